Background: an optimization exercise with open tools, aiming at small area. Do not read the settings as production practice.
Where RTL was checked, it was by simulation tests only, not by an equivalence proof against the original.
The runs stand in the order in which they began. Some may have run side by side, so a run need not build on the results above it, and the first need not be the original design.
Some runs may be left out. An edit can pass the tests and still lose a function that they never use.
Only the layout flow was run in runs 4 to 6; the RTL was not checked for function there.
Power and IR drop assume default switching activity.

$ cat flow/config.mk
export PLATFORM = sky130hd
export DESIGN_NAME = r_top
export DESIGN_NICKNAME = r_top
export VERILOG_FILES = /design/flow/design.v
export SDC_FILE = /design/flow/constraint.sdc
export NUM_CORES = 4
export LEC_CHECK = 0
export CAP_MARGIN = 20
export CORE_MARGIN = 2
export CORE_UTILIZATION = 40
export SLEW_MARGIN = 20
$ cat flow/constraint.sdc
create_clock -name core_clock -period 5.0 [get_ports {clk}]
set_input_delay 1.0000 -clock core_clock [delete_from_list [all_inputs] [get_ports {clk}]]
set_output_delay 1.0000 -clock core_clock [all_outputs]
set_load 0.01 [all_outputs]
$ cat flow/design.v
module r_fifo(
    input clk, resetn, soft_reset, write_enb, read_enb, lfd_state,
    input [7:0] data_in,
    output full, empty,
    output reg [7:0] data_out);
    reg [4 : 0] write_ptr, read_ptr;
    reg [9-1 : 0] fifo_mem [16-1 : 0];
    reg [6 : 0]packet_len_count;
    reg lfd_temp;
always@(posedge clk) begin
    if(~resetn) begin
        lfd_temp <= 0;
    end
    else begin
        lfd_temp <= lfd_state;
    end
end
   always@(posedge clk) begin
        if(~resetn) begin
            for(int i=0; i< 16; i=i+1) begin
                fifo_mem[i] <= 0;
            end            
        end
        else if(soft_reset) begin
            for(int i=0; i< 16; i=i+1) begin
                fifo_mem[i] <= 0;
            end            
        end
        else if (write_enb && ~full) begin
            {fifo_mem[write_ptr[3:0]][8], fifo_mem[write_ptr[3:0]][7:0]} <= {lfd_temp, data_in};
        end
   end
   always@(posedge clk) begin
        if(~resetn) begin
            data_out <= 0;
        end
        else if(soft_reset || (packet_len_count==0)) begin
            data_out <= 0;
        end
        else if(read_enb && ~empty) begin
            data_out <= fifo_mem[read_ptr[3:0]];
        end
   end
   always @(posedge clk) begin
        if(~resetn) begin
            packet_len_count <= 0;
        end
        else if(read_enb && ~empty) begin
            if(fifo_mem[read_ptr[3:0]][8]) begin
                packet_len_count <= fifo_mem[read_ptr[3:0]][7:2];
            end
            else if(packet_len_count == 0) begin
                packet_len_count <= packet_len_count;
            end
            else 
                packet_len_count <= packet_len_count - 1;
        end
   end
   always@(posedge clk) begin
        if(~resetn) begin
            write_ptr <= 0;
            read_ptr <= 0;
        end
        else begin
            if(write_enb && ~full) begin
                write_ptr <= write_ptr + 1;
            end
            if(read_enb && ~empty) begin
                read_ptr <= read_ptr + 1;
            end
        end
   end
   assign full = ((write_ptr[4] != read_ptr[4]) && (write_ptr[3:0] == read_ptr[3:0]));
   assign empty = ((write_ptr == read_ptr));
endmodule
module r_fsm(clk, resetn, pkt_valid,   fifo_full, fifo_empty_0, fifo_empty_1, fifo_empty_2, fifo_empty_3, soft_reset_0, soft_reset_1, soft_reset_2, soft_reset_3, parity_done, low_packet_valid,
            write_enb_reg, detect_add, ld_state, laf_state, lfd_state, full_state, rst_int_reg, busy);
            input clk, resetn, pkt_valid;
            input fifo_full, fifo_empty_0, fifo_empty_1, fifo_empty_2, fifo_empty_3;
            input soft_reset_0, soft_reset_1, soft_reset_2, soft_reset_3, parity_done, low_packet_valid;
            output reg write_enb_reg, detect_add, ld_state, laf_state, lfd_state;
            output reg full_state, rst_int_reg, busy;
            typedef enum {DECODE_ADDRESS, LOAD_FIRST_DATA, LOAD_DATA, LOAD_PARITY, FIFO_FULL_STATE, LOAD_AFTER_FULL, WAIT_TILL_EMPTY, CHECK_PARITY_ERROR} r_state;
            r_state current_state, next_state;
            always @(posedge clk) begin
                if(~resetn) begin
                    current_state <= DECODE_ADDRESS; 
                end
                else if(soft_reset_0 || soft_reset_1 || soft_reset_2 || soft_reset_3)
                    current_state <= DECODE_ADDRESS;
                else begin
                    current_state <= next_state;
                end
            end
            always@(*) begin
                write_enb_reg = 0;
                detect_add = 0;
                ld_state = 0;
                laf_state = 0;
                lfd_state = 0;
                full_state = 0;
                rst_int_reg = 0;
                busy = 0;
                next_state = DECODE_ADDRESS;
                case(current_state)
                DECODE_ADDRESS: begin
                    detect_add = 'b1;
                    if(pkt_valid && (fifo_empty_0 || fifo_empty_1 || fifo_empty_2 || fifo_empty_3)) begin
                        next_state = LOAD_FIRST_DATA;
                    end
                    else if(pkt_valid && (~fifo_empty_0 || ~fifo_empty_1 || ~fifo_empty_2 || ~fifo_empty_3)) begin
                        next_state = WAIT_TILL_EMPTY;
                    end
                    else begin
                        next_state = DECODE_ADDRESS;
                    end
                end
                LOAD_FIRST_DATA: begin
                    lfd_state = 'b1;
                    busy = 'b1;
                    next_state = LOAD_DATA;
                end
                LOAD_DATA: begin
                    ld_state = 'b1;
                    busy = 'b0;
                    write_enb_reg = 'b1;
                    if(~pkt_valid && ~fifo_full) begin
                        next_state = LOAD_PARITY;
                    end
                    else if (fifo_full) begin
                        next_state = FIFO_FULL_STATE;
                    end
                    else begin
                        next_state = LOAD_DATA;
                    end
                end
                LOAD_PARITY: begin
                    busy = 'b1;
                    write_enb_reg = 'b1;
                    next_state = CHECK_PARITY_ERROR;
                end
                FIFO_FULL_STATE: begin
                    busy = 'b1;
                    write_enb_reg = 'b0;
                    if(~fifo_full) begin
                        next_state = LOAD_AFTER_FULL;
                    end
                    else begin
                        next_state = FIFO_FULL_STATE;
                    end 
                end
                LOAD_AFTER_FULL: begin
                    laf_state = 'b1;
                    busy = 'b1;
                    write_enb_reg = 'b1;
                    if(parity_done) begin
                        next_state = DECODE_ADDRESS;
                    end
                    else if (~parity_done && low_packet_valid) begin
                        next_state = LOAD_PARITY;
                    end
                    else if (~parity_done && ~low_packet_valid) begin
                        next_state = LOAD_DATA;
                    end
                    else
                        next_state = LOAD_AFTER_FULL;
                end
                WAIT_TILL_EMPTY: begin
                    busy = 'b1;
                    write_enb_reg = 'b0;
                    if (fifo_empty_0||fifo_empty_1||fifo_empty_2||fifo_empty_3) begin
                        next_state = LOAD_FIRST_DATA;
                    end    
                    else if (~fifo_empty_0||~fifo_empty_1||~fifo_empty_2||~fifo_empty_3) begin
                        next_state = WAIT_TILL_EMPTY;
                    end    
                    else
                        next_state = WAIT_TILL_EMPTY;
                end
                CHECK_PARITY_ERROR : begin
                    rst_int_reg = 'b1;
                    busy = 'b1;
                    if(fifo_full)
                        next_state = FIFO_FULL_STATE;
                    else 
                        next_state = DECODE_ADDRESS;
                end
            endcase
        end
endmodule
module r_reg(clk, resetn, pkt_valid, data_in, fifo_full,
		  detect_add, ld_state, laf_state,full_state, lfd_state, rst_int_reg,
		  err, parity_done, low_packet_valid, dout);
    input clk, resetn, pkt_valid, fifo_full, detect_add,
        ld_state, laf_state,full_state, lfd_state, rst_int_reg;
    input [7:0] data_in;
    output reg err, parity_done, low_packet_valid;
    output reg [7:0] dout;
    reg [7:0] header_reg, full_reg, parity_reg, packet_parity;
    always@(posedge clk)    
    begin
        if(~resetn)
            begin
            parity_done<= 1'd0;
            end
        else
            begin
            if((ld_state && ~fifo_full && ~pkt_valid) || (laf_state && low_packet_valid && ~parity_done))
            parity_done<=1'd1;
                else if(detect_add)
            parity_done<= 1'd0;
            end
    end
    always@(posedge clk)
    begin
        if(~resetn)
            low_packet_valid<= 1'd0;
        else if(~pkt_valid && ld_state)
            low_packet_valid<= 1'd1;
        else if(rst_int_reg)
            low_packet_valid<= 1'd0;
    end
    always@(posedge clk)
    begin
        if(~resetn)
            begin
            dout<= 0;
            header_reg<= 8'd0;
            full_reg<= 8'd0;
            end
        else if(detect_add && pkt_valid)
            header_reg<= data_in;
        else if(lfd_state)
            dout<= header_reg;
        else if(ld_state && (~fifo_full))
            dout<= data_in;
        else if(ld_state && fifo_full)
            full_reg<= data_in;
        else if(laf_state)
            dout<= full_reg;
    end
    always@(posedge clk)
    begin
        if(~resetn)
            parity_reg<= 8'd0;
        else if(detect_add)
        parity_reg<=0;
        else if(lfd_state && pkt_valid)
            parity_reg<= parity_reg ^ header_reg;
        else if(full_state==0 && ld_state && pkt_valid)
            parity_reg<= parity_reg ^ data_in; 
    end
    always@(posedge clk)
    begin
        if(~resetn)
            err<=1'd0;
        else
            if(parity_done)
            begin
                if(packet_parity == parity_reg)
                err<= 1'd0;
                else 
                err<= 1'd1;
            end
            else 
            err<=1'd0;
    end
    always@(posedge clk)
    begin
        if(~resetn)
            packet_parity<= 8'd0;
        else if(detect_add)
        packet_parity<=0;
        else if((~fifo_full && ~pkt_valid) || (~parity_done && low_packet_valid))
            packet_parity<= data_in;
    end
endmodule
 module r_sync (clk, resetn, data_in, detect_add, full_0, full_1, full_2, full_3, empty_0, empty_1, empty_2, empty_3, write_enb_reg, read_enb_0, read_enb_1, read_enb_2, read_enb_3,
                write_enb, fifo_full, vld_out_0, vld_out_1, vld_out_2, vld_out_3, soft_reset_0, soft_reset_1, soft_reset_2, soft_reset_3);
            input [1:0] data_in;
            input clk, resetn, detect_add;
            input full_0, full_1, full_2, full_3, empty_0, empty_1, empty_2, empty_3;
            input write_enb_reg, read_enb_0, read_enb_1, read_enb_2, read_enb_3;
            output reg [3:0] write_enb;
            output reg fifo_full;
            output vld_out_0, vld_out_1, vld_out_2, vld_out_3;
            output reg soft_reset_0, soft_reset_1, soft_reset_2, soft_reset_3;
            reg [1:0] data_temp;
            reg [4:0] soft_rst_count_0, soft_rst_count_1, soft_rst_count_2, soft_rst_count_3;
            always@(posedge clk) begin
                if(~resetn) begin
                    data_temp <= 'b0;
                end
                else if(detect_add)begin
                    data_temp <= data_in;
                end
            end
        always@(*) begin
                        case(data_temp)
                            2'b00: begin
                                fifo_full = full_0;
                                if(write_enb_reg) begin
                                    write_enb = 4'b0001;
                                end                      
                                else begin
                                    write_enb = 'b0;
                                end      
                            end 
                            2'b01: begin
                                fifo_full = full_1;
                                if(write_enb_reg) begin
                                    write_enb = 4'b0010;
                                end                      
                                else begin
                                    write_enb = 'b0;
                                end      
                            end
                            2'b10: begin
                                fifo_full = full_2;
                                if(write_enb_reg) begin
                                    write_enb = 4'b0100;
                                end                      
                                else begin
                                    write_enb = 'b0;
                                end      
                            end
                            2'b11: begin
                                fifo_full = full_3;
                                if(write_enb_reg) begin
                                    write_enb = 4'b1000;
                                end                      
                                else begin
                                    write_enb = 'b0;
                                end      
                            end
                        endcase
        end
            always@(posedge clk) begin
                if(~resetn) begin
                    soft_reset_0 <= 1'b0;
                    soft_rst_count_0 <= 'd0;
                end
                else if(vld_out_0) begin
                        if(~read_enb_0) begin
                            if(soft_rst_count_0 == 29) begin
                                soft_reset_0 <= 1'b1;
                                soft_rst_count_0 <= 'd0;
                            end
                            else begin
                                soft_reset_0 <= 1'b0;
                                soft_rst_count_0 <= soft_rst_count_0 + 1;
                            end
                        end
                        else begin
                                soft_reset_0 <= 1'b0;
                                soft_rst_count_0 <= 'd0;
                        end
                end 
            end
            always@(posedge clk) begin
                if(~resetn) begin
                    soft_reset_1 <= 1'b0;
                    soft_rst_count_1 <= 'd0;
                end
                else if(vld_out_1) begin
                        if(~read_enb_1) begin
                            if(soft_rst_count_1 == 29) begin
                                soft_reset_1 <= 1'b1;
                                soft_rst_count_1 <= 'd0;
                            end
                            else begin
                                soft_reset_1 <= 1'b0;
                                soft_rst_count_1 <= soft_rst_count_1 + 1;
                            end
                        end
                        else begin
                                soft_reset_1 <= 1'b0;
                                soft_rst_count_1 <= 'd0;
                        end
                end 
            end
            always@(posedge clk) begin
                if(~resetn) begin
                    soft_reset_2 <= 1'b0;
                    soft_rst_count_2 <= 'd0;
                end
                else if(vld_out_2) begin
                        if(~read_enb_2) begin
                            if(soft_rst_count_2 == 29) begin
                                soft_reset_2 <= 1'b1;
                                soft_rst_count_2 <= 'd0;
                            end
                            else begin
                                soft_reset_2 <= 1'b0;
                                soft_rst_count_2 <= soft_rst_count_2 + 1;
                            end
                        end
                        else begin
                                soft_reset_2 <= 1'b0;
                                soft_rst_count_2 <= 'd0;
                        end
                end 
            end
            always@(posedge clk) begin
                if(~resetn) begin
                    soft_reset_3 <= 1'b0;
                    soft_rst_count_3 <= 'd0;
                end
                else if(vld_out_3) begin
                        if(~read_enb_3) begin
                            if(soft_rst_count_3 == 29) begin
                                soft_reset_3 <= 1'b1;
                                soft_rst_count_3 <= 'd0;
                            end
                            else begin
                                soft_reset_3 <= 1'b0;
                                soft_rst_count_3 <= soft_rst_count_3 + 1;
                            end
                        end
                        else begin
                                soft_reset_3 <= 1'b0;
                                soft_rst_count_3 <= 'd0;
                        end
                end 
            end
            assign vld_out_0 = ~empty_0;
            assign vld_out_1 = ~empty_1;
            assign vld_out_2 = ~empty_2;
            assign vld_out_3 = ~empty_3;
endmodule
 module r_top(clk, data_in, pkt_valid, resetn, read_enb,
             data_out_0, data_out_1, data_out_2, data_out_3, vld_out, err, busy);
    input clk, pkt_valid, resetn;
    input [3:0] read_enb;
    input [7:0] data_in;
    output [7:0] data_out_0, data_out_1, data_out_2, data_out_3;
    wire [7:0] data_out[4];
    assign data_out_0 = data_out[0];
    assign data_out_1 = data_out[1];
    assign data_out_2 = data_out[2];
    assign data_out_3 = data_out[3];
    output [3:0] vld_out;
    output err, busy;
    wire [3:0]soft_rst, wrt_enb;
    wire lfd_st;
    wire[7:0] din;
    wire [3:0] full_temp, empty_temp;
    wire fifo_full_temp;
    wire parity_done_temp, low_pkt_valid_temp;
    wire write_enb_reg_temp, detect_addr_temp, ld_state_temp, laf_state_temp, lfd_state_temp, full_state_temp, rst_int_reg_temp, busy_temp;
    genvar i;
    generate
        for(i=0; i<4; i=i+1) begin
            r_fifo fifo(
                .clk(clk), .resetn(resetn), .soft_reset(soft_rst[i]), .write_enb(wrt_enb[i]), .read_enb(read_enb[i]),
                .lfd_state(lfd_st), .data_in(din), .full(full_temp[i]), .empty(empty_temp[i]), .data_out(data_out[i])
            );
        end
    endgenerate
    r_fsm fsm(
            .clk(clk), .resetn(resetn), .pkt_valid(pkt_valid), .fifo_full(fifo_full_temp), .fifo_empty_0(empty_temp[0]), .fifo_empty_1(empty_temp[1]), .fifo_empty_2(empty_temp[2]), .fifo_empty_3(empty_temp[3]), 
            .soft_reset_0(soft_rst[0]), .soft_reset_1(soft_rst[1]), .soft_reset_2(soft_rst[2]), .soft_reset_3(soft_rst[3]), .parity_done(parity_done_temp), .low_packet_valid(low_pkt_valid_temp),
            .write_enb_reg(write_enb_reg_temp), .detect_add(detect_addr_temp), .ld_state(ld_state_temp), .laf_state(laf_state_temp), .lfd_state(lfd_st), .full_state(full_state_temp), .rst_int_reg(rst_int_reg_temp), .busy(busy)  
        );
    r_reg regg(
            .clk(clk), .resetn(resetn), .pkt_valid(pkt_valid), .data_in(data_in), .fifo_full(fifo_full_temp),
            .detect_add(detect_addr_temp), .ld_state(ld_state_temp), .laf_state(laf_state_temp),.full_state(full_state_temp), .lfd_state(lfd_st), .rst_int_reg(rst_int_reg_temp),
            .err(err), .parity_done(parity_done_temp), .low_packet_valid(low_pkt_valid_temp), .dout(din)
        );
    r_sync sync (
            .clk(clk), .resetn(resetn), .data_in(data_in[1:0]), .detect_add(detect_addr_temp), .full_0(full_temp[0]), .full_1(full_temp[1]), .full_2(full_temp[2]), .full_3(full_temp[3]), 
            .empty_0(empty_temp[0]), .empty_1(empty_temp[1]), .empty_2(empty_temp[2]), .empty_3(empty_temp[3]), .write_enb_reg(write_enb_reg_temp), 
            .read_enb_0(read_enb[0]), .read_enb_1(read_enb[1]), .read_enb_2(read_enb[2]), .read_enb_3(read_enb[3]),
            .write_enb(wrt_enb), .fifo_full(fifo_full_temp), .vld_out_0(vld_out[0]), .vld_out_1(vld_out[1]), .vld_out_2(vld_out[2]), .vld_out_3(vld_out[3]), 
            .soft_reset_0(soft_rst[0]), .soft_reset_1(soft_rst[1]), .soft_reset_2(soft_rst[2]), .soft_reset_3(soft_rst[3])
        );
 endmodule
$ cat flow/run.sh
#!/bin/bash
# synth_recipe.tcl (not shown) runs the flow's synth.tcl, then flattens the netlist and writes it again
# the make line also repeats each setting of config.mk as NAME=value (left out here)
make -C /OpenROAD-flow-scripts/flow DESIGN_CONFIG=/design/flow/config.mk WORK_HOME=/design/flow/orfs CLKGATE_MAP_FILE= SYNTH_SCRIPT=/design/flow/synth_recipe.tcl finish
==> results of run 1 <==
==> path summary, 6_finish.rpt <==
path	start	end	cells past startpoint
hold reg to reg	genblk1[2].fifo.data_out[5]$_SDFFE_PP0P_	genblk1[2].fifo.data_out[5]$_SDFFE_PP0P_	2
setup / recovery	genblk1[1].fifo.write_ptr[2]$_SDFFE_PN0N_	vld_out[1]	5
hold / removal	genblk1[2].fifo.data_out[5]$_SDFFE_PP0P_	genblk1[2].fifo.data_out[5]$_SDFFE_PP0P_	2
setup reg to reg	fsm.current_state[2]$_SDFF_PP0_	genblk1[1].fifo.fifo_mem[0][8]$_SDFFCE_PN0P_	5
==> critical path, delay by kind of cell (launching register included) <==
kind	cells	cell delay, ns
and+or+nand+nor	2	0.93
buffers and inverters	2	0.86
DFF	1	0.69
xor gates and xnor gates	1	0.21
==> placed cells by master (no fill, tap or decap), types with 15 or more instances in the layout <==
cell type and instances:
inv_1 28, clkbuf_16 88, clkinv_2 15, a21oi_1 77
xnor2_1 33, o21ai_0 67, nand2_1 203, dfxtp_1 176
ha_1 33, buf_4 72, nor2_1 155, clkinv_1 20
edfxtp_1 576, nand4_1 28, mux4_2 158, clkdlybuf4s50_1 51
xor2_1 55, nand3_1 18, mux2i_1 35, clkbuf_1 16
a22oi_1 41, and3_1 146, nand2b_1 24, and2_1 440
==> cell usage after synthesis (all sizes together) (2+ instances only) <==
master | number | area (um^2)
o32ai | 4 | 35.0
a2111oi | 2 | 55.1
and2 | 442 | 2770
ha | 36 | 450
nand3b | 5 | 37.5
nor2 | 168 | 661
a31oi | 12 | 75.1
a311oi | 2 | 17.5
nor3 | 24 | 190
a22o | 3 | 26.3
buf | 44 | 233
xnor2 | 33 | 289
a22oi | 41 | 308
and3 | 146 | 913
o221a | 4 | 45.0
or3 | 12 | 75.1
a221o | 7 | 70.1
clkinv | 5 | 18.8
nand3 | 22 | 160
o31ai | 2 | 20.0
a31o | 2 | 17.5
nand2 | 203 | 762
nor4b | 6 | 82.6
o31a | 2 | 17.5
mux4 | 158 | 3560
nand4 | 28 | 175
o21ai | 69 | 345
nor4 | 16 | 130
o21a | 2 | 15.0
a21oi | 78 | 390
a221oi | 7 | 96.3
nand2b | 24 | 150
a21boi | 4 | 30.0
mux2i | 35 | 350
o41a | 2 | 22.5
dfxtp | 189 | 3780
clkbuf | 149 | 559
inv | 28 | 105
a211oi | 15 | 125
and3b | 4 | 35.0
nor2b | 14 | 87.6
edfxtp | 576 | 17300
xor2 | 55 | 482
a21o | 3 | 22.5
==> cell type report <==
cell class,instances,share of cell area
well taps,1155,0.0364
flip-flops and latches,765,0.531
diodes,3,0.000189
multi-input cells,1705,0.334
repair buffers,124,0.0266
clock buffers,111,0.0594
inverters,33,0.00315
clock inverters,42,0.00932
==> metal layers <==
| metal | vias to the layer above | share of wire |
|---|---|---|
| met5 | - | 0.00037 |
| met2 | 578 | 0.50 |
| li1 | 9878 | - |
| met4 | 6 | 0.022 |
| met1 | 10800 | 0.42 |
| met3 | 134 | 0.056 |
==> per-stage QoR <==
| step | cells | power (mW) | hold slack [ns] | cell area [um^2] |
|---|---|---|---|---|
| after global routing | 3935 | 15.1 | 0.481 | 39700 |
| after global placement | 3782 | 8.60 | 0.444 | 37000 |
| final | 3938 | 14.6 | 0.451 | 39700 |
| after CTS | 3935 | 14.8 | 0.458 | 39700 |
| after floorplan | 2696 | 8.17 | 0.430 | 35200 |
| after detailed placement | 3782 | 8.64 | 0.450 | 37000 |
==> power groups by stage <==
stage          Sequential, mW  Clock [mW]  Combinational [mW]
2_1_floorplan            7.24           0               0.935
3_3_place_gp             7.39           0                1.21
3_5_place_dp             7.41           0                1.24
4_1_cts                  7.28        6.25                1.24
5_1_grt                  7.31        6.50                1.34
6_report                 7.28        6.14                1.23
==> cell families after synthesis <==
kind of cell / share of synthesized area
adder cells (fa/ha/maj): 0.0128
buffers and inverters: 0.0260
AO/OA/AOI/OAI: 0.0523
XOR/XNOR: 0.0219
AND/OR/NAND/NOR: 0.177
flip-flops: 0.599
multiplexers: 0.111
==> flow_summary.toml, run 1 <==
[layout]
multiInputGateArea_um2 = 13300
area_growth_pct = 12.8
max_flop_register = "genblk1.fifo.fifo_mem"
layout.nets = 2764
largest_register_ffs = 576
reg.largest.list = "genblk1.fifo.fifo_mem (576), genblk1.fifo.data_out (32), genblk1.fifo.packet_len_count (28)"
layout-drive-gt1-share = 0.151
regArea_um2 = 21100
fin_util = 0.457
fillers = 7809

[cts]
ctsResizeCount = 0
clockBufferDepth = 3
cts_tree = "yes"
cts_max_level = 3
path_clk_slew_ns = 0.06
cts_sinks = 765
ctsRootBufferMaster = "clkbuf_16"
cts_setup_buffers = 0
cts_hold_buf = 0
clk_latency_ns = 0.62
numCtsBuffers = 84

[grt]
grt_pass1_vias = 21800
use_met3 = 0.0299
grt_pass1_wl_um = 134000
globalRouteOverflowTotal = 0
grt_use_total = 0.194
gr-usage-met2 = 0.325
grt-busiest-layer = "met2"
grt_antenna_before_repair = 9
use_met1 = 0.262
grt_max_degree = 66

[detailed_routing]
drtAntennaViolNets = 0
routed_via_density = 5.45
drc = 0
wl_per_cell_um = 22.2
drt_iter0_markers = 2050
routed_wl_um = 87200
vias = 21400
firstDrtPassIters = 5

[setup_path]
slowest_stage = "dfxtp_1"
crit_chain = "xor2_1 -> nor4_4 -> and2_0 -> clkinv_1 -> clkdlybuf4s50_1"
crit_type = "reg -> out"
cp-end-kind = "primary output"
cp_max_fo = 11
r2r_setup_slack_ns = 1.20
startpoint_type = "flop"
cpPeakStageDelay_ns = 0.69
crit_arrival_ns = 3.30
crit_required_ns = 4.00

[synthesis]
synth-edff-count = 576
ys_seq_area_frac = 0.599
ys.warnings.count = 5
synth_nets = 2747
ys_seq_elements = 765
syn_inst = 2696
synthFlopType = "edfxtp_1"
synthArstFlopShare = 0
synth.distinct_cells = 70
syn_area_per_cell_um2 = 13.1
netlist_area_um2 = 35200

[floorplanning]
rows = 108
die_h_um = 301
core_area_um2 = 87000
die_area_um2 = 90400
ios = 53
start_util = 0.405
die_w_um = 301

[power]
peakVddDrop_v = 0.000235
pwr-share-clk = 0.419
leakage_nw = 14.5
pwr-share-comb = 0.084
switchingPower_mw = 3.51
power.density_nw_per_um2 = 369
internal_power_mw = 11.1
power_frac_seq = 0.497
p_sw_frac = 0.240

[timing]
rsz0062_at_grt = "false"
max_slew_margin = 0.262
tightest_slew_ns = 1.11
tns_ns = 0
min_period_over_period = 0.861
hold_viol = 0
setup_ws_ns = 0.696
setup_viol = 0
slew_viol_final = 0
max_freq_mhz = 232
period_needed_ns = 4.30
fin_skew_ns = 0.0303

[run_status]
status = "timing/DRC/antenna clean"

[hold_path]
min_path_type = "reg -> reg"

[placed_design]
dp_slack_ns = 1.22
gp_congestion = 0.825
portBuffers = 52
hpwl_um = 56400

[job]
drv_cap = 0
==> inputs of run 2 (changes only) <==
==> flow/design.v (replaced) <==
module r_fifo(
    input clk, resetn, soft_reset, write_enb, read_enb,
    input [8:0] wdata,           
    input clr,                   
    output full, empty,
    output reg [7:0] data_out);
    reg [4:0] write_ptr, read_ptr;
    reg [8:0] fifo_mem [0:15];
    reg [5:0] packet_len_count;
    wire wr = write_enb & ~full;
    wire rd = read_enb & ~empty;
    genvar r;
    generate
        for (r = 0; r < 16; r = r + 1) begin : row
            always @(posedge clk)
                if (clr || (wr && write_ptr[3:0] == r))
                    fifo_mem[r] <= wdata;
        end
    endgenerate
    wire [8:0] rdata = fifo_mem[read_ptr[3:0]];
    wire plc_zero = (packet_len_count == 6'd0);
    always @(posedge clk) begin
        if (~resetn || soft_reset || plc_zero)
            data_out <= 8'd0;
        else if (rd)
            data_out <= rdata[7:0];
    end
    always @(posedge clk) begin
        if (~resetn)
            packet_len_count <= 6'd0;
        else if (rd) begin
            if (rdata[8])
                packet_len_count <= rdata[7:2];
            else if (!plc_zero)
                packet_len_count <= packet_len_count - 6'd1;
        end
    end
    always @(posedge clk) begin
        if (~resetn) begin
            write_ptr <= 5'd0;
            read_ptr <= 5'd0;
        end else begin
            if (wr) write_ptr <= write_ptr + 5'd1;
            if (rd) read_ptr <= read_ptr + 5'd1;
        end
    end
    assign full = (write_ptr[4] != read_ptr[4]) && (write_ptr[3:0] == read_ptr[3:0]);
    assign empty = (write_ptr == read_ptr);
endmodule
module r_fsm(
    input clk, resetn, pkt_valid, fifo_full, any_empty, any_soft_reset,
    input parity_done, low_packet_valid,
    output write_enb_reg, detect_add, ld_state, laf_state, lfd_state,
    output rst_int_reg, busy);
    localparam [2:0] DECODE_ADDRESS     = 3'd0,
                     LOAD_FIRST_DATA    = 3'd1,
                     LOAD_DATA          = 3'd2,
                     LOAD_PARITY        = 3'd3,
                     FIFO_FULL_STATE    = 3'd4,
                     LOAD_AFTER_FULL    = 3'd5,
                     WAIT_TILL_EMPTY    = 3'd6,
                     CHECK_PARITY_ERROR = 3'd7;
    reg [2:0] state, next_state;
    always @(posedge clk) begin
        if (~resetn || any_soft_reset)
            state <= DECODE_ADDRESS;
        else
            state <= next_state;
    end
    always @(*) begin
        next_state = DECODE_ADDRESS;
        case (state)
            DECODE_ADDRESS:
                if (pkt_valid) next_state = any_empty ? LOAD_FIRST_DATA : WAIT_TILL_EMPTY;
                else           next_state = DECODE_ADDRESS;
            LOAD_FIRST_DATA:   next_state = LOAD_DATA;
            LOAD_DATA:
                if (fifo_full)       next_state = FIFO_FULL_STATE;
                else if (~pkt_valid) next_state = LOAD_PARITY;
                else                 next_state = LOAD_DATA;
            LOAD_PARITY:       next_state = CHECK_PARITY_ERROR;
            FIFO_FULL_STATE:   next_state = fifo_full ? FIFO_FULL_STATE : LOAD_AFTER_FULL;
            LOAD_AFTER_FULL:
                if (parity_done)           next_state = DECODE_ADDRESS;
                else if (low_packet_valid) next_state = LOAD_PARITY;
                else                       next_state = LOAD_DATA;
            WAIT_TILL_EMPTY:   next_state = any_empty ? LOAD_FIRST_DATA : WAIT_TILL_EMPTY;
            CHECK_PARITY_ERROR: next_state = fifo_full ? FIFO_FULL_STATE : DECODE_ADDRESS;
        endcase
    end
    assign detect_add    = (state == DECODE_ADDRESS);
    assign lfd_state     = (state == LOAD_FIRST_DATA);
    assign ld_state      = (state == LOAD_DATA);
    assign laf_state     = (state == LOAD_AFTER_FULL);
    assign rst_int_reg   = (state == CHECK_PARITY_ERROR);
    assign write_enb_reg = ld_state | laf_state | (state == LOAD_PARITY);
    assign busy          = ~(detect_add | ld_state);
endmodule
module r_reg(
    input clk, resetn, pkt_valid, fifo_full,
    input detect_add, ld_state, laf_state, lfd_state, rst_int_reg,
    input [7:0] data_in,
    output reg err, parity_done, low_packet_valid,
    output reg [7:0] dout);
    reg [7:0] header_reg, full_reg, parity_reg, packet_parity;
    always @(posedge clk) begin
        if (~resetn)
            parity_done <= 1'b0;
        else if ((ld_state && ~fifo_full && ~pkt_valid) || (laf_state && low_packet_valid && ~parity_done))
            parity_done <= 1'b1;
        else if (detect_add)
            parity_done <= 1'b0;
    end
    always @(posedge clk) begin
        if (~resetn)
            low_packet_valid <= 1'b0;
        else if (~pkt_valid && ld_state)
            low_packet_valid <= 1'b1;
        else if (rst_int_reg)
            low_packet_valid <= 1'b0;
    end
    always @(posedge clk) begin
        if (~resetn)
            header_reg <= 8'd0;
        else if (detect_add && pkt_valid)
            header_reg <= data_in;
    end
    always @(posedge clk) begin
        if (~resetn)
            full_reg <= 8'd0;
        else if (ld_state && fifo_full)
            full_reg <= data_in;
    end
    always @(posedge clk) begin
        if (~resetn)
            dout <= 8'd0;
        else if (lfd_state)
            dout <= header_reg;
        else if (ld_state && ~fifo_full)
            dout <= data_in;
        else if (laf_state)
            dout <= full_reg;
    end
    always @(posedge clk) begin
        if (~resetn || detect_add)
            parity_reg <= 8'd0;
        else if (lfd_state && pkt_valid)
            parity_reg <= parity_reg ^ header_reg;
        else if (ld_state && pkt_valid)
            parity_reg <= parity_reg ^ data_in;
    end
    always @(posedge clk) begin
        if (~resetn)
            err <= 1'b0;
        else
            err <= parity_done && (packet_parity != parity_reg);
    end
    always @(posedge clk) begin
        if (~resetn || detect_add)
            packet_parity <= 8'd0;
        else if ((~fifo_full && ~pkt_valid) || (~parity_done && low_packet_valid))
            packet_parity <= data_in;
    end
endmodule
module r_sync(
    input clk, resetn, detect_add, write_enb_reg,
    input [1:0] data_in,
    input [3:0] full, empty, read_enb,
    output [3:0] write_enb,
    output fifo_full,
    output [3:0] vld_out,
    output reg [3:0] soft_reset);
    reg [1:0] data_temp;
    always @(posedge clk) begin
        if (~resetn)
            data_temp <= 2'b0;
        else if (detect_add)
            data_temp <= data_in;
    end
    assign fifo_full = full[data_temp];
    assign write_enb = {4{write_enb_reg}} & (4'b0001 << data_temp);
    assign vld_out = ~empty;
    genvar i;
    generate
        for (i = 0; i < 4; i = i + 1) begin : tmr
            reg [4:0] cnt;
            always @(posedge clk) begin
                if (~resetn) begin
                    soft_reset[i] <= 1'b0;
                    cnt <= 5'd0;
                end else if (vld_out[i]) begin
                    if (read_enb[i]) begin
                        soft_reset[i] <= 1'b0;
                        cnt <= 5'd0;
                    end else if (cnt == 5'd29) begin
                        soft_reset[i] <= 1'b1;
                        cnt <= 5'd0;
                    end else begin
                        soft_reset[i] <= 1'b0;
                        cnt <= cnt + 5'd1;
                    end
                end
            end
        end
    endgenerate
endmodule
module r_top(clk, data_in, pkt_valid, resetn, read_enb,
             data_out_0, data_out_1, data_out_2, data_out_3, vld_out, err, busy);
    input clk, pkt_valid, resetn;
    input [3:0] read_enb;
    input [7:0] data_in;
    output [7:0] data_out_0, data_out_1, data_out_2, data_out_3;
    output [3:0] vld_out;
    output err, busy;
    wire [3:0] soft_rst, wrt_enb, full, empty;
    wire fifo_full, parity_done, low_pkt_valid;
    wire write_enb_reg, detect_add, ld_state, laf_state, lfd_state, rst_int_reg;
    wire [7:0] din;
    wire [7:0] data_out [0:3];
    assign data_out_0 = data_out[0];
    assign data_out_1 = data_out[1];
    assign data_out_2 = data_out[2];
    assign data_out_3 = data_out[3];
    reg lfd_temp;
    always @(posedge clk) begin
        if (~resetn) lfd_temp <= 1'b0;
        else         lfd_temp <= lfd_state;
    end
    genvar i;
    generate
        for (i = 0; i < 4; i = i + 1) begin : fifo
            wire clr = ~resetn | soft_rst[i];
            wire [8:0] wdata = {lfd_temp, din} & {9{~clr}};
            r_fifo u (
                .clk(clk), .resetn(resetn), .soft_reset(soft_rst[i]), .write_enb(wrt_enb[i]),
                .read_enb(read_enb[i]), .wdata(wdata), .clr(clr),
                .full(full[i]), .empty(empty[i]), .data_out(data_out[i]));
        end
    endgenerate
    r_fsm fsm(
        .clk(clk), .resetn(resetn), .pkt_valid(pkt_valid), .fifo_full(fifo_full),
        .any_empty(|empty), .any_soft_reset(|soft_rst),
        .parity_done(parity_done), .low_packet_valid(low_pkt_valid),
        .write_enb_reg(write_enb_reg), .detect_add(detect_add), .ld_state(ld_state),
        .laf_state(laf_state), .lfd_state(lfd_state), .rst_int_reg(rst_int_reg), .busy(busy));
    r_reg regg(
        .clk(clk), .resetn(resetn), .pkt_valid(pkt_valid), .fifo_full(fifo_full),
        .detect_add(detect_add), .ld_state(ld_state), .laf_state(laf_state),
        .lfd_state(lfd_state), .rst_int_reg(rst_int_reg), .data_in(data_in),
        .err(err), .parity_done(parity_done), .low_packet_valid(low_pkt_valid), .dout(din));
    r_sync sync(
        .clk(clk), .resetn(resetn), .detect_add(detect_add), .write_enb_reg(write_enb_reg),
        .data_in(data_in[1:0]), .full(full), .empty(empty), .read_enb(read_enb),
        .write_enb(wrt_enb), .fifo_full(fifo_full), .vld_out(vld_out), .soft_reset(soft_rst));
endmodule
==> run 2 against run 1 <==
Setup slack improved by 0.29 ns. Critical path depth unchanged. Still clean. Highest routed layer unchanged. Non-clock buffer count increased by 22. Sequential power increased by 7.3%. Clock skew decreased by 0.013 ns. Critical path type unchanged. Routed wire length decreased by 8.5%.
==> flow_summary.toml, run 2 <==
[job]
drv_cap = 0

[synthesis]
synth_most_common_cell = "edfxtp_1"
syn_area_per_cell_um2 = 13.0
yosys.area.top_type_share = 0.559
synthMuxAreaShare = 0.0316
synth_nets = 2445
ys_seq_elements = 745
synthFlopType = "edfxtp_1"
synthTopCellsByArea = "edfxtp_1, dfxtp_1, nand2_1"
synthAdderAreaFrac = 0.0194
ys.warnings.count = 6
netlist_area_um2 = 30900
synth_top_family_by_area = "compound AO/OA/AOI/OAI gates"
synth-simple-area-share = 0.101
synth-edff-count = 576
synth_xor_area_frac = 0.0238
synth-compound-area-share = 0.130
ys_seq_area_frac = 0.668
synth_common_cells = "edfxtp_1, nand2_1, nor2_1"
synth.distinct_cells = 88
synthArstFlopShare = 0
yosys.area.top_type = "edfxtp_1"
syn_inst = 2382

[detailed_routing]
routed_via_density = 5.68
routed_wl_um = 79800
met3_length_um = 6060
drtAntennaViolNets = 0
drc = 0
drt_iter0_markers = 2063
firstDrtPassIters = 6
wl_per_cell_um = 22.4
vias = 20200
wl_met2_um = 37400
highest_layer = "met5"
met1_length_um = 33700

[timing]
tightest_slew_ns = 1.09
setup_viol = 0
rsz0062_at_grt = "false"
hold_viol = 0
min_period_over_period = 0.803
slew_viol_final = 0
max_freq_mhz = 249
fin_skew_ns = 0.0172
tns_ns = 0
max_slew_margin = 0.271
setup_ws_ns = 0.984
period_needed_ns = 4.02

[floorplanning]
rows = 101
die_h_um = 282
die_w_um = 282
core_area_um2 = 76200
die_area_um2 = 79600
ios = 53
start_util = 0.406

[cts]
cts_setup_buffers = 0
cts_sinks = 745
cts_tree = "yes"
cts_hold_buf = 0
path_clk_slew_ns = 0.06
cts_max_level = 3
ctsRootBufferMaster = "clkbuf_16"
numCtsBuffers = 77
ctsResizeCount = 0
clockBufferDepth = 3
clk_latency_ns = 0.61

[setup_path]
cp_max_fo = 49
startpoint_type = "flop"
cp-end-kind = "primary output"
crit_required_ns = 4.00
crit_type = "reg -> out"
crit_arrival_ns = 3.02

[layout]
mostFrequentLayoutCell = "edfxtp_1"
fin_util = 0.463
largest_register_ffs = 576
finalNonFillerCells = 3555
max_flop_register = "fifo.u.fifo_mem"
final_cell_mix = "edfxtp_1, nand2_1, nor2_1, dfxtp_1, o21ai_0"
reg.largest.list = "fifo.u.fifo_mem (576), fifo.u.data_out (32), fifo.u.packet_len_count (24)"
layout-drive-gt1-share = 0.107
layout.nets = 2522
area_growth_pct = 14.0

[placed_design]
portBuffers = 52
dp_slack_ns = 1.45
placed_cells = 3410
hpwl_um = 49400
gp_congestion = 0.867

[grt]
globalRouteOverflowTotal = 0
grt_use_total = 0.199
grt_antenna_before_repair = 6
grt_max_degree = 53
grt_pass1_vias = 19600
grt_pass1_wl_um = 120000

[power]
power.density_nw_per_um2 = 442
peakVddDrop_v = 0.000203
leakage_nw = 12.4
total_power_mw = 15.6

[run_status]
status = "timing/DRC/antenna clean"

[hold_path]
min_path_type = "reg -> reg"
run 2: layout make-up:
cell class	count	area, um^2
inverter	43	161
clock inverter	41	343
multi-input combinational	1446	9470
antenna	6	15.0
fill	6769	40900
clock buffer	98	2100
sequential	745	20700
tap	1030	1290
timing repair buffer	146	1220
run 2: critical path, stage by stage, from the launching register on:
cell,delay (ns)
dfxtp_2,1.03
xnor2_1,0.20
nand4_1,0.17
nor2_1,0.27
inv_2,0.17
clkdlybuf4s50_1,0.57
run 2: power by group:
group	switching [mW]	total (mW)	internal, mW	leakage (nW)
sequential	0.346	7.81	7.47	7.31
clock	2.31	5.58	3.27	1.20
combinational	1.49	2.20	0.708	3.84
total	4.14	15.6	11.4	12.4
run 2: metal layers:
| layer | vias up | global-route usage |
|---|---|---|
| met5 | - | 0 |
| met2 | 756 | 0.321 |
| met1 | 9986 | 0.265 |
| li1 | 9264 | - |
| met4 | 6 | 0.0771 |
| met3 | 165 | 0.0418 |
run 2: cells by family (layout without fill, tap and decap cells):
group,Yosys count,in the layout
flops,745,745
compound gates,580,580
simple gates,652,652
mux,82,82
other cells,0,6
fa+ha+maj,48,48
xor+xnor,84,84
buf+inv,191,328
run 2: final timing paths:
check | slack, ns | cells past startpoint | to | from
max | 0.98 | 5 | vld_out[1] | fifo[1].u.read_ptr[3]$_SDFFE_PN0P_
min | 0.45 | 2 | fifo[2].u.data_out[3]$_SDFFE_PP0P_ | fifo[2].u.data_out[3]$_SDFFE_PP0P_
max reg2reg | 1.37 | 9 | fifo[1].u.packet_len_count[0]$_SDFFE_PN0P_ | fifo[1].u.read_ptr[0]$_SDFFE_PN0P_
min reg2reg | 0.45 | 2 | fifo[2].u.data_out[3]$_SDFFE_PP0P_ | fifo[2].u.data_out[3]$_SDFFE_PP0P_
run 2: metrics by stage:
stage / cell area, um^2 / hold WS (ns)
CTS: 35300 / 0.454
global placement: 32800 / 0.445
floorplan: 30900 / 0.445
global route: 35300 / 0.471
finish: 35300 / 0.452
detailed placement: 32800 / 0.446
==> inputs of run 3 (changes only) <==
--- a/flow/config.mk
+++ b/flow/config.mk
@@ -9,3 +9,3 @@
 export CORE_MARGIN = 2
-export CORE_UTILIZATION = 40
+export CORE_UTILIZATION = 70
 export SLEW_MARGIN = 20
==> run 3 against run 2 <==
Design area is 1.3% lower. Synthesized cell count stayed put. Combinational power hardly changed. Routed wire length is 5.7% lower. Synthesized area stayed put. Global-route usage is 13 points higher. Largest power group unchanged. Sequential share of layout area is 0.79 points higher. Utilization is 33 points higher. Hold slack better by 0.0047 ns. Via count is 2.6% higher. Sequential cell count stayed put. Final cell count is 13% lower. Highest routed layer is now met4.
==> flow_summary.toml, run 3 <==
[power]
total_power_mw = 15.7
pwr-share-comb = 0.139
leakage_nw = 12.4
switchingPower_mw = 4.11
internal_power_mw = 11.6
power.density_nw_per_um2 = 451
peakVddDrop_v = 0.000452
pwr-share-clk = 0.362
p_sw_frac = 0.262
power_frac_seq = 0.499

[layout]
mostFrequentLayoutCell = "edfxtp_1"
fillers = 2645
max_flop_register = "fifo.u.fifo_mem"
area_growth_pct = 12.5
largest_register_ffs = 576
layout-drive-gt1-share = 0.111
reg.largest.list = "fifo.u.fifo_mem (576), fifo.u.data_out (32), fifo.u.packet_len_count (24)"
final_cell_area_um2 = 34800
layout.nets = 2522
antenna_cells = 0
multiInputGateArea_um2 = 9470
final_cell_mix = "edfxtp_1, nand2_1, nor2_1, dfxtp_1, o21ai_0"
regArea_um2 = 20700

[setup_path]
cp-end-kind = "primary output"
crit_type = "reg -> out"
startpoint_type = "flop"
crit_arrival_ns = 2.75
r2r_setup_slack_ns = 1.32
cp_max_fo = 17
crit_chain = "xor2_1 -> nor4_4 -> nand2b_1 -> buf_4 -> clkdlybuf4s50_1"
slowest_stage = "dfxtp_1"
critPathTopFamily = "flip-flops"
cp_num_buf_inv = 2
crit_required_ns = 4.00
cpPeakStageDelay_ns = 0.76

[synthesis]
syn_inst = 2382
synth-edff-count = 576
yosys.area.top_type = "edfxtp_1"
yosys.area.top_type_share = 0.559
synthTopCellsByArea = "edfxtp_1, dfxtp_1, nand2_1"
synth_common_cells = "edfxtp_1, nand2_1, nor2_1"
synthFlopType = "edfxtp_1"
ys_seq_elements = 745
synthArstFlopShare = 0
synth_most_common_cell = "edfxtp_1"
ys.warnings.count = 6
netlist_area_um2 = 30900
synth_nets = 2445
syn_area_per_cell_um2 = 13.0
ys_seq_area_frac = 0.668
synth.distinct_cells = 88

[grt]
globalRouteOverflowTotal = 0
grt_antenna_before_repair = 0
grt_use_total = 0.329
grt_pass1_vias = 19800
grt_pass1_wl_um = 116000
grt_max_degree = 53

[timing]
max_slew_margin = 0.311
min_period_over_period = 0.750
max_freq_mhz = 267
tns_ns = 0
period_needed_ns = 3.75
finalHoldWorstSlack_ns = 0.456
rsz0062_at_grt = "false"
slew_viol_final = 0
fin_skew_ns = 0.0175
tightest_slew_ns = 1.03
setup_viol = 0
hold_viol = 0

[cts]
clk_latency_ns = 0.61
cts_max_level = 3
path_clk_slew_ns = 0.06
numCtsBuffers = 74
cts_tree = "yes"
cts_setup_buffers = 0
ctsResizeCount = 0
cts_sinks = 745
clockBufferDepth = 3
cts_hold_buf = 0
ctsRootBufferMaster = "clkbuf_16"

[floorplanning]
ios = 53
start_util = 0.704
die_h_um = 214
rows = 77
die_w_um = 214
core_area_um2 = 43900
die_area_um2 = 45900

[detailed_routing]
drt_iter0_markers = 3156
drtAntennaViolNets = 0
wl_per_cell_um = 24.2
vias = 20700
routed_wl_um = 75300
drc = 0
routed_via_density = 6.66
firstDrtPassIters = 10

[run_status]
status = "timing/DRC/antenna clean"

[placed_design]
hpwl_um = 46000
portBuffers = 52
gp_congestion = 0.901
placed_area_um2 = 32300

[hold_path]
min_path_type = "reg -> reg"

[job]
drv_cap = 0
==> run 3: cell counts after synthesis <==
Identical to the previous run, type by type.
==> run 3: cells by family after synthesis <==
family | Yosys count | share of synthesized area
buf+inv | 191 | 0.0256
compound gates | 580 | 0.130
simple gates | 652 | 0.101
fa+ha+maj | 48 | 0.0194
flops | 745 | 0.668
xor+xnor | 84 | 0.0238
mux | 82 | 0.0316
==> run 3: final timing paths <==
path / from / endpoint / depth (start not counted)
worst max-delay path: fifo[3].u.read_ptr[2]$_SDFFE_PN0P_ / vld_out[3] / 5
worst min-delay path: fifo[3].u.data_out[4]$_SDFFE_PP0P_ / fifo[3].u.data_out[4]$_SDFFE_PP0P_ / 2
worst max register to register: fifo[1].u.read_ptr[0]$_SDFFE_PN0P_ / fifo[1].u.packet_len_count[0]$_SDFFE_PN0P_ / 9
worst min register to register: fifo[3].u.data_out[4]$_SDFFE_PP0P_ / fifo[3].u.data_out[4]$_SDFFE_PP0P_ / 2
==> run 3: metal layers <==
metal	track usage	vias up	wire [um]	share of wire
met2	0.523	1157	35700	0.47
met4	0.114	0	2410	0.032
met1	0.467	10100	29900	0.40
li1	-	9237	-	-
met5	0	-	0	0
met3	0.0576	183	7230	0.096
==> run 3: worst register-to-register path: cells and delay by family (launching register included) <==
kind	cells	cell delay, ns
AND/OR/NAND/NOR	1	0.34
buffers and inverters	1	0.33
flip-flops	1	0.47
AO/OA/AOI/OAI	6	1.73
adder cells (fa/ha/maj)	1	0.71
==> run 3: area by class of cell <==
| type | instances | area share |
|---|---|---|
| Sequential cell | 745 | 0.594 |
| Multi-Input combinational cell | 1446 | 0.272 |
| Clock buffer | 102 | 0.0611 |
| Timing Repair Buffer | 149 | 0.0359 |
| Tap cell | 592 | 0.0213 |
| Clock inverter | 33 | 0.0110 |
| Inverter | 43 | 0.00464 |
==> run 3: stage by stage <==
stage | cells | util | setup slack, ns
5_1_grt | 3110 | 0.792 | 1.10
4_1_cts | 3110 | 0.792 | 1.19
6_report | 3110 | 0.792 | 1.25
2_1_floorplan | 2382 | - | 2.34
3_3_place_gp | 2975 | 0.735 | 1.51
3_5_place_dp | 2975 | 0.735 | 1.41
==> run 3: power by group through the flow <==
stage / sequential, mW / clock (mW) / combinational (mW)
after global routing: 7.88 / 5.96 / 2.37
after floorplan: 7.78 / 0 / 1.49
after global placement: 7.90 / 0 / 2.07
final: 7.82 / 5.69 / 2.18
after CTS: 7.81 / 5.73 / 2.15
after detailed placement: 7.93 / 0 / 2.13
==> inputs of run 4 (changes only) <==
--- a/flow/design.v
+++ b/flow/design.v
@@ -19,3 +19,8 @@
     endgenerate
-    wire [8:0] rdata = fifo_mem[read_ptr[3:0]];
+    reg [8:0] rdata;
+    always @(*) begin
+        rdata = 9'd0;
+        for (int k = 0; k < 16; k = k + 1)
+            rdata = rdata | (fifo_mem[k] & {9{read_ptr[3:0] == k}});
+    end
     wire plc_zero = (packet_len_count == 6'd0);
@@ -104,3 +109,3 @@
     output reg [7:0] dout);
-    reg [7:0] header_reg, full_reg, parity_reg, packet_parity;
+    reg [7:0] full_reg, parity_reg, packet_parity;
     always @(posedge clk) begin
@@ -123,8 +128,2 @@
         if (~resetn)
-            header_reg <= 8'd0;
-        else if (detect_add && pkt_valid)
-            header_reg <= data_in;
-    end
-    always @(posedge clk) begin
-        if (~resetn)
             full_reg <= 8'd0;
@@ -134,7 +133,3 @@
     always @(posedge clk) begin
-        if (~resetn)
-            dout <= 8'd0;
-        else if (lfd_state)
-            dout <= header_reg;
-        else if (ld_state && ~fifo_full)
+        if ((detect_add && pkt_valid) || (ld_state && ~fifo_full))
             dout <= data_in;
@@ -147,3 +142,3 @@
         else if (lfd_state && pkt_valid)
-            parity_reg <= parity_reg ^ header_reg;
+            parity_reg <= parity_reg ^ dout;
         else if (ld_state && pkt_valid)
@@ -186,2 +181,3 @@
             reg [4:0] cnt;
+            wire last = cnt[4] & ~cnt[2] & ~cnt[1] & ~cnt[0];
             always @(posedge clk) begin
@@ -194,3 +190,3 @@
                         cnt <= 5'd0;
-                    end else if (cnt == 5'd29) begin
+                    end else if (last) begin
                         soft_reset[i] <= 1'b1;
@@ -199,3 +195,3 @@
                         soft_reset[i] <= 1'b0;
-                        cnt <= cnt + 5'd1;
+                        cnt <= {cnt[3:0], ~(cnt[4] ^ cnt[2])};
                     end
--- a/flow/config.mk
+++ b/flow/config.mk
@@ -9,3 +9,6 @@
 export CORE_MARGIN = 2
-export CORE_UTILIZATION = 70
+export CORE_UTILIZATION = 40
+export CTS_BUF_LIST = sky130_fd_sc_hd__clkbuf_16
+export CTS_CLUSTER_DIAMETER = 80
+export CTS_CLUSTER_SIZE = 30
 export SLEW_MARGIN = 20
==> run 4 against run 3 <==
Largest power group unchanged. Largest cell class unchanged. Utilization shrank 35 points. Sequential cell count shrank 8. Sequential power shrank 4.3%. Global-route usage shrank 14 points. Sequential share of layout area grew 2.2 points. Synthesized area shrank 1.8%. Fmax shrank 8.9%. First-iteration DRC count shrank 35%. Count of clock-buffer cells in the layout shrank 65. Critical path depth is the same. Still clean on timing, DRC and antenna.
==> flow_summary.toml, run 4 <==
[cts]
ctsResizeCount = 0
cts_hold_buf = 0
clk_latency_ns = 0.60
path_clk_slew_ns = 0.10
ctsRootBufferMaster = "clkbuf_16"
clockBufferDepth = 3
cts_max_level = 2
cts_tree = "yes"
cts_sinks = 737
numCtsBuffers = 35
cts_setup_buffers = 0

[setup_path]
r2r-start = "fsm.state[1]$_SDFF_PP0_"
cpPeakStageDelay_ns = 0.67
rr_endpoint = "fifo[0].u.fifo_mem[1][0]$_DFFE_PP_"
slowest_stage = "clkdlybuf4s50_1"
cp_max_fo = 9
crit_type = "reg -> out"
crit_required_ns = 4.00
reg2reg_depth = 6
cp-end-kind = "primary output"
crit_arrival_ns = 3.12
startpoint_type = "flop"
crit_chain = "xor2_1 -> nor4_2 -> and2_1 -> clkinv_1 -> clkdlybuf4s50_1"
r2r_setup_slack_ns = 1.79

[timing]
max_slew_margin = 0.273
tightest_slew_ns = 1.08
period_needed_ns = 4.12
fin_skew_ns = 0.0253
hold_viol = 0
slew_viol_final = 0
min_period_over_period = 0.823
tns_ns = 0
setup_viol = 0
rsz0062_at_grt = "false"
max_freq_mhz = 243

[synthesis]
synth_nets = 2336
synth_common_cells = "edfxtp_1, nand2_1, dfxtp_1"
syn_inst = 2277
synth_most_common_cell = "edfxtp_1"
yosys.area.top_type = "edfxtp_1"
synth-edff-count = 584
synth.distinct_cells = 83
syn_area_per_cell_um2 = 13.3
synthFlopType = "edfxtp_1"
netlist_area_um2 = 30400
ys_seq_area_frac = 0.678
yosys.area.top_type_share = 0.577
synthTopCellsByArea = "edfxtp_1, dfxtp_1, nand2_1"
synthArstFlopShare = 0
ys_seq_elements = 737
ys.warnings.count = 6

[layout]
layout.nets = 2375
final_cell_mix = "edfxtp_1, nand2_1, dfxtp_1, nor2_1, o21ai_0"
layout-drive-gt1-share = 0.0931
final_cell_area_um2 = 33500
mostFrequentLayoutCell = "edfxtp_1"
area_growth_pct = 10.1
max_flop_register = "fifo.u.fifo_mem"
reg.largest.list = "fifo.u.fifo_mem (576), fifo.u.data_out (32), fifo.u.packet_len_count (24)"
largest_register_ffs = 576

[grt]
globalRouteOverflowTotal = 0
grt_max_degree = 51
grt_antenna_before_repair = 4
grt_pass1_vias = 18600
grt_pass1_wl_um = 115000
grt_use_total = 0.192

[job]
drv_cap = 0

[placed_design]
placed_area_um2 = 32300
gp_congestion = 0.840
hpwl_um = 47600
portBuffers = 52

[detailed_routing]
vias = 19300
routed_via_density = 5.80
routed_wl_um = 76300
drc = 0
drtAntennaViolNets = 0
drt_iter0_markers = 2038
wl_per_cell_um = 23.0
firstDrtPassIters = 7

[power]
total_power_mw = 12.3
peakVddDrop_v = 0.000189
leakage_nw = 11.4
power.density_nw_per_um2 = 368

[floorplanning]
core_area_um2 = 75600
die_area_um2 = 78200
rows = 101
ios = 53
die_w_um = 280
start_util = 0.402
die_h_um = 280

[run_status]
status = "timing/DRC/antenna clean"

[hold_path]
hold_depth = 2
holdPathEnd = "fifo[2].u.data_out[5]$_SDFFE_PP0P_"
worstHoldStart = "fifo[2].u.data_out[5]$_SDFFE_PP0P_"
min_path_type = "reg -> reg"
==> run 4: stage by stage <==
stage	hold WS [ns]	instances	utilization	worst slack, ns
2_1_floorplan	0.432	2277	-	2.46
3_3_place_gp	0.441	3257	0.427	1.40
3_5_place_dp	0.448	3257	0.427	1.39
4_1_cts	0.461	3320	0.443	0.855
5_1_grt	0.474	3320	0.443	0.697
6_report	0.456	3323	0.443	0.883
==> run 4: worst max-delay path by stage <==
| stage | start | to | slack [ns] |
|---|---|---|---|
| final | fifo[3].u.read_ptr[0]$_SDFFE_PN0P_ | vld_out[3] | 0.88 |
| after global routing | fifo[3].u.read_ptr[0]$_SDFFE_PN0P_ | vld_out[3] | 0.70 |
| after CTS | fifo[3].u.read_ptr[0]$_SDFFE_PN0P_ | vld_out[3] | 0.86 |
| after detailed placement | resetn | fifo[1].u.fifo_mem[10][1]$_DFFE_PP_ | 1.39 |
| after global placement | resetn | fifo[1].u.fifo_mem[10][5]$_DFFE_PP_ | 1.40 |
| after floorplan | resetn | fifo[2].u.fifo_mem[0][0]$_DFFE_PP_ | 2.46 |
==> run 4: final cells by class <==
type | instances | area [um^2]
well taps | 978 | 1220
repair buffers | 149 | 1250
fillers | 6741 | 42100
clock buffers | 37 | 926
diodes | 3 | 7.51
flip-flops and latches | 737 | 20600
multi-input cells | 1350 | 9050
inverters | 43 | 163
clock inverters | 26 | 246
==> run 4: report_power, final <==
| group | total (mW) | internal [mW] | switching [mW] | leakage (nW) |
|---|---|---|---|---|
| Clock | 3.50 | 1.49 | 2.01 | 0.595 |
| Combinational | 1.34 | 0.445 | 0.890 | 3.55 |
| Sequential | 7.48 | 7.25 | 0.235 | 7.21 |
| Total | 12.3 | 9.18 | 3.13 | 11.4 |
==> run 4: worst max-delay path, delay by kind of cell (launching register included) <==
family        cells  cell delay [ns]
simple gates      2             0.97
buf+inv           2             0.97
flops             1             0.48
xor+xnor          1             0.12
==> run 4: routing by layer <==
layer  track usage  wire, um
met1         0.269     33300
met2         0.316     36800
met3        0.0252      4510
met4        0.0492      1590
met5             0        11
==> run 4: cells by family (layout without fill, tap and decap cells) <==
logic type | Yosys count | in the layout | share of synthesized area
other | 0 | 3 | 0
flip-flops | 737 | 737 | 0.678
buffers and inverters | 190 | 255 | 0.0255
multiplexers | 91 | 91 | 0.0340
XOR/XNOR | 61 | 61 | 0.0176
AO/OA/AOI/OAI | 582 | 582 | 0.136
AND/OR/NAND/NOR | 572 | 572 | 0.0911
adder cells (fa/ha/maj) | 44 | 44 | 0.0181
==> inputs of run 5 (changes only) <==
--- a/flow/config.mk
+++ b/flow/config.mk
@@ -12,3 +12,3 @@
 export CTS_CLUSTER_DIAMETER = 80
-export CTS_CLUSTER_SIZE = 30
+export CTS_CLUSTER_SIZE = 22
 export SLEW_MARGIN = 20
==> run 5 against run 4 <==
Combinational power about the same. Hold slack worse by 0.00068 ns. Sequential power about the same. Largest power group unchanged. Highest routed layer unchanged.
==> flow_summary.toml, run 5 <==
[run_status]
status = "timing/DRC/antenna clean"

[floorplanning]
core_area_um2 = 75600
rows = 101
die_area_um2 = 78200
ios = 53
start_util = 0.402
die_h_um = 280
die_w_um = 280

[cts]
cts_sinks = 737
cts_hold_buf = 0
cts_setup_buffers = 0
clk_latency_ns = 0.61
numCtsBuffers = 41
cts_tree = "yes"
ctsResizeCount = 0
clockBufferDepth = 3
path_clk_slew_ns = 0.09
ctsRootBufferMaster = "clkbuf_16"
cts_max_level = 2

[layout]
largest_register_ffs = 576
final_cell_area_um2 = 33500
layout.nets = 2381
fillers = 6750
layout-drive-gt1-share = 0.0909
max_flop_register = "fifo.u.fifo_mem"
reg.largest.list = "fifo.u.fifo_mem (576), fifo.u.data_out (32), fifo.u.packet_len_count (24)"
area_growth_pct = 10.4
mostFrequentLayoutCell = "edfxtp_1"
final_cell_mix = "edfxtp_1, nand2_1, dfxtp_1, nor2_1, o21ai_0"

[synthesis]
synth_most_common_cell = "edfxtp_1"
yosys.area.top_type = "edfxtp_1"
syn_area_per_cell_um2 = 13.3
synthFlopType = "edfxtp_1"
synthTopCellsByArea = "edfxtp_1, dfxtp_1, nand2_1"
netlist_area_um2 = 30400
ys.warnings.count = 6
ys_seq_area_frac = 0.678
yosys.area.top_type_share = 0.577
synth_nets = 2336
synthArstFlopShare = 0
synth-edff-count = 584
synth_common_cells = "edfxtp_1, nand2_1, dfxtp_1"
synth.distinct_cells = 83
ys_seq_elements = 737
syn_inst = 2277

[setup_path]
crit_type = "reg -> out"
reg2reg_depth = 6
slowest_stage = "clkdlybuf4s50_1"
worst-path-stages = 5
startpoint_type = "flop"
crit_arrival_ns = 3.09
r2r_setup_slack_ns = 1.71
r2r-start = "fsm.state[1]$_SDFF_PP0_"
crit_required_ns = 4.00
cp-end-kind = "primary output"
cp_num_buf_inv = 2
crit_chain = "xor2_1 -> nor4_2 -> and2_1 -> clkinv_1 -> clkdlybuf4s50_1"
rr_endpoint = "fifo[0].u.fifo_mem[1][1]$_DFFE_PP_"
cp_max_fo = 9
crit_start = "fifo[3].u.read_ptr[0]$_SDFFE_PN0P_"
critPathTopFamily = "buffers and inverters"
cpPeakStageDelay_ns = 0.66
setup.worst_path.end = "vld_out[3]"

[detailed_routing]
highest_layer = "met5"
routed_wl_um = 76900
met3_length_um = 4800
routed_via_density = 5.80
wl_met2_um = 36600
met1_length_um = 33700
drt_iter0_markers = 1833
wl_per_cell_um = 23.1
drc = 0
vias = 19400
drtAntennaViolNets = 0
firstDrtPassIters = 6

[power]
switchingPower_mw = 3.13
p_sw_frac = 0.252
total_power_mw = 12.4
peakVddDrop_v = 0.000238
power.density_nw_per_um2 = 370
internal_power_mw = 9.28
leakage_nw = 11.4
pwr-share-comb = 0.108
pwr-share-clk = 0.289
power_frac_seq = 0.603

[timing]
fin_skew_ns = 0.0270
tns_ns = 0
rsz0062_at_grt = "false"
max_freq_mhz = 245
period_needed_ns = 4.09
min_period_over_period = 0.818
setup_viol = 0
max_slew_margin = 0.265
tightest_slew_ns = 1.10
slew_viol_final = 0
hold_viol = 0

[placed_design]
portBuffers = 52
hpwl_um = 47600
placed_area_um2 = 32300
gp_congestion = 0.840

[grt]
grt_use_total = 0.193
grt_pass1_wl_um = 115000
globalRouteOverflowTotal = 0
grt_antenna_before_repair = 4
grt_max_degree = 51
grt_pass1_vias = 18700

[hold_path]
min_path_type = "reg -> reg"
hold_depth = 2

[job]
drv_cap = 0
## run 5: stage by stage
step | hold WS (ns) | worst slack, ns | utilization | cells
3_5_place_dp | 0.448 | 1.39 | 0.427 | 3257
5_1_grt | 0.474 | 0.686 | 0.444 | 3333
2_1_floorplan | 0.432 | 2.46 | - | 2277
6_report | 0.456 | 0.910 | 0.444 | 3337
4_1_cts | 0.460 | 0.858 | 0.444 | 3333
3_3_place_gp | 0.441 | 1.40 | 0.427 | 3257
## run 5: worst min path at each step
stage | start | end | slack, ns
floorplan | sync.tmr[0].cnt[3]$_SDFFE_PN0N_ | sync.tmr[0].cnt[3]$_SDFFE_PN0N_ | 0.43
global placement | sync.tmr[3].cnt[3]$_SDFFE_PN0N_ | sync.tmr[3].cnt[3]$_SDFFE_PN0N_ | 0.44
detailed placement | fifo[2].u.data_out[5]$_SDFFE_PP0P_ | fifo[2].u.data_out[5]$_SDFFE_PP0P_ | 0.45
CTS | fifo[2].u.data_out[5]$_SDFFE_PP0P_ | fifo[2].u.data_out[5]$_SDFFE_PP0P_ | 0.46
global route | fifo[2].u.data_out[5]$_SDFFE_PP0P_ | fifo[2].u.data_out[5]$_SDFFE_PP0P_ | 0.47
finish | fifo[2].u.data_out[5]$_SDFFE_PP0P_ | fifo[2].u.data_out[5]$_SDFFE_PP0P_ | 0.46
## run 5: worst reg2reg max path: cells and delay by family (launching register included)
| family | cells | cell delay (ns) |
|---|---|---|
| AOI/OAI and AO/OA | 2 | 1.38 |
| and+or+nand+nor | 3 | 0.72 |
| buffers and inverters | 1 | 0.30 |
| DFF | 1 | 0.58 |
## run 5: layout make-up
type	count	area, um^2	share of cell area
sequential	737	20600	0.614
multi-input combinational	1350	9050	0.270
timing repair buffer	149	1250	0.0372
tap	978	1220	0.0365
clock buffer	43	1080	0.0321
clock inverter	33	166	0.00496
inverter	43	163	0.00485
antenna	4	10.0	0.000298
## run 5: kinds of logic (layout without fill, tap and decap cells)
kind of cell,Yosys count,in the layout,synth area share
AO/OA/AOI/OAI,582,582,0.136
XOR/XNOR,61,61,0.0176
adder cells (fa/ha/maj),44,44,0.0181
buffers and inverters,190,268,0.0255
flip-flops,737,737,0.678
multiplexers,91,91,0.0340
other,0,4,0
AND/OR/NAND/NOR,572,572,0.0911
## run 5: power groups by stage
stage / Combinational (mW) / Sequential (mW) / Clock [mW]
2_1_floorplan: 0.869 / 7.50 / 0
3_3_place_gp: 1.30 / 7.60 / 0
3_5_place_dp: 1.33 / 7.63 / 0
4_1_cts: 1.34 / 7.48 / 3.67
5_1_grt: 1.46 / 7.53 / 3.87
6_report: 1.34 / 7.48 / 3.59
## run 5: layer usage
layer,GRT usage,up-vias
met1,0.269,9806
met4,0.0547,2
li1,-,8851
met5,0,-
met2,0.315,597
met3,0.0289,95
==> inputs of run 6 (changes only) <==
--- a/flow/config.mk
+++ b/flow/config.mk
@@ -9,6 +9,6 @@
 export CORE_MARGIN = 2
-export CORE_UTILIZATION = 40
+export CORE_UTILIZATION = 70
 export CTS_BUF_LIST = sky130_fd_sc_hd__clkbuf_16
-export CTS_CLUSTER_DIAMETER = 80
-export CTS_CLUSTER_SIZE = 22
+export CTS_CLUSTER_DIAMETER = 60
+export CTS_CLUSTER_SIZE = 30
 export SLEW_MARGIN = 20
==> run 6 against run 5 <==
Still clean on timing, DRC and antenna. Sequential power about the same. Synthesized area unchanged. Clock power up 9.2%. First-iteration DRC count up 40%. Synthesized cell count unchanged. Sequential share of layout area up 0.56 points. Critical endpoint is now vld_out[2].
==> flow_summary.toml, run 6 <==
[timing]
finalHoldWorstSlack_ns = 0.469
fin_skew_ns = 0.0256
hold_viol = 0
max_slew_margin = 0.278
period_needed_ns = 4.13
rsz0062_at_grt = "false"
setup_viol = 0
tightest_slew_ns = 1.08
tns_ns = 0
min_period_over_period = 0.827
slew_viol_final = 0
max_freq_mhz = 242

[placed_design]
placed_cells = 2863
gp_congestion = 0.839
portBuffers = 52
hpwl_um = 43800
placed_area_um2 = 31800

[layout]
max_flop_register = "fifo.u.fifo_mem"
reg.largest.list = "fifo.u.fifo_mem (576), fifo.u.data_out (32), fifo.u.packet_len_count (24)"
final_cell_area_um2 = 33200
largest_register_ffs = 576
finalNonFillerCells = 2936
final_cell_mix = "edfxtp_1, nand2_1, dfxtp_1, nor2_1, o21ai_0"
mostFrequentLayoutCell = "edfxtp_1"
layout-drive-gt1-share = 0.0974
layout.nets = 2379
area_growth_pct = 9.39

[floorplanning]
ios = 53
core_area_um2 = 43000
die_w_um = 212
die_h_um = 212
start_util = 0.707
die_area_um2 = 45100
rows = 76

[grt]
grt_antenna_before_repair = 2
grt_pass1_vias = 19100
grt_use_total = 0.325
grt_max_degree = 75
globalRouteOverflowTotal = 0
grt_pass1_wl_um = 110000

[setup_path]
reg2reg_depth = 9
crit_required_ns = 4.00
crit_start = "fifo[2].u.read_ptr[3]$_SDFFE_PN0P_"
startpoint_type = "flop"
cp_num_buf_inv = 3
slowest_stage = "clkdlybuf4s50_1"
cp_max_fo = 44
crit_chain = "buf_4 -> xor2_1 -> nor4_2 -> and2_0 -> inv_2 -> clkdlybuf4s50_1"
critPathTopFamily = "buffers and inverters"
cpPeakStageDelay_ns = 0.53
cp-end-kind = "primary output"
r2r-start = "fifo[1].u.read_ptr[0]$_SDFFE_PN0P_"
crit_type = "reg -> out"
crit_arrival_ns = 3.13
worst-path-stages = 6

[power]
power_frac_seq = 0.588
peakVddDrop_v = 0.000338
power.density_nw_per_um2 = 383
switchingPower_mw = 3.26
internal_power_mw = 9.48
leakage_nw = 11.5
p_sw_frac = 0.256
pwr-share-comb = 0.104
pwr-share-clk = 0.308
total_power_mw = 12.7

[synthesis]
ys_seq_elements = 737
synth-edff-count = 584
yosys.area.top_type = "edfxtp_1"
synth_most_common_cell = "edfxtp_1"
synth_common_cells = "edfxtp_1, nand2_1, dfxtp_1"
ys_seq_area_frac = 0.678
synthFlopType = "edfxtp_1"
netlist_area_um2 = 30400
syn_inst = 2277
synthTopCellsByArea = "edfxtp_1, dfxtp_1, nand2_1"
yosys.area.top_type_share = 0.577
synthArstFlopShare = 0
synth.distinct_cells = 83
ys.warnings.count = 6
synth_nets = 2336
syn_area_per_cell_um2 = 13.3

[cts]
cts_max_level = 2
cts_hold_buf = 0
clk_latency_ns = 0.61
path_clk_slew_ns = 0.10
ctsRootBufferMaster = "clkbuf_16"
ctsResizeCount = 0
clockBufferDepth = 3
cts_sinks = 737
numCtsBuffers = 40
cts_setup_buffers = 0
cts_tree = "yes"

[hold_path]
min_path_type = "reg -> reg"
worstHoldStart = "sync.soft_reset[2]$_SDFFE_PN0N_"
hold_depth = 2

[detailed_routing]
wl_per_cell_um = 24.6
routed_wl_um = 72200
vias = 19800
drc = 0
drt_iter0_markers = 2569
drtAntennaViolNets = 0
firstDrtPassIters = 8
routed_via_density = 6.73

[job]
drv_cap = 0

[run_status]
status = "timing/DRC/antenna clean"
run 6: cell count changes in the layout (fill, tap and decap cells not counted), moves of 3 or more:
| cell | change |
|---|---|
| bufinv_16 | +3 |
| clkinv_8 | +6 |
| diode_2 | -3 |
| inv_1 | -20 |
| inv_12 | +6 |
| inv_8 | +3 |
run 6: layout make-up:
class	instances	area, um^2
Fill cell	2663	9750
Multi-Input combinational cell	1350	9040
Clock inverter	31	422
Inverter	43	161
Sequential cell	737	20600
Timing Repair Buffer	148	1250
Tap cell	585	732
Antenna cell	1	2.50
Clock buffer	41	1030
run 6: cells by family (layout without fill, tap and decap cells):
family | count (synthesis) | in the layout | synth area share
buffers and inverters | 190 | 263 | 0.0255
xor gates and xnor gates | 61 | 61 | 0.0176
muxes | 91 | 91 | 0.0340
adders and majority gates | 44 | 44 | 0.0181
DFF | 737 | 737 | 0.678
AOI/OAI and AO/OA | 582 | 582 | 0.136
and+or+nand+nor | 572 | 572 | 0.0911
other | 0 | 1 | 0
run 6: metrics by stage:
stage	utilization	setup WS, ns
floorplan	-	2.46
finish	0.773	0.866
global route	0.773	0.672
detailed placement	0.739	1.51
global placement	0.739	1.56
CTS	0.773	0.859
run 6: power groups by stage:
stage	sequential [mW]	combinational (mW)	clock, mW
after global routing	7.54	1.43	4.17
after floorplan	7.50	0.869	0
final	7.49	1.33	3.92
after global placement	7.60	1.25	0
after CTS	7.49	1.31	3.97
after detailed placement	7.62	1.30	0
run 6: layer usage:
metal / part of all wire / track usage
met1: 0.40 / 0.468
met2: 0.47 / 0.511
met3: 0.10 / 0.0495
met4: 0.032 / 0.117
met5: 0 / 0
run 6: final timing paths:
check / end / slack (ns)
min reg2reg: sync.soft_reset[2]$_SDFFE_PN0N_ / 0.47
min: sync.soft_reset[2]$_SDFFE_PN0N_ / 0.47
max: vld_out[2] / 0.87
max reg2reg: fifo[1].u.packet_len_count[0]$_SDFFE_PN0P_ / 1.71
run 6: worst register-to-register path: stages (launching register included):
cell,delay [ns]
dfxtp_1,0.46
inv_1,0.11
ha_1,0.57
buf_4,0.38
a22oi_1,0.23
o32ai_1,0.12
a311oi_1,0.23
nand3_1,0.50
o21a_1,0.37
o32ai_1,0.23

## port drivers added, routing unchanged
The flow's constraints put no driver on any port. The routed layouts listed below were extracted and timed again, unchanged, in two steps. Step 1 sets driving cells, clkbuf_16 on the clock port and buf_2 on the other inputs (assumed; they add their load-dependent delay and slew). Step 2 also shifts input and output timing later by t, the mid clock arrival at the registers, as if the neighbouring blocks saw the same clock. Three values: no drivers, after step 1, after step 2; two values: the first two.
| run | shift t [ns] | setup slack, ns | worst slew at a driven data input, ns | cell pins on the clock port's net |
|---|---|---|---|---|
| run 1 | 0.677 | 0.696 / 0.628 / 1.200 | 0.14 | 1 |
| run 2 | 0.659 | 0.984 / 0.927 / 1.373 | 0.15 | 1 |
| run 3 | 0.659 | 1.250 / 1.191 / 1.321 | 0.09 | 1 |
| run 4 | 0.649 | 0.883 / 0.821 / 1.289 | 0.10 | 1 |
| run 5 | 0.663 | 0.910 / 0.849 / 1.325 | 0.09 | 1 |
| run 6 | 0.657 | 0.866 / 0.805 / 1.462 | 0.03 | 1 |
After both steps every run listed still meets setup and hold.
